Background: an optimization exercise with open tools, aiming at small area. Do not read the settings as production practice. RTL that was checked went through simulation tests only; none was proved equivalent to the original. Order is by start time. A run may have started before the one above it ended, and the first run may already hold edits. Some runs may be left out. An edit can pass the tests and still lose a function that they never use. Function not checked in runs 2 to 4: the RTL went through the layout flow alone. Power is estimated from default activity; no workload was simulated.

==> design/flow/design.v <==
module music_rom (
    input side,
    input song,
    input [5:0] idx,
    output reg [6:0] w
);
always @(*) begin
    case ({side, song, idx})
        8'b00000000: w = 7'b0001_010;
        8'b00000001: w = 7'b0100_010;
        8'b00000010: w = 7'b0101_010;
        8'b00000011: w = 7'b0110_010;
        8'b00000100: w = 7'b1010_010;
        8'b00000101: w = 7'b1101_100;
        8'b00000110: w = 7'b0110_010;
        8'b00000111: w = 7'b1000_010;
        8'b00001000: w = 7'b1100_100;
        8'b00001001: w = 7'b0110_010;
        8'b00001010: w = 7'b1010_010;
        8'b00001011: w = 7'b1011_100;
        8'b00001100: w = 7'b0110_010;
        8'b00001101: w = 7'b1010_010;
        8'b00001110: w = 7'b1101_010;
        8'b00001111: w = 7'b1010_010;
        8'b00010000: w = 7'b0110_010;
        8'b00010001: w = 7'b1000_010;
        8'b00010010: w = 7'b1100_010;
        8'b00010011: w = 7'b1000_010;
        8'b00010100: w = 7'b0110_010;
        8'b00010101: w = 7'b1001_010;
        8'b00010110: w = 7'b1100_010;
        8'b00010111: w = 7'b1001_010;
        8'b00011000: w = 7'b0011_010;
        8'b00011001: w = 7'b0111_010;
        8'b00011010: w = 7'b1011_010;
        8'b00011011: w = 7'b0111_010;
        8'b00011100: w = 7'b0011_010;
        8'b00011101: w = 7'b0111_010;
        8'b00011110: w = 7'b1011_010;
        8'b00011111: w = 7'b1010_010;
        8'b00100000: w = 7'b0110_010;
        8'b00100001: w = 7'b1010_010;
        8'b00100010: w = 7'b1101_100;
        8'b00100011: w = 7'b0110_010;
        8'b00100100: w = 7'b1000_010;
        8'b00100101: w = 7'b1100_100;
        8'b00100110: w = 7'b0101_010;
        8'b00100111: w = 7'b1010_010;
        8'b00101000: w = 7'b1011_100;
        8'b00101001: w = 7'b0110_010;
        8'b00101010: w = 7'b1010_010;
        8'b00101011: w = 7'b1101_010;
        8'b00101100: w = 7'b1010_010;
        8'b00101101: w = 7'b0010_010;
        8'b00101110: w = 7'b0110_010;
        8'b00101111: w = 7'b1100_010;
        8'b00110000: w = 7'b0110_010;
        8'b00110001: w = 7'b0011_010;
        8'b00110010: w = 7'b0111_010;
        8'b00110011: w = 7'b1011_100;
        8'b00110100: w = 7'b0110_010;
        8'b00110101: w = 7'b1010_010;
        8'b00110110: w = 7'b1101_010;
        8'b00110111: w = 7'b1010_010;
        8'b00111000: w = 7'b0110_010;
        8'b00111001: w = 7'b1010_010;
        8'b00111010: w = 7'b1101_100;
        8'b00111011: w = 7'b0001_000;
        8'b00111100: w = 7'b0001_000;
        8'b00111101: w = 7'b0001_000;
        8'b00111110: w = 7'b0001_000;
        8'b00111111: w = 7'b0001_000;
        8'b01000000: w = 7'b0101_100;
        8'b01000001: w = 7'b0101_100;
        8'b01000010: w = 7'b0011_010;
        8'b01000011: w = 7'b0101_010;
        8'b01000100: w = 7'b0111_010;
        8'b01000101: w = 7'b0101_010;
        8'b01000110: w = 7'b1000_010;
        8'b01000111: w = 7'b0101_010;
        8'b01001000: w = 7'b0111_010;
        8'b01001001: w = 7'b0101_010;
        8'b01001010: w = 7'b0100_010;
        8'b01001011: w = 7'b0110_010;
        8'b01001100: w = 7'b1000_010;
        8'b01001101: w = 7'b0110_010;
        8'b01001110: w = 7'b1001_010;
        8'b01001111: w = 7'b0110_010;
        8'b01010000: w = 7'b1000_010;
        8'b01010001: w = 7'b0110_010;
        8'b01010010: w = 7'b0011_010;
        8'b01010011: w = 7'b0101_010;
        8'b01010100: w = 7'b0111_010;
        8'b01010101: w = 7'b0101_010;
        8'b01010110: w = 7'b1000_010;
        8'b01010111: w = 7'b0101_010;
        8'b01011000: w = 7'b0111_010;
        8'b01011001: w = 7'b0101_010;
        8'b01011010: w = 7'b0010_010;
        8'b01011011: w = 7'b0100_010;
        8'b01011100: w = 7'b0111_010;
        8'b01011101: w = 7'b0100_010;
        8'b01011110: w = 7'b1000_010;
        8'b01011111: w = 7'b0100_010;
        8'b01100000: w = 7'b0111_010;
        8'b01100001: w = 7'b0100_010;
        8'b01100010: w = 7'b0011_010;
        8'b01100011: w = 7'b0101_010;
        8'b01100100: w = 7'b0111_010;
        8'b01100101: w = 7'b0101_010;
        8'b01100110: w = 7'b1000_010;
        8'b01100111: w = 7'b0101_010;
        8'b01101000: w = 7'b0111_010;
        8'b01101001: w = 7'b0101_010;
        8'b01101010: w = 7'b0100_010;
        8'b01101011: w = 7'b0110_010;
        8'b01101100: w = 7'b1000_010;
        8'b01101101: w = 7'b0110_010;
        8'b01101110: w = 7'b1001_010;
        8'b01101111: w = 7'b0110_010;
        8'b01110000: w = 7'b1000_010;
        8'b01110001: w = 7'b0110_010;
        8'b01110010: w = 7'b0011_010;
        8'b01110011: w = 7'b0101_010;
        8'b01110100: w = 7'b0111_010;
        8'b01110101: w = 7'b0101_010;
        8'b01110110: w = 7'b1101_010;
        8'b01110111: w = 7'b1010_010;
        8'b01111000: w = 7'b0110_010;
        8'b01111001: w = 7'b1010_010;
        8'b01111010: w = 7'b1101_100;
        8'b01111011: w = 7'b0001_000;
        8'b01111100: w = 7'b0001_000;
        8'b01111101: w = 7'b0001_000;
        8'b01111110: w = 7'b0001_000;
        8'b01111111: w = 7'b0001_000;
        8'b10000000: w = 7'b0001_010;
        8'b10000001: w = 7'b0101_010;
        8'b10000010: w = 7'b0101_010;
        8'b10000011: w = 7'b0110_010;
        8'b10000100: w = 7'b0111_010;
        8'b10000101: w = 7'b0111_010;
        8'b10000110: w = 7'b1001_010;
        8'b10000111: w = 7'b1001_010;
        8'b10001000: w = 7'b1001_010;
        8'b10001001: w = 7'b1000_010;
        8'b10001010: w = 7'b0001_010;
        8'b10001011: w = 7'b0101_010;
        8'b10001100: w = 7'b0110_010;
        8'b10001101: w = 7'b0110_010;
        8'b10001110: w = 7'b1000_010;
        8'b10001111: w = 7'b1001_001;
        8'b10010000: w = 7'b1000_011;
        8'b10010001: w = 7'b0111_010;
        8'b10010010: w = 7'b0001_100;
        8'b10010011: w = 7'b0101_010;
        8'b10010100: w = 7'b0101_010;
        8'b10010101: w = 7'b0111_010;
        8'b10010110: w = 7'b1000_001;
        8'b10010111: w = 7'b0111_011;
        8'b10011000: w = 7'b0110_010;
        8'b10011001: w = 7'b0011_010;
        8'b10011010: w = 7'b0100_010;
        8'b10011011: w = 7'b0101_100;
        8'b10011100: w = 7'b0111_010;
        8'b10011101: w = 7'b1000_001;
        8'b10011110: w = 7'b0111_011;
        8'b10011111: w = 7'b0110_010;
        8'b10100000: w = 7'b0001_010;
        8'b10100001: w = 7'b0010_010;
        8'b10100010: w = 7'b0111_100;
        8'b10100011: w = 7'b1001_010;
        8'b10100100: w = 7'b1001_010;
        8'b10100101: w = 7'b1001_010;
        8'b10100110: w = 7'b1000_010;
        8'b10100111: w = 7'b0001_010;
        8'b10101000: w = 7'b0101_010;
        8'b10101001: w = 7'b0110_100;
        8'b10101010: w = 7'b1000_010;
        8'b10101011: w = 7'b1001_001;
        8'b10101100: w = 7'b1000_011;
        8'b10101101: w = 7'b0111_010;
        8'b10101110: w = 7'b0001_010;
        8'b10101111: w = 7'b0101_100;
        8'b10110000: w = 7'b1010_010;
        8'b10110001: w = 7'b0001_010;
        8'b10110010: w = 7'b0101_010;
        8'b10110011: w = 7'b0100_010;
        8'b10110100: w = 7'b0111_100;
        8'b10110101: w = 7'b0111_010;
        8'b10110110: w = 7'b0111_010;
        8'b10110111: w = 7'b0101_010;
        8'b10111000: w = 7'b0001_010;
        8'b10111001: w = 7'b0110_001;
        8'b10111010: w = 7'b0101_111;
        8'b10111011: w = 7'b0001_000;
        8'b10111100: w = 7'b0001_000;
        8'b10111101: w = 7'b0001_000;
        8'b10111110: w = 7'b0001_000;
        8'b10111111: w = 7'b0001_000;
        8'b11000000: w = 7'b0110_011;
        8'b11000001: w = 7'b0111_011;
        8'b11000010: w = 7'b1000_100;
        8'b11000011: w = 7'b1000_100;
        8'b11000100: w = 7'b1000_100;
        8'b11000101: w = 7'b1000_100;
        8'b11000110: w = 7'b0111_010;
        8'b11000111: w = 7'b0110_010;
        8'b11001000: w = 7'b0101_010;
        8'b11001001: w = 7'b0110_010;
        8'b11001010: w = 7'b0101_010;
        8'b11001011: w = 7'b0100_110;
        8'b11001100: w = 7'b0010_010;
        8'b11001101: w = 7'b0011_111;
        8'b11001110: w = 7'b0001_111;
        8'b11001111: w = 7'b0001_101;
        8'b11010000: w = 7'b0001_111;
        8'b11010001: w = 7'b0110_011;
        8'b11010010: w = 7'b0111_011;
        8'b11010011: w = 7'b1000_100;
        8'b11010100: w = 7'b1000_100;
        8'b11010101: w = 7'b1000_100;
        8'b11010110: w = 7'b1000_100;
        8'b11010111: w = 7'b0111_010;
        8'b11011000: w = 7'b0110_010;
        8'b11011001: w = 7'b0101_010;
        8'b11011010: w = 7'b0110_010;
        8'b11011011: w = 7'b0101_010;
        8'b11011100: w = 7'b0100_110;
        8'b11011101: w = 7'b0010_010;
        8'b11011110: w = 7'b0011_111;
        8'b11011111: w = 7'b0001_111;
        8'b11100000: w = 7'b0101_010;
        8'b11100001: w = 7'b0110_010;
        8'b11100010: w = 7'b0101_010;
        8'b11100011: w = 7'b0100_110;
        8'b11100100: w = 7'b1001_010;
        8'b11100101: w = 7'b1001_010;
        8'b11100110: w = 7'b1000_010;
        8'b11100111: w = 7'b0001_010;
        8'b11101000: w = 7'b0101_010;
        8'b11101001: w = 7'b0110_100;
        8'b11101010: w = 7'b1000_010;
        8'b11101011: w = 7'b1001_001;
        8'b11101100: w = 7'b1000_011;
        8'b11101101: w = 7'b0111_010;
        8'b11101110: w = 7'b0001_010;
        8'b11101111: w = 7'b0101_100;
        8'b11110000: w = 7'b1010_010;
        8'b11110001: w = 7'b0001_010;
        8'b11110010: w = 7'b0101_010;
        8'b11110011: w = 7'b0100_010;
        8'b11110100: w = 7'b0111_100;
        8'b11110101: w = 7'b0111_010;
        8'b11110110: w = 7'b0111_010;
        8'b11110111: w = 7'b0101_010;
        8'b11111000: w = 7'b0001_010;
        8'b11111001: w = 7'b0110_001;
        8'b11111010: w = 7'b0101_111;
        8'b11111011: w = 7'b0001_000;
        8'b11111100: w = 7'b0001_000;
        8'b11111101: w = 7'b0001_000;
        8'b11111110: w = 7'b0001_000;
        8'b11111111: w = 7'b0001_000;
        default: w = 7'b0001_000;
    endcase
end
endmodule
module top(
    input clk,
    input rst,
    input [1:0] mode_switch,
    output [1:0] rail,
    input [3:0] row1,
    output [2:0] col1,
    output speaker1,
    input [3:0] row2,
    output [2:0] col2,
    output speaker2,
    input wire uart_rx,
    output wire uart_tx,
    output notes_left,
    output notes_right,
    output [6:0] seg,
    output [7:0] an,
    output red, green, blue,
    output red_r, green_r, blue_r,
    output reg [1:0] send_note,
    output counter
);
    localparam [13:0] L14_1     = 14'h0001;
    localparam [13:0] L14_5208  = 14'h3027;
    localparam [13:0] L14_6246  = 14'h2206;
    localparam [13:0] L14_10415 = 14'h1be3;
    localparam [13:0] L14_10416 = 14'h37c6;
    localparam [13:0] L14_M3    = 14'h3800;   
    localparam [13:0] L14_M2    = 14'h3000;   
    localparam [15:0] L16_50000 = 16'h290f;
    localparam [23:0] L24_2001  = 24'h127758;
    localparam [23:0] L24_IDLE  = 24'h42d9e8;  
    localparam [7:0]  L8_249    = 8'hec;
    localparam [7:0]  L8_M1     = 8'h80;       
    function [13:0] l14(input [13:0] x);
        l14 = {x[12:0], ~(x[13] ^ x[4] ^ x[2] ^ x[0])};
    endfunction
    function [15:0] l16(input [15:0] x);
        l16 = {x[14:0], ~(x[15] ^ x[14] ^ x[12] ^ x[3])};
    endfunction
    function [23:0] l24(input [23:0] x);
        l24 = {x[22:0], ~(x[23] ^ x[22] ^ x[21] ^ x[16])};
    endfunction
    function [7:0] l8(input [7:0] x);
        l8 = {x[6:0], ~(x[7] ^ x[5] ^ x[4] ^ x[3])};
    endfunction
    reg [13:0] sr;           
    reg [3:0]  sq;           
    reg [1:0]  col_sel;
    reg [2:0]  col;
    reg [7:0]  blk;          
    wire sr_end    = (sr == L14_10416);
    wire scan_wrap = (sq == 4'd9) && (sr == L14_6246);
    always @(posedge clk) begin
        if (!rst || scan_wrap || sr_end) sr <= 14'd0;
        else sr <= l14(sr);
    end
    always @(posedge clk or negedge rst) begin
        if (!rst) begin
            sq <= 4'd0;
            col_sel <= 2'd0;
            col <= 3'b000;
            blk <= L8_M1;
        end else begin
            if (scan_wrap) begin
                sq <= 4'd0;
                col_sel <= (col_sel == 2'd2) ? 2'd0 : col_sel + 2'd1;
                blk <= (blk == L8_249) ? 8'd0 : l8(blk);
            end else if (sr_end)
                sq <= sq + 4'd1;
            case (col_sel)
                2'd0: col <= 3'b100;
                2'd1: col <= 3'b010;
                default: col <= 3'b001;
            endcase
        end
    end
    assign col1 = col;
    assign col2 = col;
    reg [7:0] cnt_val;
    reg       cnt_tx;
    wire cnt_load = (blk == L8_249) && (sr == L14_1);
    always @(posedge clk or negedge rst) begin
        if (!rst) begin
            cnt_val <= 8'd0;
            cnt_tx <= 1'b1;
        end else if (cnt_load) begin
            case (sq)
                4'd0: cnt_tx <= 1'b0;
                4'd1: cnt_tx <= cnt_val[0];
                4'd2: cnt_tx <= cnt_val[1];
                4'd3: cnt_tx <= cnt_val[2];
                4'd4: cnt_tx <= cnt_val[3];
                4'd5: cnt_tx <= cnt_val[4];
                4'd6: cnt_tx <= cnt_val[5];
                4'd7: cnt_tx <= cnt_val[6];
                4'd8: cnt_tx <= cnt_val[7];
                default: cnt_tx <= 1'b1;
            endcase
            if (sq == 4'd9) cnt_val <= cnt_val + 8'd1;
        end
    end
    assign counter = cnt_tx;
    wire k1 = |row1;
    wire k2 = |row2;
    reg [23:0] kc1, kc2;
    reg pk1, pk2, kp1, kp2;
    reg [3:0] note1, note2;
    wire [23:0] kv1 = (k1 == pk1) ? kc1 : 24'd0;
    wire [23:0] kv2 = (k2 == pk2) ? kc2 : 24'd0;
    wire trig1 = k1 & pk1 & ~kp1 & (kc1 == L24_2001);
    wire trig2 = k2 & pk2 & ~kp2 & (kc2 == L24_2001);
    wire idle1 = ~k1 & ~pk1 & (kc1 == L24_IDLE);
    wire idle2 = ~k2 & ~pk2 & (kc2 == L24_IDLE);
    reg [3:0] dec1, dec2;
    always @(*) begin
        case ({row1, col_sel})
            6'b1000_00: dec1 = 4'd12;
            6'b1000_01: dec1 = 4'd11;
            6'b1000_10: dec1 = 4'd10;
            6'b0100_00: dec1 = 4'd9;
            6'b0100_01: dec1 = 4'd8;
            6'b0100_10: dec1 = 4'd7;
            6'b0010_00: dec1 = 4'd6;
            6'b0010_01: dec1 = 4'd5;
            6'b0010_10: dec1 = 4'd4;
            6'b0001_00: dec1 = 4'd3;
            6'b0001_01: dec1 = 4'd2;
            6'b0001_10: dec1 = 4'd1;
            default: dec1 = 4'd15;
        endcase
        case ({row2, col_sel})
            6'b1000_00: dec2 = 4'd11;
            6'b1000_01: dec2 = 4'd12;
            6'b1000_10: dec2 = 4'd10;
            6'b0100_00: dec2 = 4'd8;
            6'b0100_01: dec2 = 4'd9;
            6'b0100_10: dec2 = 4'd7;
            6'b0010_00: dec2 = 4'd5;
            6'b0010_01: dec2 = 4'd6;
            6'b0010_10: dec2 = 4'd4;
            6'b0001_00: dec2 = 4'd2;
            6'b0001_01: dec2 = 4'd3;
            6'b0001_10: dec2 = 4'd1;
            default: dec2 = 4'd15;
        endcase
    end
    always @(posedge clk) begin
        if (!rst) begin
            kc1 <= 24'd0;
            kc2 <= 24'd0;
        end else begin
            kc1 <= l24(kv1);
            kc2 <= l24(kv2);
        end
    end
    always @(posedge clk or negedge rst) begin
        if (!rst) begin
            pk1 <= 1'b0; pk2 <= 1'b0;
            kp1 <= 1'b0; kp2 <= 1'b0;
            note1 <= 4'd15;
            note2 <= 4'd0;
        end else begin
            pk1 <= k1; pk2 <= k2;
            kp1 <= k1 & (kp1 | trig1);
            kp2 <= k2 & (kp2 | trig2);
            if (trig1) note1 <= dec1;
            else if (idle1) note1 <= 4'd15;
            if (trig2) note2 <= dec2;
            else if (idle2) note2 <= 4'd15;
        end
    end
    reg [18:0] tp1;
    reg [16:0] tp2;
    always @(*) begin
        case ({mode_switch, note1})
            6'h01: tp1 = 142975;
            6'h02: tp1 = 127551;
            6'h03: tp1 = 113636;
            6'h04: tp1 = 101192;
            6'h05: tp1 = 95556;
            6'h06: tp1 = 85122;
            6'h07: tp1 = 71563;
            6'h08: tp1 = 67515;
            6'h09: tp1 = 63776;
            6'h0a: tp1 = 50619;
            6'h0b: tp1 = 47778;
            6'h0c: tp1 = 37927;
            6'h11: tp1 = 142975;
            6'h12: tp1 = 113636;
            6'h13: tp1 = 95556;
            6'h14: tp1 = 75850;
            6'h15: tp1 = 63776;
            6'h16: tp1 = 56818;
            6'h17: tp1 = 47778;
            6'h18: tp1 = 37927;
            6'h21: tp1 = 286255;
            6'h22: tp1 = 255102;
            6'h23: tp1 = 227273;
            6'h24: tp1 = 214617;
            6'h25: tp1 = 191076;
            default: tp1 = 0;
        endcase
        case ({mode_switch, note2})
            6'h01: tp2 = 63766;
            6'h02: tp2 = 56818;
            6'h03: tp2 = 50619;
            6'h04: tp2 = 47778;
            6'h05: tp2 = 42551;
            6'h06: tp2 = 37927;
            6'h07: tp2 = 35794;
            6'h08: tp2 = 31888;
            6'h09: tp2 = 28409;
            6'h11: tp2 = 75850;
            6'h12: tp2 = 63776;
            6'h13: tp2 = 56818;
            6'h14: tp2 = 50619;
            6'h15: tp2 = 47778;
            6'h16: tp2 = 42551;
            6'h17: tp2 = 37927;
            6'h21: tp2 = 95556;
            6'h22: tp2 = 85122;
            6'h23: tp2 = 75850;
            6'h24: tp2 = 71563;
            6'h25: tp2 = 63776;
            6'h26: tp2 = 56818;
            6'h27: tp2 = 53603;
            6'h28: tp2 = 47778;
            6'h29: tp2 = 42551;
            default: tp2 = 0;
        endcase
    end
    reg [18:0] pc1;
    reg [16:0] pc2;
    reg spk1, spk2;
    wire z1 = (tp1 == 19'd0);
    wire z2 = (tp2 == 17'd0);
    wire w1 = (pc1 >= tp1);
    wire w2 = (pc2 >= tp2);
    always @(posedge clk) begin
        if (!rst || z1 || w1) pc1 <= 19'd0;
        else pc1 <= pc1 + 19'd1;
        if (!rst || z2 || w2) pc2 <= 17'd0;
        else pc2 <= pc2 + 17'd1;
    end
    always @(posedge clk or negedge rst) begin
        if (!rst) begin
            spk1 <= 1'b0;
            spk2 <= 1'b0;
        end else begin
            spk1 <= ~z1 & (spk1 ^ w1);
            spk2 <= ~z2 & (spk2 ^ w2);
        end
    end
    assign speaker1 = spk1;
    assign speaker2 = spk2;
    reg [15:0] dc1 [0:3];
    reg [15:0] dc2 [0:3];
    reg [3:0] st1, st2;
    wire [3:0] mis1 = note1 ^ st1;
    wire [3:0] mis2 = note2 ^ st2;
    wire [3:0] hit1, hit2;
    genvar gi;
    generate
        for (gi = 0; gi < 4; gi = gi + 1) begin : g_deb
            assign hit1[gi] = mis1[gi] & (dc1[gi] == L16_50000);
            assign hit2[gi] = mis2[gi] & (dc2[gi] == L16_50000);
            always @(posedge clk) begin
                if (!rst || !mis1[gi] || hit1[gi]) dc1[gi] <= 16'd0;
                else dc1[gi] <= l16(dc1[gi]);
                if (!rst || !mis2[gi] || hit2[gi]) dc2[gi] <= 16'd0;
                else dc2[gi] <= l16(dc2[gi]);
            end
        end
    endgenerate
    wire [3:0] st1_n = st1 ^ hit1;
    wire [3:0] st2_n = st2 ^ hit2;
    wire kx = ((|hit1) & ~(&st1_n)) | ((|hit2) & ~(&st2_n));
    reg kd1, btn;
    always @(posedge clk or negedge rst) begin
        if (!rst) begin
            st1 <= 4'b1111;
            st2 <= 4'b1111;
            kd1 <= 1'b0;
            btn <= 1'b0;
        end else begin
            st1 <= st1_n;
            st2 <= st2_n;
            kd1 <= kx;
            btn <= kd1;
        end
    end
    reg endgame, right_win;
    reg [1:0] ust;
    reg usend;
    reg [5:0] ud;           
    reg [1:0] txs;
    reg [3:0] bidx;
    reg txb;
    reg [13:0] btm;
    wire uready = (txs == 2'd0);
    wire bdone = (btm == L14_10416);
    always @(posedge clk or negedge rst) begin
        if (!rst) begin
            ust <= 2'd0;
            usend <= 1'b0;
        end else begin
            usend <= 1'b0;
            if (endgame) begin
                case (ust)
                    2'd0: if (btn) ust <= 2'd1;
                    2'd1: if (uready) begin usend <= 1'b1; ust <= 2'd2; end
                    default: ust <= 2'd0;
                endcase
            end else begin
                case (ust)
                    2'd0: if (btn) ust <= 2'd1;
                    2'd1: if (uready) begin usend <= 1'b1; ust <= 2'd2; end
                    2'd2: if (!usend && uready) ust <= 2'd3;
                    default: if (uready) begin usend <= 1'b1; ust <= 2'd0; end
                endcase
            end
        end
    end
    always @(posedge clk) begin
        if (uready) begin
            if (endgame) begin
                if (ust == 2'd1) ud <= 6'b01_0010;
            end else begin
                if (ust == 2'd1) ud <= {2'b00, note1};
                else if (ust == 2'd3) ud <= {2'b10, note2};
            end
        end
    end
    reg fbit;
    always @(*) begin
        case (bidx)
            4'd0: fbit = 1'b0;
            4'd1: fbit = ud[0];
            4'd2: fbit = ud[1];
            4'd3: fbit = ud[2];
            4'd4: fbit = ud[3];
            4'd5: fbit = ud[4];
            4'd6: fbit = ud[5];
            4'd7: fbit = 1'b1;
            4'd8: fbit = 1'b0;
            default: fbit = 1'b1;
        endcase
    end
    always @(posedge clk or negedge rst) begin
        if (!rst) begin
            txs <= 2'd0;
            txb <= 1'b1;
        end else begin
            case (txs)
                2'd0: if (usend) txs <= 2'd1;
                2'd1: begin txb <= fbit; txs <= 2'd2; end
                2'd2: if (bdone && bidx == 4'd9) txs <= 2'd0;
                      else if (bdone) txs <= 2'd1;
                default: txs <= 2'd0;
            endcase
        end
    end
    always @(posedge clk) begin
        if (txs == 2'd0) bidx <= 4'd0;
        else if (txs == 2'd2 && bdone) bidx <= bidx + 4'd1;
        if (uready || bdone) btm <= 14'd0;
        else btm <= l14(btm);
    end
    assign uart_tx = txb;
    reg [1:0] rxs;
    reg [13:0] rtm;
    reg [2:0] ridx;
    reg [7:0] sh;
    reg rdy, rdy_d;
    wire r_mid = (rtm == L14_5208);
    wire r_end = (rtm == L14_10416);
    always @(posedge clk or negedge rst) begin
        if (!rst) begin
            rxs <= 2'd0;
            rdy <= 1'b0;
            rdy_d <= 1'b0;
        end else begin
            rdy_d <= rdy;
            rdy <= 1'b0;
            case (rxs)
                2'd0: if (!uart_rx) rxs <= 2'd1;
                2'd1: if (r_mid) rxs <= uart_rx ? 2'd0 : 2'd2;
                2'd2: if (r_end && ridx == 3'd7) rxs <= 2'd3;
                default: if (r_end) begin rdy <= uart_rx; rxs <= 2'd0; end
            endcase
        end
    end
    always @(posedge clk) begin
        if (rxs == 2'd0) begin
            rtm <= 14'd0;
            ridx <= 3'd0;
        end else if ((rxs == 2'd1 && r_mid) || (rxs == 2'd2 && r_end)) begin
            rtm <= 14'd0;
        end else begin
            rtm <= l14(rtm);
        end
        if (rxs == 2'd2 && r_end) begin
            ridx <= ridx + 3'd1;
            sh <= {uart_rx, sh[7:1]};
        end
    end
    wire isC = (sh == 8'h43);
    wire isc = (sh == 8'h63);
    wire isR = (sh == 8'h52);
    wire isr = (sh == 8'h72);
    reg [4:0] q1, q2;
    reg [3:0] o1, o2;
    wire inc1 = rdy_d & isC;
    wire inc2 = rdy_d & isc;
    wire ge1 = q1[4] | q1[3] | (q1[2] & q1[1]);
    wire ge2 = q2[4] | q2[3] | (q2[2] & q2[1]);
    wire [1:0] sn_next = (rdy & isR) ? 2'b01 : (rdy & isr) ? 2'b10 : send_note;
    always @(posedge clk or negedge rst) begin
        if (!rst) begin
            q1 <= 5'd0; o1 <= 4'd0;
            q2 <= 5'd0; o2 <= 4'd0;
            endgame <= 1'b0;
            right_win <= 1'b0;
            send_note <= 2'b00;
        end else begin
            send_note <= sn_next;
            if (inc1) begin
                if (q1 == 5'd25 && o1 == 4'd5) begin q1 <= 5'd0; o1 <= 4'd0; end
                else if (o1 == 4'd9) begin q1 <= q1 + 5'd1; o1 <= 4'd0; end
                else o1 <= o1 + 4'd1;
            end
            if (inc2) begin
                if (q2 == 5'd25 && o2 == 4'd5) begin q2 <= 5'd0; o2 <= 4'd0; end
                else if (o2 == 4'd9) begin q2 <= q2 + 5'd1; o2 <= 4'd0; end
                else o2 <= o2 + 4'd1;
            end
            if (ge1) begin
                endgame <= 1'b1;
                right_win <= 1'b0;
            end else if (ge2) begin
                endgame <= 1'b1;
                right_win <= 1'b1;
            end
        end
    end
    reg [20:0] gt;
    always @(posedge clk or negedge rst) begin
        if (!rst) gt <= 21'd2047;
        else gt <= gt + 21'd1;
    end
    wire [2:0] dsel = gt[13:11];
    reg [3:0] digit;
    always @(*) begin
        case (dsel)
            3'd0: digit = o2;
            3'd1: digit = q2[3:0];
            3'd4: digit = o1;
            3'd5: digit = q1[3:0];
            default: digit = 4'd15;
        endcase
    end
    assign an = ~(8'b00000001 << dsel);
    reg [6:0] segr;
    always @(*) begin
        case (digit)
            4'd0: segr = 7'b1000000;
            4'd1: segr = 7'b1111001;
            4'd2: segr = 7'b0100100;
            4'd3: segr = 7'b0110000;
            4'd4: segr = 7'b0011001;
            4'd5: segr = 7'b0010010;
            4'd6: segr = 7'b0000010;
            4'd7: segr = 7'b1111000;
            4'd8: segr = 7'b0000000;
            4'd9: segr = 7'b0010000;
            default: segr = 7'b1111111;
        endcase
    end
    assign seg = segr;
    reg [6:0] pm;            
    reg [1:0] dir;
    reg [7:0] pa, pb;
    reg lr, lg, lb;
    wire lev = (gt == 21'h1007ff);
    wire pm_zero = (gt[18:0] == 19'd2046) || (pm == 7'd100);
    always @(posedge clk) begin
        if (!rst || pm_zero) pm <= 7'd0;
        else pm <= pm + 7'd1;
    end
    wire lta = (pm < pa);
    wire ltb = (pm < pb);
    always @(posedge clk or negedge rst) begin
        if (!rst) begin
            dir <= 2'd0;
            pa <= 8'd50;
            pb <= 8'd0;
            lr <= 1'b0; lg <= 1'b0; lb <= 1'b0;
        end else begin
            lr <= (dir == 2'd0 & lta) | (dir == 2'd2 & ltb);
            lg <= (dir == 2'd1 & lta) | (dir == 2'd0 & ltb);
            lb <= (dir == 2'd2 & lta) | (dir == 2'd1 & ltb);
            if (lev) begin
                if (endgame) begin
                    pa <= 8'd50;
                    pb <= 8'd0;
                    dir <= right_win ? 2'd0 : 2'd2;
                end else if (pa != 8'd0) begin
                    pa <= pa - 8'd1;
                    pb <= pb + 8'd1;
                end else begin
                    pa <= pb + 8'd1;
                    pb <= 8'd0;
                    dir <= (dir == 2'd2) ? 2'd0 : dir + 2'd1;
                end
            end
        end
    end
    assign red = lr;
    assign green = lg;
    assign blue = lb;
    assign red_r = lr;
    assign green_r = lg;
    assign blue_r = lb;
    reg [3:0] lf;
    always @(posedge clk or negedge rst) begin
        if (!rst) lf <= 4'b1011;
        else lf <= {lf[2:0], lf[3] ^ lf[2]};
    end
    assign rail = {lf[2], lf[1] | (lf[3:1] == 3'b000)};
    wire mclr = (send_note == 2'b00) || (sn_next != send_note);
    wire mside = send_note[1];
    reg [3:0] mslot;
    reg msidx;
    reg [13:0] mbaud;
    reg [5:0] midx;
    reg mcs, msd;
    wire mend = (mbaud == L14_10415);
    wire [6:0] nn = msd ? (mside ? 7'd36 : 7'd54) : 7'd59;
    always @(posedge clk) begin
        if (mclr) begin
            mslot <= 4'd15;
            midx <= 6'd0;
            msd <= 1'b0;
        end else begin
            msd <= mode_switch[0];
            if (mslot == 4'd15) begin
                if ({1'b0, midx} < nn) begin
                    mcs <= mode_switch[0];
                    msidx <= 1'b0;
                    mbaud <= L14_M2;
                    mslot <= 4'd0;
                end
            end else if (mend) begin
                if (mslot == 4'd9) begin
                    if (!msidx) begin
                        msidx <= 1'b1;
                        mslot <= 4'd0;
                        mbaud <= L14_M3;
                    end else begin
                        mslot <= 4'd10;
                    end
                end else if (mslot == 4'd10) begin
                    midx <= midx + 6'd1;
                    mslot <= 4'd15;
                end else begin
                    mslot <= mslot + 4'd1;
                    mbaud <= 14'd0;
                end
            end else begin
                mbaud <= l14(mbaud);
            end
        end
    end
    wire [6:0] mw;
    music_rom rom (.side(mside), .song(mcs), .idx(midx), .w(mw));
    reg [7:0] mbyte;
    always @(*) begin
        if (!msidx)
            mbyte = {2'b01, mside, 1'b0, mw[6:3]};
        else if (!mside)
            mbyte = (mw[2:0] == 3'b010) ? 8'h32 : (mw[2:0] == 3'b100) ? 8'h34 : 8'h58;
        else
            mbyte = (mw[2:0] == 3'b000) ? 8'h58 : {5'b00110, mw[2:0]};
    end
    reg mtx;
    always @(*) begin
        case (mslot)
            4'd1: mtx = 1'b0;
            4'd2: mtx = mbyte[0];
            4'd3: mtx = mbyte[1];
            4'd4: mtx = mbyte[2];
            4'd5: mtx = mbyte[3];
            4'd6: mtx = mbyte[4];
            4'd7: mtx = mbyte[5];
            4'd8: mtx = mbyte[6];
            4'd9: mtx = mbyte[7];
            default: mtx = 1'b1;
        endcase
    end
    assign notes_left = ~send_note[0] | mtx;
    assign notes_right = ~send_note[1] | mtx;
endmodule
==> design/flow/run.sh <==
#!/bin/bash
# synth_recipe.tcl (not shown) runs the flow's synth.tcl, then flattens the netlist and writes it again
# the make line also repeats each setting of config.mk as NAME=value (left out here)
make -C /OpenROAD-flow-scripts/flow DESIGN_CONFIG=/design/flow/config.mk WORK_HOME=/design/flow/orfs CLKGATE_MAP_FILE= SYNTH_SCRIPT=/design/flow/synth_recipe.tcl finish
==> design/flow/config.mk <==
export PLATFORM = sky130hd
export DESIGN_NAME = top
export DESIGN_NICKNAME = top
export VERILOG_FILES = /design/flow/design.v
export SDC_FILE = /design/flow/constraint.sdc
export NUM_CORES = 4
export LEC_CHECK = 0
export CAP_MARGIN = 20
export CORE_MARGIN = 2
export CORE_UTILIZATION = 40
export SLEW_MARGIN = 20
==> design/flow/constraint.sdc <==
create_clock -name core_clock -period 14.0 [get_ports {clk}]
set_input_delay 2.8000 -clock core_clock [delete_from_list [all_inputs] [get_ports {clk}]]
set_output_delay 2.8000 -clock core_clock [all_outputs]
set_load 0.01 [all_outputs]
==> results of run 1 <==
per-stage QoR:
step                      cell area [um2]  cells  power (W)
after floorplan                     23660   2619   0.001413
after global placement              24590   3318   0.001452
after detailed placement            24590   3318   0.001456
after CTS                           26140   3405   0.002694
after global routing                26160   3405   0.002764
final                               26160   3405   0.002653
area by class of cell:
cell class,instances,area share
inverter,104,0.01492
timing repair buffer,63,0.02263
clock inverter,13,0.005883
clock buffer,74,0.05314
multi-input combinational,1941,0.4932
sequential,437,0.3732
tap,773,0.03698
power breakdown:
part	internal, W	switching (W)
sequential	0.00128	0.0000155
clock	0.000706	0.000517
combinational	0.0000552	0.0000750
routing by layer:
metal  track usage  wire, um  vias to the layer above
li1              -         -                     9141
met5             0         0                        -
met2        0.2917     24940                      504
met4       0.05689      1433                        0
met3       0.02572      2970                       94
met1        0.2368     24680                     8827
logic make-up after synthesis:
family / synth area share
buffers and inverters: 0.04331
DFF: 0.4124
AOI/OAI and AO/OA: 0.1403
and+or+nand+nor: 0.2568
adders and majority gates: 0.07773
muxes: 0.01724
xor gates and xnor gates: 0.05219
state kept, by name, summed over array words and instances, names as in the netlist, 5 cells and up:
signal	count
dc2	64
cnt_val	8
pb	8
pm	7
ud	6
pc2	17
q2	5
blk	8
pc1	19
sr	14
rtm	14
pa	8
kc2	24
gt	21
mbaud	14
q1	5
kc1	24
btm	14
midx	6
sh	8
dc1	64
cells in the final DEF, fill, tap and decap left out, types with 33 or more instances in the layout:
master	count
nand2_1	199
a21oi_1	112
dfxtp_1	274
clkbuf_16	49
xor2_1	65
clkdlybuf4s50_1	47
o21ai_0	131
inv_1	101
nand3_1	83
dfrtp_1	95
nand4_1	37
nor2_1	227
xnor2_1	76
edfxtp_1	33
nand2b_1	48
ha_1	147
nor2b_1	50
and3_1	35
nor3_1	51
and2_1	223
how the worst max path moves through the flow:
stage | startpoint | end | slack, ns | cells after the start
after global placement | mode_switch[1] | pc2[13] | 6.97 | 16
after detailed placement | mode_switch[1] | pc2[13] | 6.84 | 16
final | midx[0] | notes_left | 6.24 | 10
after global routing | midx[2] | notes_right | 6.04 | 12
after floorplan | mode_switch[1] | pc2[10] | 7.91 | 17
after CTS | midx[0] | notes_left | 6.30 | 10
==> flow_summary.ini, run 1 <==
[status]
run_status = finished clean

[worst_setup_path]
end_kind = output port
path_class = register to output port
critPathArrivalTime_ns = 4.96
required_ns = 11.20
path_max_fanout = 17
r2r_end = pc2[9]
worstReg2RegStart = note2[0]
rrSetupSlack_ns = 9.42
crit_buf_inv = 2
cp-start-kind = register
crit_slowest_cell = ha_1
path_delay_family = simple AND/OR/NAND/NOR gates
crit_chain = inv_1 -> ha_1 -> nor3_1 -> o211a_1 -> or4_1 -> nand2_1 -> o311ai_0 -> a2111oi_4 -> nand4_1 -> clkdlybuf4s50_1
slowest_delay_ns = 0.83
worstRegToRegCells = 15

[synth]
synth_edf_count = 33
synth.cell_area_um2 = 23660
yosys_warnings = 4
seq_area_frac_synth = 0.4124
yosysUniqueCellTypes = 100
syn_inst = 2619
synth_top_area_share = 0.2335
syn-num-nets = 2779
synth_area_leaders = dfxtp_1 23%, dfrtp_1 10%, ha_1 7.8%, and2_1 5.9%, edfxtp_1 4.2%
yosysTopAreaCell = dfxtp_1
synth_most_common_cell = dfxtp_1
synth_async_sr_flop_share = 0.2929
ys_seq_elements = 437
ys_top_cells_by_count = 276 x dfxtp_1, 227 x nor2_1, 223 x and2_1
avgSynthCellArea_um2 = 9.035
synthFlopType = dfxtp_1

[route]
drt-initial-drc-count = 1689
drtPass1Iterations = 5
drt_wl_total_um = 54020
drc_errors = 0
wl_per_cell_um = 15.87
viasPerCell = 5.453
num_vias = 18570
postRouteAntennaNets = 0

[sta]
rsz0062_at_grt = no
worst_slew_pin_slew_ns = 0.8436
setup_ws_ns = 6.242
slew_viol_final = 0
timing.fmax_ghz = 0.1289
setup_violations = 0
slew_headroom = 0.4376
tns_ns = 0
layout_min_cycle_time_ns = 7.758
finalHoldViolations = 0
holdWs_ns = 0.3564
worst_clock_skew_ns = 0.04402
fin_crit_sh = 0.5542

[placed_design]
io_buffers = 49
gp_congestion = 0.9212
post-place-ws_ns = 6.842
place_hpwl_um = 37030

[clocking]
root_buffer = clkbuf_16
clkTransAtPathRegs_ns = 0.06
ctsResizeCount = 0
h-tree-depth = 2
cts_sinks = 437
postCtsSetupBuffers = 0
cts_buffers = 47
cts_tree = built
ctsHoldBuffers = 0
clk-insertion-delay-late_ns = 0.61
cts_buffer_depth = 3

[finish]
antenna_cells = 0
regArea_um2 = 9763
multiInputGateArea_um2 = 12900
drive_gt1_frac = 0.06269
finish.utilization = 0.4449
nets = 2754
n_fill_cell = 5673
areaGrowthSynthToFinish_pct = 10.54

[global_route]
grt_use_total = 0.1765
grt_pass1_vias = 17910
grt_first_pass_wirelength_um = 90360
antenna_found_initial = 0
grt_overflow = 0
grt_max_degree = 81

[power_and_ir_drop]
leakage_nw = 10.35
powerDensity_nw_per_um2 = 101.4
ir_worst_vdd_mv = 0.09155

[worst_hold_path]
min_to = lf[1]
holdPathStages = 0
hold_start = lf[0]
hp-class = register to register

[floorplanning]
io_pins = 50
dieArea_um2 = 61120
row_count = 89
die_w_um = 247.2
initial_utilization = 0.4025
die_y_um = 247.2
core_um2 = 58800

[run]
drv_cap = 0
==> inputs of run 2 (changes only) <==
--- a/design/flow/design.v
+++ b/design/flow/design.v
@@ -325,3 +325,3 @@
     end
-    always @(posedge clk or negedge rst) begin
+    always @(posedge clk) begin
         if (!rst) begin
@@ -350,3 +350,3 @@
     wire cnt_load = (blk == L8_249) && (sr == L14_1);
-    always @(posedge clk or negedge rst) begin
+    always @(posedge clk) begin
         if (!rst) begin
@@ -424,3 +424,3 @@
     end
-    always @(posedge clk or negedge rst) begin
+    always @(posedge clk) begin
         if (!rst) begin
@@ -513,3 +513,3 @@
     end
-    always @(posedge clk or negedge rst) begin
+    always @(posedge clk) begin
         if (!rst) begin
@@ -547,3 +547,3 @@
     reg kd1, btn;
-    always @(posedge clk or negedge rst) begin
+    always @(posedge clk) begin
         if (!rst) begin
@@ -570,3 +570,3 @@
     wire bdone = (btm == L14_10416);
-    always @(posedge clk or negedge rst) begin
+    always @(posedge clk) begin
         if (!rst) begin
@@ -617,3 +617,3 @@
     end
-    always @(posedge clk or negedge rst) begin
+    always @(posedge clk) begin
         if (!rst) begin
@@ -645,3 +645,3 @@
     wire r_end = (rtm == L14_10416);
-    always @(posedge clk or negedge rst) begin
+    always @(posedge clk) begin
         if (!rst) begin
@@ -686,3 +686,3 @@
     wire [1:0] sn_next = (rdy & isR) ? 2'b01 : (rdy & isr) ? 2'b10 : send_note;
-    always @(posedge clk or negedge rst) begin
+    always @(posedge clk) begin
         if (!rst) begin
@@ -715,3 +715,3 @@
     reg [20:0] gt;
-    always @(posedge clk or negedge rst) begin
+    always @(posedge clk) begin
         if (!rst) gt <= 21'd2047;
@@ -760,3 +760,3 @@
     wire ltb = (pm < pb);
-    always @(posedge clk or negedge rst) begin
+    always @(posedge clk) begin
         if (!rst) begin
@@ -793,3 +793,3 @@
     reg [3:0] lf;
-    always @(posedge clk or negedge rst) begin
+    always @(posedge clk) begin
         if (!rst) lf <= 4'b1011;
--- a/design/flow/config.mk
+++ b/design/flow/config.mk
@@ -7,2 +7,3 @@
 export LEC_CHECK = 0
+export ABC_AREA = 1
 export CAP_MARGIN = 20
==> run 2 against run 1 <==
Against the previous run:
- critical path type unchanged
- largest power group is now the clock network
- final area is 0.22% lower
- clock power is 9.8% higher
- critical endpoint is now notes_right
- via count is 8.8% higher
==> flow_summary.ini, run 2 <==
[floorplanning]
row_count = 88
die_y_um = 245.6
dieArea_um2 = 60300
core_um2 = 57700
io_pins = 50
die_w_um = 245.6
initial_utilization = 0.4046

[finish]
final_common_cell = inv_1
nets = 3425
antenna_cells = 0
n_fill_cell = 5953
drive_gt1_frac = 0.05325
areaGrowthSynthToFinish_pct = 11.83
layout_common_cells = 542 x inv_1, 526 x nor2_1, 502 x nand2_1, 404 x dfxtp_1, 190 x nand3_1
regArea_um2 = 9079
top_regs = dc1 x64, dc2 x64
multiInputGateArea_um2 = 11690
design_area_um2 = 26100

[route]
postRouteAntennaNets = 0
wl_per_cell_um = 13.51
drt_wl_total_um = 54980
viasPerCell = 4.961
drtPass1Iterations = 8
num_vias = 20190
drt-initial-drc-count = 1385
drc_errors = 0

[status]
run_status = finished clean

[clocking]
cts_buffers = 50
h-tree-depth = 2
ctsResizeCount = 0
ctsHoldBuffers = 0
cts_buffer_depth = 3
cts_sinks = 437
cts_tree = built
clk-insertion-delay-late_ns = 0.62
clkTransAtPathRegs_ns = 0.06
root_buffer = clkbuf_16
postCtsSetupBuffers = 0

[run]
drv_cap = 0

[power_and_ir_drop]
seqPwrFrac = 0.456
ir_worst_vdd_mv = 0.1008
switching_share = 0.2493
p_switching_w = 0.0007246
leakage_nw = 10.83
p_clk_frac = 0.461
power.total_w = 0.002906
power.share.combinational = 0.083
powerDensity_nw_per_um2 = 111.3
internal_power_w = 0.002182

[synth]
yosys_warnings = 4
ys_seq_elements = 437
synth_xor_xnor_area_share = 0.03114
synth_async_sr_flop_share = 0
synth_edf_count = 33
synth_compound_area_frac = 0.1083
synthAdderAreaFrac = 0.07826
synthFlopType = dfxtp_1
ys_top_cells_by_count = 543 x inv_1, 526 x nor2_1, 502 x nand2_1
synth_top_family_by_area = simple AND/OR/NAND/NOR gates
syn_inst = 3248
synth_area_leaders = dfxtp_1 35%, inv_1 8.7%, nor2_1 8.5%, nand2_1 8.1%, ha_1 7.8%
synth_most_common_cell = inv_1
synthSimpleGateAreaFrac = 0.2825
synth.cell_area_um2 = 23340
yosysTopAreaCell = dfxtp_1
syn-num-nets = 3407
synth_mux_area_frac = 0
seq_area_frac_synth = 0.3890
avgSynthCellArea_um2 = 7.186
synth_top_area_share = 0.3465
yosysUniqueCellTypes = 70

[sta]
worst_clock_skew_ns = 0.05136
rsz0062_at_grt = no
holdWs_ns = 0.3986
timing.fmax_ghz = 0.1433
fin_crit_sh = 0.4986
slew_viol_final = 0
layout_min_cycle_time_ns = 6.980
slew_headroom = 0.3625
setup_violations = 0
worst_slew_pin_slew_ns = 0.9543
setup_ws_ns = 7.020
tns_ns = 0
finalHoldViolations = 0

[placed_design]
post-place-ws_ns = 7.703
io_buffers = 49
gp_congestion = 0.9381
dpl-instance-area_um2 = 24370
place_hpwl_um = 39170

[worst_setup_path]
crit_chain = clkinv_1 -> nand2_1 -> o21ai_0 -> nand2_1 -> nand2_1 -> nor2_1 -> nor2_1 -> nor2_1 -> nand2_1 -> nand2_1 -> nand2_1 -> nand3_1 -> nand3_1 -> nand4_1 -> clkdlybuf4s50_1
crit_buf_inv = 2
critPathArrivalTime_ns = 4.18
cp-start-kind = register
crit_slowest_cell = edfxtp_1
path_delay_family = buffers and inverters
path_class = register to output port
end_kind = output port
crit_top_cell = nand2_1
path_max_fanout = 21
required_ns = 11.20
slowest_delay_ns = 0.92

[global_route]
grt_first_pass_wirelength_um = 92260
antenna_found_initial = 2
grt_max_degree = 54
grt_overflow = 0
grt_use_total = 0.1818
grt_pass1_vias = 19160

[worst_hold_path]
hp-class = register to register
-- run 2: per-stage QoR --
step / std cells / util
final: 4070 / 0.4524
after detailed placement: 3979 / 0.4223
after CTS: 4070 / 0.4523
after global placement: 3979 / 0.4223
after floorplan: 3248 / -
after global routing: 4070 / 0.4524
-- run 2: logic make-up after synthesis --
logic type	Yosys count
flip-flops	437
XOR/XNOR	83
AO/OA/AOI/OAI	434
buffers and inverters	649
AND/OR/NAND/NOR	1499
adder cells (fa/ha/maj)	146
-- run 2: worst min-delay path: stages (launching register included) --
cell and delay (ns):
dfxtp_1 0.29, inv_1 0.06, nor2_1 0.05
-- run 2: final cells by class --
type | count | share of cell area
well taps | 765 | 0.03667
flip-flops and latches | 437 | 0.3478
multi-input cells | 2162 | 0.4478
repair buffers | 60 | 0.02176
inverters | 555 | 0.07981
clock buffers | 69 | 0.05498
clock inverters | 22 | 0.01117
-- run 2: path summary, 6_finish.rpt --
kind | end | from | slack [ns] | depth (start not counted)
setup reg to reg | pc1[16] | note1[2] | 10.13 | 13
setup / recovery | notes_right | mcs | 7.02 | 15
hold reg to reg | dc1[1][12] | dc1[1][11] | 0.40 | 2
hold / removal | dc1[1][12] | dc1[1][11] | 0.40 | 2
-- run 2: layer usage --
metal | up-vias | share of wire | GRT usage
li1 | 10520 | - | -
met1 | 8934 | 0.47 | 0.2431
met2 | 598 | 0.44 | 0.2919
met3 | 133 | 0.060 | 0.03165
met4 | 4 | 0.030 | 0.06863
met5 | - | 0.00047 | 0
-- run 2: power groups by stage --
stage                     clock [W]  sequential (W)  combinational [W]
after global placement            0         0.00135           0.000240
after CTS                   0.00138         0.00133           0.000245
after floorplan                   0         0.00134           0.000186
final                       0.00134         0.00133           0.000242
after detailed placement          0         0.00135           0.000241
after global routing        0.00143         0.00133           0.000277
==> inputs of run 3 (changes only) <==
--- a/design/flow/design.v
+++ b/design/flow/design.v
@@ -1 +1,105 @@
+module tone_table1 (
+    input [1:0] mode,
+    input [3:0] note,
+    output [18:0] tp,
+    output zero
+);
+    wire [24:0] oh;
+    assign oh[0] = ({mode, note} == 6'h01);   
+    assign oh[1] = ({mode, note} == 6'h02);   
+    assign oh[2] = ({mode, note} == 6'h03);   
+    assign oh[3] = ({mode, note} == 6'h04);   
+    assign oh[4] = ({mode, note} == 6'h05);   
+    assign oh[5] = ({mode, note} == 6'h06);   
+    assign oh[6] = ({mode, note} == 6'h07);   
+    assign oh[7] = ({mode, note} == 6'h08);   
+    assign oh[8] = ({mode, note} == 6'h09);   
+    assign oh[9] = ({mode, note} == 6'h0a);   
+    assign oh[10] = ({mode, note} == 6'h0b);   
+    assign oh[11] = ({mode, note} == 6'h0c);   
+    assign oh[12] = ({mode, note} == 6'h11);   
+    assign oh[13] = ({mode, note} == 6'h12);   
+    assign oh[14] = ({mode, note} == 6'h13);   
+    assign oh[15] = ({mode, note} == 6'h14);   
+    assign oh[16] = ({mode, note} == 6'h15);   
+    assign oh[17] = ({mode, note} == 6'h16);   
+    assign oh[18] = ({mode, note} == 6'h17);   
+    assign oh[19] = ({mode, note} == 6'h18);   
+    assign oh[20] = ({mode, note} == 6'h21);   
+    assign oh[21] = ({mode, note} == 6'h22);   
+    assign oh[22] = ({mode, note} == 6'h23);   
+    assign oh[23] = ({mode, note} == 6'h24);   
+    assign oh[24] = ({mode, note} == 6'h25);   
+    assign tp[0] = oh[0] | oh[1] | oh[6] | oh[7] | oh[9] | oh[11] | oh[12] | oh[19] | oh[20] | oh[22] | oh[23];
+    assign tp[1] = oh[0] | oh[1] | oh[5] | oh[6] | oh[7] | oh[9] | oh[10] | oh[11] | oh[12] | oh[15] | oh[17] | oh[18] | oh[19] | oh[20] | oh[21];
+    assign tp[2] = oh[0] | oh[1] | oh[2] | oh[4] | oh[11] | oh[12] | oh[13] | oh[14] | oh[19] | oh[20] | oh[21] | oh[24];
+    assign tp[3] = oh[0] | oh[1] | oh[3] | oh[6] | oh[7] | oh[9] | oh[12] | oh[15] | oh[20] | oh[21] | oh[22] | oh[23];
+    assign tp[4] = oh[0] | oh[1] | oh[7] | oh[9] | oh[12] | oh[17] | oh[21] | oh[23];
+    assign tp[5] = oh[0] | oh[1] | oh[2] | oh[7] | oh[8] | oh[9] | oh[10] | oh[11] | oh[12] | oh[13] | oh[16] | oh[17] | oh[18] | oh[19] | oh[20] | oh[21] | oh[24];
+    assign tp[6] = oh[0] | oh[2] | oh[3] | oh[4] | oh[12] | oh[13] | oh[14] | oh[15] | oh[17] | oh[21] | oh[22] | oh[23] | oh[24];
+    assign tp[7] = oh[2] | oh[5] | oh[6] | oh[7] | oh[9] | oh[10] | oh[13] | oh[17] | oh[18] | oh[22];
+    assign tp[8] = oh[2] | oh[3] | oh[4] | oh[6] | oh[7] | oh[8] | oh[9] | oh[13] | oh[14] | oh[16] | oh[17] | oh[22];
+    assign tp[9] = oh[0] | oh[1] | oh[2] | oh[3] | oh[6] | oh[7] | oh[10] | oh[12] | oh[13] | oh[18] | oh[20] | oh[22] | oh[23] | oh[24];
+    assign tp[10] = oh[0] | oh[4] | oh[5] | oh[6] | oh[7] | oh[9] | oh[11] | oh[12] | oh[14] | oh[17] | oh[19] | oh[20] | oh[21] | oh[22] | oh[23];
+    assign tp[11] = oh[0] | oh[2] | oh[3] | oh[5] | oh[8] | oh[10] | oh[12] | oh[13] | oh[15] | oh[16] | oh[17] | oh[18] | oh[20] | oh[24];
+    assign tp[12] = oh[1] | oh[2] | oh[4] | oh[6] | oh[8] | oh[10] | oh[11] | oh[13] | oh[14] | oh[16] | oh[17] | oh[18] | oh[19] | oh[20] | oh[22];
+    assign tp[13] = oh[0] | oh[1] | oh[2] | oh[4] | oh[8] | oh[10] | oh[12] | oh[13] | oh[14] | oh[15] | oh[16] | oh[18] | oh[21] | oh[22] | oh[24];
+    assign tp[14] = oh[1] | oh[4] | oh[5] | oh[8] | oh[9] | oh[14] | oh[16] | oh[17] | oh[20] | oh[21] | oh[22] | oh[23] | oh[24];
+    assign tp[15] = oh[1] | oh[2] | oh[3] | oh[8] | oh[9] | oh[10] | oh[11] | oh[13] | oh[16] | oh[17] | oh[18] | oh[19] | oh[21] | oh[24];
+    assign tp[16] = oh[1] | oh[2] | oh[3] | oh[4] | oh[5] | oh[6] | oh[7] | oh[13] | oh[14] | oh[15] | oh[21] | oh[22] | oh[23];
+    assign tp[17] = oh[0] | oh[12] | oh[21] | oh[22] | oh[23] | oh[24];
+    assign tp[18] = oh[20];
+    assign zero = ~|oh;
+endmodule
+module tone_table2 (
+    input [1:0] mode,
+    input [3:0] note,
+    output [16:0] tp,
+    output zero
+);
+    wire [24:0] oh;
+    assign oh[0] = ({mode, note} == 6'h01);   
+    assign oh[1] = ({mode, note} == 6'h02);   
+    assign oh[2] = ({mode, note} == 6'h03);   
+    assign oh[3] = ({mode, note} == 6'h04);   
+    assign oh[4] = ({mode, note} == 6'h05);   
+    assign oh[5] = ({mode, note} == 6'h06);   
+    assign oh[6] = ({mode, note} == 6'h07);   
+    assign oh[7] = ({mode, note} == 6'h08);   
+    assign oh[8] = ({mode, note} == 6'h09);   
+    assign oh[9] = ({mode, note} == 6'h11);   
+    assign oh[10] = ({mode, note} == 6'h12);   
+    assign oh[11] = ({mode, note} == 6'h13);   
+    assign oh[12] = ({mode, note} == 6'h14);   
+    assign oh[13] = ({mode, note} == 6'h15);   
+    assign oh[14] = ({mode, note} == 6'h16);   
+    assign oh[15] = ({mode, note} == 6'h17);   
+    assign oh[16] = ({mode, note} == 6'h21);   
+    assign oh[17] = ({mode, note} == 6'h22);   
+    assign oh[18] = ({mode, note} == 6'h23);   
+    assign oh[19] = ({mode, note} == 6'h24);   
+    assign oh[20] = ({mode, note} == 6'h25);   
+    assign oh[21] = ({mode, note} == 6'h26);   
+    assign oh[22] = ({mode, note} == 6'h27);   
+    assign oh[23] = ({mode, note} == 6'h28);   
+    assign oh[24] = ({mode, note} == 6'h29);   
+    assign tp[0] = oh[2] | oh[4] | oh[5] | oh[8] | oh[12] | oh[14] | oh[15] | oh[19] | oh[22] | oh[24];
+    assign tp[1] = oh[0] | oh[1] | oh[2] | oh[3] | oh[4] | oh[5] | oh[6] | oh[9] | oh[11] | oh[12] | oh[13] | oh[14] | oh[15] | oh[17] | oh[18] | oh[19] | oh[21] | oh[22] | oh[23] | oh[24];
+    assign tp[2] = oh[0] | oh[4] | oh[5] | oh[14] | oh[15] | oh[16] | oh[24];
+    assign tp[3] = oh[2] | oh[8] | oh[9] | oh[12] | oh[18] | oh[19];
+    assign tp[4] = oh[0] | oh[1] | oh[2] | oh[4] | oh[6] | oh[7] | oh[8] | oh[11] | oh[12] | oh[14] | oh[21] | oh[24];
+    assign tp[5] = oh[1] | oh[2] | oh[3] | oh[4] | oh[5] | oh[8] | oh[10] | oh[11] | oh[12] | oh[13] | oh[14] | oh[15] | oh[20] | oh[21] | oh[22] | oh[23] | oh[24];
+    assign tp[6] = oh[1] | oh[6] | oh[8] | oh[9] | oh[11] | oh[16] | oh[18] | oh[21] | oh[22];
+    assign tp[7] = oh[1] | oh[2] | oh[3] | oh[6] | oh[7] | oh[8] | oh[11] | oh[12] | oh[13] | oh[17] | oh[19] | oh[21] | oh[23];
+    assign tp[8] = oh[0] | oh[1] | oh[2] | oh[6] | oh[10] | oh[11] | oh[12] | oh[16] | oh[19] | oh[20] | oh[21] | oh[22];
+    assign tp[9] = oh[3] | oh[4] | oh[6] | oh[8] | oh[13] | oh[14] | oh[19] | oh[23] | oh[24];
+    assign tp[10] = oh[1] | oh[2] | oh[4] | oh[5] | oh[7] | oh[8] | oh[11] | oh[12] | oh[14] | oh[15] | oh[16] | oh[17] | oh[19] | oh[21] | oh[24];
+    assign tp[11] = oh[0] | oh[1] | oh[3] | oh[6] | oh[7] | oh[8] | oh[9] | oh[10] | oh[11] | oh[13] | oh[17] | oh[18] | oh[20] | oh[21] | oh[23];
+    assign tp[12] = oh[0] | oh[1] | oh[3] | oh[5] | oh[7] | oh[10] | oh[11] | oh[13] | oh[15] | oh[16] | oh[19] | oh[20] | oh[21] | oh[22] | oh[23];
+    assign tp[13] = oh[0] | oh[3] | oh[4] | oh[7] | oh[8] | oh[9] | oh[10] | oh[13] | oh[14] | oh[16] | oh[18] | oh[20] | oh[23] | oh[24];
+    assign tp[14] = oh[0] | oh[1] | oh[2] | oh[7] | oh[8] | oh[10] | oh[11] | oh[12] | oh[16] | oh[17] | oh[20] | oh[21] | oh[22];
+    assign tp[15] = oh[0] | oh[1] | oh[2] | oh[3] | oh[4] | oh[5] | oh[6] | oh[10] | oh[11] | oh[12] | oh[13] | oh[14] | oh[15] | oh[20] | oh[21] | oh[22] | oh[23] | oh[24];
+    assign tp[16] = oh[9] | oh[16] | oh[17] | oh[18] | oh[19];
+    assign zero = ~|oh;
+endmodule
 module music_rom (
@@ -67,7 +171,7 @@
         8'b00111010: w = 7'b1101_100;
-        8'b00111011: w = 7'b0001_000;
-        8'b00111100: w = 7'b0001_000;
-        8'b00111101: w = 7'b0001_000;
-        8'b00111110: w = 7'b0001_000;
-        8'b00111111: w = 7'b0001_000;
+        8'b00111011: w = 7'b1101_100;
+        8'b00111100: w = 7'b1101_100;
+        8'b00111101: w = 7'b1101_100;
+        8'b00111110: w = 7'b1101_100;
+        8'b00111111: w = 7'b1101_100;
         8'b01000000: w = 7'b0101_100;
@@ -131,7 +235,7 @@
         8'b01111010: w = 7'b1101_100;
-        8'b01111011: w = 7'b0001_000;
-        8'b01111100: w = 7'b0001_000;
-        8'b01111101: w = 7'b0001_000;
-        8'b01111110: w = 7'b0001_000;
-        8'b01111111: w = 7'b0001_000;
+        8'b01111011: w = 7'b1101_100;
+        8'b01111100: w = 7'b1101_100;
+        8'b01111101: w = 7'b1101_100;
+        8'b01111110: w = 7'b1101_100;
+        8'b01111111: w = 7'b1101_100;
         8'b10000000: w = 7'b0001_010;
@@ -195,7 +299,7 @@
         8'b10111010: w = 7'b0101_111;
-        8'b10111011: w = 7'b0001_000;
-        8'b10111100: w = 7'b0001_000;
-        8'b10111101: w = 7'b0001_000;
-        8'b10111110: w = 7'b0001_000;
-        8'b10111111: w = 7'b0001_000;
+        8'b10111011: w = 7'b0101_111;
+        8'b10111100: w = 7'b0101_111;
+        8'b10111101: w = 7'b0101_111;
+        8'b10111110: w = 7'b0101_111;
+        8'b10111111: w = 7'b0101_111;
         8'b11000000: w = 7'b0110_011;
@@ -259,7 +363,7 @@
         8'b11111010: w = 7'b0101_111;
-        8'b11111011: w = 7'b0001_000;
-        8'b11111100: w = 7'b0001_000;
-        8'b11111101: w = 7'b0001_000;
-        8'b11111110: w = 7'b0001_000;
-        8'b11111111: w = 7'b0001_000;
+        8'b11111011: w = 7'b0101_111;
+        8'b11111100: w = 7'b0101_111;
+        8'b11111101: w = 7'b0101_111;
+        8'b11111110: w = 7'b0101_111;
+        8'b11111111: w = 7'b0101_111;
         default: w = 7'b0001_000;
@@ -295,4 +399,4 @@
     localparam [13:0] L14_10416 = 14'h37c6;
-    localparam [13:0] L14_M3    = 14'h3800;   
-    localparam [13:0] L14_M2    = 14'h3000;   
+    localparam [13:0] L14_10417 = 14'h2f8d;
+    localparam [13:0] L14_10418 = 14'h1f1a;
     localparam [15:0] L16_50000 = 16'h290f;
@@ -301,2 +405,4 @@
     localparam [7:0]  L8_249    = 8'hec;
+    localparam [3:0]  L4_0      = 4'h0;
+    localparam [3:0]  L4_9      = 4'h9;
     localparam [7:0]  L8_M1     = 8'h80;       
@@ -320,3 +426,3 @@
     wire sr_end    = (sr == L14_10416);
-    wire scan_wrap = (sq == 4'd9) && (sr == L14_6246);
+    wire scan_wrap = (sq == L4_9) && (sr == L14_6246);
     always @(posedge clk) begin
@@ -327,3 +433,3 @@
         if (!rst) begin
-            sq <= 4'd0;
+            sq <= L4_0;
             col_sel <= 2'd0;
@@ -333,3 +439,3 @@
             if (scan_wrap) begin
-                sq <= 4'd0;
+                sq <= L4_0;
                 col_sel <= (col_sel == 2'd2) ? 2'd0 : col_sel + 2'd1;
@@ -337,3 +443,3 @@
             end else if (sr_end)
-                sq <= sq + 4'd1;
+                sq <= {sq[2:0], ~(sq[3] ^ sq[2])};
             case (col_sel)
@@ -349,2 +455,3 @@
     reg       cnt_tx;
+    reg       cnt_cy;
     wire cnt_load = (blk == L8_249) && (sr == L14_1);
@@ -355,15 +462,12 @@
         end else if (cnt_load) begin
-            case (sq)
-                4'd0: cnt_tx <= 1'b0;
-                4'd1: cnt_tx <= cnt_val[0];
-                4'd2: cnt_tx <= cnt_val[1];
-                4'd3: cnt_tx <= cnt_val[2];
-                4'd4: cnt_tx <= cnt_val[3];
-                4'd5: cnt_tx <= cnt_val[4];
-                4'd6: cnt_tx <= cnt_val[5];
-                4'd7: cnt_tx <= cnt_val[6];
-                4'd8: cnt_tx <= cnt_val[7];
-                default: cnt_tx <= 1'b1;
-            endcase
-            if (sq == 4'd9) cnt_val <= cnt_val + 8'd1;
+            if (sq == L4_0) begin
+                cnt_tx <= 1'b0;
+                cnt_cy <= 1'b1;
+            end else if (sq == L4_9) begin
+                cnt_tx <= 1'b1;
+            end else begin
+                cnt_tx <= cnt_val[0];
+                cnt_val <= {cnt_val[0] ^ cnt_cy, cnt_val[7:1]};
+                cnt_cy <= cnt_val[0] & cnt_cy;
+            end
         end
@@ -440,62 +544,7 @@
     end
-    reg [18:0] tp1;
-    reg [16:0] tp2;
-    always @(*) begin
-        case ({mode_switch, note1})
-            6'h01: tp1 = 142975;
-            6'h02: tp1 = 127551;
-            6'h03: tp1 = 113636;
-            6'h04: tp1 = 101192;
-            6'h05: tp1 = 95556;
-            6'h06: tp1 = 85122;
-            6'h07: tp1 = 71563;
-            6'h08: tp1 = 67515;
-            6'h09: tp1 = 63776;
-            6'h0a: tp1 = 50619;
-            6'h0b: tp1 = 47778;
-            6'h0c: tp1 = 37927;
-            6'h11: tp1 = 142975;
-            6'h12: tp1 = 113636;
-            6'h13: tp1 = 95556;
-            6'h14: tp1 = 75850;
-            6'h15: tp1 = 63776;
-            6'h16: tp1 = 56818;
-            6'h17: tp1 = 47778;
-            6'h18: tp1 = 37927;
-            6'h21: tp1 = 286255;
-            6'h22: tp1 = 255102;
-            6'h23: tp1 = 227273;
-            6'h24: tp1 = 214617;
-            6'h25: tp1 = 191076;
-            default: tp1 = 0;
-        endcase
-        case ({mode_switch, note2})
-            6'h01: tp2 = 63766;
-            6'h02: tp2 = 56818;
-            6'h03: tp2 = 50619;
-            6'h04: tp2 = 47778;
-            6'h05: tp2 = 42551;
-            6'h06: tp2 = 37927;
-            6'h07: tp2 = 35794;
-            6'h08: tp2 = 31888;
-            6'h09: tp2 = 28409;
-            6'h11: tp2 = 75850;
-            6'h12: tp2 = 63776;
-            6'h13: tp2 = 56818;
-            6'h14: tp2 = 50619;
-            6'h15: tp2 = 47778;
-            6'h16: tp2 = 42551;
-            6'h17: tp2 = 37927;
-            6'h21: tp2 = 95556;
-            6'h22: tp2 = 85122;
-            6'h23: tp2 = 75850;
-            6'h24: tp2 = 71563;
-            6'h25: tp2 = 63776;
-            6'h26: tp2 = 56818;
-            6'h27: tp2 = 53603;
-            6'h28: tp2 = 47778;
-            6'h29: tp2 = 42551;
-            default: tp2 = 0;
-        endcase
-    end
+    wire [18:0] tp1;
+    wire [16:0] tp2;
+    wire z1, z2;
+    tone_table1 tt1 (.mode(mode_switch), .note(note1), .tp(tp1), .zero(z1));
+    tone_table2 tt2 (.mode(mode_switch), .note(note2), .tp(tp2), .zero(z2));
     reg [18:0] pc1;
@@ -503,4 +552,2 @@
     reg spk1, spk2;
-    wire z1 = (tp1 == 19'd0);
-    wire z2 = (tp2 == 17'd0);
     wire w1 = (pc1 >= tp1);
@@ -714,8 +761,15 @@
     end
-    reg [20:0] gt;
+    reg [10:0] glo;
+    reg [9:0]  gup;
+    wire glo_last = (glo == 11'd0);
     always @(posedge clk) begin
-        if (!rst) gt <= 21'd2047;
-        else gt <= gt + 21'd1;
+        if (!rst) begin
+            glo <= 11'd0;
+            gup <= 10'd0;
+        end else begin
+            glo <= {glo[9:0], glo[10] ^ glo[8] ^ (glo[9:0] == 10'd0)};
+            gup <= gup + {9'd0, glo_last};
+        end
     end
-    wire [2:0] dsel = gt[13:11];
+    wire [2:0] dsel = gup[2:0];
     reg [3:0] digit;
@@ -752,4 +806,4 @@
     reg lr, lg, lb;
-    wire lev = (gt == 21'h1007ff);
-    wire pm_zero = (gt[18:0] == 19'd2046) || (pm == 7'd100);
+    wire lev = glo_last && (gup == 10'd512);
+    wire pm_zero = ((glo == 11'h400) && (gup[7:0] == 8'd0)) || (pm == 7'd100);
     always @(posedge clk) begin
@@ -805,5 +859,9 @@
     reg mcs, msd;
-    wire mend = (mbaud == L14_10415);
+    wire mend = (mslot == 4'd0)  ? (mbaud == (msidx ? L14_10418 : L14_10417)) :
+                (mslot == 4'd10) ? (mbaud == 14'd0) : (mbaud == L14_10415);
     wire [6:0] nn = msd ? (mside ? 7'd36 : 7'd54) : 7'd59;
+    wire mgo = (mslot == 4'd15) && ({1'b0, midx} < nn);
     always @(posedge clk) begin
+        if (mclr || mgo || mend) mbaud <= 14'd0;
+        else mbaud <= l14(mbaud);
         if (mclr) begin
@@ -814,18 +872,10 @@
             msd <= mode_switch[0];
-            if (mslot == 4'd15) begin
-                if ({1'b0, midx} < nn) begin
-                    mcs <= mode_switch[0];
-                    msidx <= 1'b0;
-                    mbaud <= L14_M2;
-                    mslot <= 4'd0;
-                end
-            end else if (mend) begin
+            if (mgo) begin
+                mcs <= mode_switch[0];
+                msidx <= 1'b0;
+                mslot <= 4'd0;
+            end else if (mend && mslot != 4'd15) begin
                 if (mslot == 4'd9) begin
-                    if (!msidx) begin
-                        msidx <= 1'b1;
-                        mslot <= 4'd0;
-                        mbaud <= L14_M3;
-                    end else begin
-                        mslot <= 4'd10;
-                    end
+                    msidx <= 1'b1;
+                    mslot <= msidx ? 4'd10 : 4'd0;
                 end else if (mslot == 4'd10) begin
@@ -835,6 +885,3 @@
                     mslot <= mslot + 4'd1;
-                    mbaud <= 14'd0;
                 end
-            end else begin
-                mbaud <= l14(mbaud);
             end
@@ -844,11 +891,3 @@
     music_rom rom (.side(mside), .song(mcs), .idx(midx), .w(mw));
-    reg [7:0] mbyte;
-    always @(*) begin
-        if (!msidx)
-            mbyte = {2'b01, mside, 1'b0, mw[6:3]};
-        else if (!mside)
-            mbyte = (mw[2:0] == 3'b010) ? 8'h32 : (mw[2:0] == 3'b100) ? 8'h34 : 8'h58;
-        else
-            mbyte = (mw[2:0] == 3'b000) ? 8'h58 : {5'b00110, mw[2:0]};
-    end
+    wire [7:0] mbyte = msidx ? {5'b00110, mw[2:0]} : {2'b01, mside, 1'b0, mw[6:3]};
     reg mtx;
--- a/design/flow/config.mk
+++ b/design/flow/config.mk
@@ -7,6 +7,8 @@
 export LEC_CHECK = 0
-export ABC_AREA = 1
-export CAP_MARGIN = 20
+export ABC_AREA = 0
+export CAP_MARGIN = 0
 export CORE_MARGIN = 2
-export CORE_UTILIZATION = 40
-export SLEW_MARGIN = 20
+export CORE_UTILIZATION = 70
+export CTS_CLUSTER_DIAMETER = 60
+export CTS_CLUSTER_SIZE = 30
+export SLEW_MARGIN = 0
==> run 3 against run 2 <==
Against the previous run:
- critical endpoint is now notes_left
- still clean on timing, DRC and antenna
- global-route usage grew 12 points
- via count decreased by 8.0%
- worst hold slack improved by 0.036 ns
- highest routed layer is now met4
- clock skew down 0.035 ns
- sequential share of layout area increased by 2.4 points
- area after synthesis is 3.4% lower
- largest cell class unchanged
- non-clock buffer count grew 6
- core utilization up 31 points
- clock-buffer cell count down 37
- sequential power barely moved
==> flow_summary.ini, run 3 <==
[synth]
yosysUniqueCellTypes = 84
syn-num-nets = 2745
ys_top_cells_by_count = 418 x dfxtp_1, 276 x nor2_1, 255 x and2_1
seq_area_frac_synth = 0.3977
synthFlopType = dfxtp_1
synth.cell_area_um2 = 22550
synth_edf_count = 20
synth_top_area_share = 0.3711
synth_area_leaders = dfxtp_1 37%, and2_1 7.1%, ha_1 6.7%, nor2_1 4.6%, a21oi_1 3.0%
avgSynthCellArea_um2 = 8.636
yosys_warnings = 4
yosysTopAreaCell = dfxtp_1
ys_seq_elements = 438
synth_most_common_cell = dfxtp_1
synth_async_sr_flop_share = 0
syn_inst = 2611

[worst_setup_path]
r2r_end = pc2[0]
end_kind = output port
cp-start-kind = register
crit_start = midx[2]
rrSetupSlack_ns = 9.69
path_class = register to output port
endpoint = notes_left
path_max_fanout = 71
worstRegToRegCells = 12
critPathArrivalTime_ns = 4.66
required_ns = 11.20
worstReg2RegStart = note2[1]

[sta]
worst_clock_skew_ns = 0.01682
setup_violations = 0
timing.fmax_ghz = 0.1341
tns_ns = 0
finalHoldViolations = 0
rsz0062_at_grt = no
fin_crit_sh = 0.5327
holdWs_ns = 0.4346
slew_headroom = 0.1647
worst_slew_pin_slew_ns = 1.250
layout_min_cycle_time_ns = 7.457
slew_viol_final = 0

[power_and_ir_drop]
power.total_w = 0.002444
internal_power_w = 0.001810
power.share.combinational = 0.085
switching_share = 0.2596
seqPwrFrac = 0.536
p_switching_w = 0.0006346
leakage_nw = 9.349
ir_worst_vdd_mv = 0.1430
p_clk_frac = 0.379
powerDensity_nw_per_um2 = 101.4

[placed_design]
io_buffers = 49
place_hpwl_um = 34630
gp_congestion = 0.9894

[route]
postRouteAntennaNets = 0
num_vias = 18570
drc_errors = 0
drt_wl_total_um = 51610
wl_per_cell_um = 17.35
viasPerCell = 6.244
drtPass1Iterations = 7
drt-initial-drc-count = 1502

[clocking]
clk-insertion-delay-late_ns = 0.57
h-tree-depth = 1
cts_buffers = 28
ctsHoldBuffers = 0
ctsResizeCount = 0
cts_buffer_depth = 3
cts_tree = built
clkTransAtPathRegs_ns = 0.10
root_buffer = clkbuf_16
postCtsSetupBuffers = 0
cts_sinks = 438

[finish]
nets = 2685
final_common_cell = dfxtp_1
layout_common_cells = 416 x dfxtp_1, 276 x nor2_1, 255 x and2_1, 151 x nand2_1, 134 x a21oi_1
drive_gt1_frac = 0.04432
areaGrowthSynthToFinish_pct = 6.864
top_regs = dc1 x64, dc2 x64
antenna_cells = 0

[global_route]
grt_use_total = 0.3030
antenna_found_initial = 0
grt_overflow = 0
grt_max_degree = 80
grt_first_pass_wirelength_um = 85920
grt_pass1_vias = 17980

[worst_hold_path]
hp-class = register to register

[floorplanning]
io_pins = 50
die_w_um = 183.5
row_count = 65
initial_utilization = 0.7128
dieArea_um2 = 33660
die_y_um = 183.5
core_um2 = 31640

[run]
drv_cap = 0

[status]
run_status = finished clean
run 3: cell type report:
| type | instances | area [um2] |
|---|---|---|
| clock buffers | 32 | 757.0 |
| inverters | 96 | 360.3 |
| repair buffers | 66 | 608.1 |
| well taps | 402 | 503.0 |
| clock inverters | 19 | 302.8 |
| multi-input cells | 1921 | 12590 |
| fillers | 2236 | 7540 |
| flip-flops and latches | 438 | 8971 |
run 3: logic make-up after synthesis:
group                      after synthesis  share of synthesized area
AOI/OAI and AO/OA                      485                     0.1388
buffers and inverters                  252                    0.04372
and+or+nand+nor                       1131                     0.2728
muxes                                   51                    0.02813
xor gates and xnor gates               133                    0.05166
adders and majority gates              121                    0.06714
DFF                                    438                     0.3977
run 3: routing by layer:
| layer | wire length, um | track usage | up-vias |
|---|---|---|---|
| met5 | 0 | 0 | - |
| met3 | 2760 | 0.03467 | 140 |
| met4 | 1803 | 0.1114 | 0 |
| met2 | 24990 | 0.5313 | 661 |
| met1 | 22050 | 0.3851 | 8774 |
| li1 | - | - | 8994 |
run 3: worst min-delay path by stage:
| stage | startpoint | to | depth (start not counted) |
|---|---|---|---|
| floorplan | lf[0] | lf[1] | 1 |
| global placement | lf[0] | lf[1] | 1 |
| detailed placement | lf[0] | lf[1] | 1 |
| CTS | lf[0] | lf[1] | 1 |
| global route | lf[0] | lf[1] | 1 |
| finish | lf[0] | lf[1] | 1 |
run 3: per-stage QoR:
stage | utilization | setup slack, ns | instance area (um2) | cells
floorplan | - | 8.233 | 22550 | 2611
global placement | 0.7282 | 7.062 | 23040 | 2923
detailed placement | 0.7282 | 6.894 | 23040 | 2923
CTS | 0.7617 | 6.588 | 24100 | 2974
global route | 0.7617 | 6.249 | 24100 | 2974
finish | 0.7617 | 6.543 | 24100 | 2974
run 3: power groups by stage:
stage	combinational (W)	clock [W]	sequential (W)
4_1_cts	0.000207	0.000941	0.00131
6_report	0.000208	0.000926	0.00131
3_5_place_dp	0.000205	0	0.00134
2_1_floorplan	0.000150	0	0.00133
3_3_place_gp	0.000195	0	0.00134
5_1_grt	0.000232	0.000988	0.00132
run 3: critical path, stage by stage, from the launching register on:
cell and delay [ns]:
dfxtp_2 0.33, buf_4 0.56, clkinv_1 0.71, ha_1 0.57
nor2b_1 0.16, o311ai_0 0.32, a31oi_1 0.07, nor3_1 0.24
nor4_1 0.09, or3_1 0.40, nand4_1 0.10, clkdlybuf4s50_1 0.54
==> inputs of run 4 (changes only) <==
--- a/design/flow/config.mk
+++ b/design/flow/config.mk
@@ -7,3 +7,3 @@
 export LEC_CHECK = 0
-export ABC_AREA = 0
+export ABC_AREA = 1
 export CAP_MARGIN = 0
@@ -11,4 +11,4 @@
 export CORE_UTILIZATION = 70
-export CTS_CLUSTER_DIAMETER = 60
-export CTS_CLUSTER_SIZE = 30
+export CTS_CLUSTER_DIAMETER = 100
+export CTS_CLUSTER_SIZE = 25
 export SLEW_MARGIN = 0
==> run 4 against run 3 <==
Against the previous run:
- worst setup slack improved by 0.81 ns
- area after synthesis rose by 0.29%
- synthesized cell count rose by 22%
- global-route usage rose by 1.9 points
- still clean on timing, DRC and antenna
- power fell by 9.2%
- combinational power barely moved
- largest power group unchanged
- highest routed layer unchanged
==> flow_summary.ini, run 4 <==
[worst_setup_path]
path_class = register to output port
cp-start-kind = register
required_ns = 11.20
path_max_fanout = 12
crit_slowest_cell = dfxtp_1
worstReg2RegStart = note1[1]
rrSetupSlack_ns = 10.15
r2r_end = pc1[8]
crit_top_cell = nand2_1
end_kind = output port
crit_chain = inv_1 -> ha_1 -> nor2_1 -> a21oi_1 -> nand3_1 -> nand2_1 -> nand2_1 -> nand2_1 -> nand2_1 -> nand2_1 -> nand2_1 -> nor2_1 -> nor2_1 -> nand3_1 -> clkdlybuf4s50_1
critPathArrivalTime_ns = 3.84
slowest_delay_ns = 0.64
worstRegToRegCells = 18

[sta]
slew_headroom = 0.3217
worst_slew_pin_slew_ns = 1.013
worst_clock_skew_ns = 0.03954
timing.fmax_ghz = 0.1505
tns_ns = 0
layout_min_cycle_time_ns = 6.643
slew_viol_final = 0
finalHoldViolations = 0
fin_crit_sh = 0.4745
holdWs_ns = 0.4078
rsz0062_at_grt = no
setup_violations = 0

[route]
drc_errors = 0
wl_per_cell_um = 15.17
drt_wl_total_um = 54590
viasPerCell = 5.739
drtPass1Iterations = 7
num_vias = 20650
postRouteAntennaNets = 0
drt-initial-drc-count = 1842

[power_and_ir_drop]
internal_power_w = 0.001664
leakage_nw = 10.17
seqPwrFrac = 0.589
powerDensity_nw_per_um2 = 92.88
p_switching_w = 0.0005561
power.share.combinational = 0.095
p_clk_frac = 0.316
switching_share = 0.2505
ir_worst_vdd_mv = 0.1169

[synth]
avgSynthCellArea_um2 = 7.098
ys_seq_elements = 438
yosysUniqueCellTypes = 66
yosysTopAreaCell = dfxtp_1
seq_area_frac_synth = 0.3966
syn-num-nets = 3320
synth.cell_area_um2 = 22620
synthFlopType = dfxtp_1
synth_most_common_cell = nand2_1
yosys_warnings = 4
synth_top_area_share = 0.3700
synth_edf_count = 20
ys_top_cells_by_count = 560 x nand2_1, 553 x nor2_1, 519 x inv_1
synth_async_sr_flop_share = 0
synth_area_leaders = dfxtp_1 37%, nand2_1 9.3%, nor2_1 9.2%, inv_1 8.6%, ha_1 6.7%
syn_inst = 3186

[floorplanning]
initial_utilization = 0.7130
core_um2 = 31720
die_w_um = 183.7
row_count = 65
die_y_um = 183.7
dieArea_um2 = 33760
io_pins = 50

[clocking]
clk-insertion-delay-late_ns = 0.57
cts_tree = built
clkTransAtPathRegs_ns = 0.11
postCtsSetupBuffers = 0
cts_buffers = 22
h-tree-depth = 1
cts_sinks = 438
ctsHoldBuffers = 0
root_buffer = clkbuf_16
cts_buffer_depth = 3
ctsResizeCount = 0

[finish]
nets = 3321
top_regs = dc1 x64, dc2 x64
layout_common_cells = 560 x nand2_1, 553 x nor2_1, 518 x inv_1, 418 x dfxtp_1, 196 x nand3_1
areaGrowthSynthToFinish_pct = 5.688
n_fill_cell = 2282
antenna_cells = 0
final_common_cell = nand2_1
drive_gt1_frac = 0.03473

[placed_design]
io_buffers = 49
place_hpwl_um = 40100
gp_congestion = 0.9643

[global_route]
grt_max_degree = 66
grt_first_pass_wirelength_um = 91690
antenna_found_initial = 0
grt_pass1_vias = 19890
grt_overflow = 0
grt_use_total = 0.3217

[run]
drv_cap = 0

[worst_hold_path]
min_to = dc1[0][14]
hp-class = register to register
holdPathStages = 2
hold_start = dc1[0][13]

[status]
run_status = finished clean
==> run 4: cell count changes in the layout (fill, tap and decap cells not counted), moves of 48 or more <==
cell | previous run | this run
nand4_1 | 34 | 113
inv_1 | 92 | 518
and2_1 | 255 | 0
nand3_1 | 84 | 196
nand2_1 | 151 | 560
nand2b_1 | 49 | 1
nor2b_1 | 49 | 0
nor2_1 | 276 | 553
==> run 4: power groups by stage <==
stage / logic [W] / registers [W] / clock network (W)
global route: 0.000235 / 0.00131 / 0.000758
CTS: 0.000209 / 0.00131 / 0.000714
global placement: 0.000194 / 0.00133 / 0
finish: 0.000211 / 0.00131 / 0.000702
detailed placement: 0.000206 / 0.00134 / 0
floorplan: 0.000144 / 0.00133 / 0
==> run 4: how the worst max path moves through the flow <==
stage                       end  cells after the start            from
floorplan               pc1[10]                     22  mode_switch[0]
global placement         pc1[7]                     17  mode_switch[0]
detailed placement       pc1[8]                     17  mode_switch[1]
CTS                 notes_right                     15         midx[1]
global route             pc1[8]                     17  mode_switch[0]
finish              notes_right                     15         midx[1]
==> run 4: logic make-up (layout without fill, tap and decap cells) <==
group,count (synthesis),after routing,synth area share
AOI/OAI and AO/OA,312,312,0.07856
adders and majority gates,121,121,0.06694
buffers and inverters,617,627,0.1081
and+or+nand+nor,1617,1617,0.3185
DFF,438,438,0.3966
xor gates and xnor gates,81,81,0.03137
==> run 4: metal layers <==
metal	global-route usage	up-vias	part of all wire
li1	-	10190	-
met1	0.4039	9451	0.42
met2	0.5686	820	0.48
met3	0.03467	184	0.062
met4	0.1238	0	0.037
met5	0	-	0
==> run 4: cell type report <==
| class | instances | area [um2] | share of cell area |
|---|---|---|---|
| Timing Repair Buffer | 58 | 553.0 | 0.02314 |
| Clock inverter | 5 | 80.08 | 0.003350 |
| Inverter | 536 | 2022 | 0.08459 |
| Multi-Input combinational cell | 2131 | 11200 | 0.4687 |
| Tap cell | 402 | 503.0 | 0.02104 |
| Sequential cell | 438 | 8969 | 0.3752 |
| Clock buffer | 28 | 573.1 | 0.02398 |
==> run 4: stage by stage <==
stage / cells / power (W) / utilization / instance area [um2] / worst slack [ns]
5_1_grt: 3598 / 0.002304 / 0.7536 / 23900 / 7.121
6_report: 3598 / 0.002220 / 0.7536 / 23900 / 7.357
2_1_floorplan: 3186 / 0.001474 / - / 22620 / 8.746
4_1_cts: 3598 / 0.002230 / 0.7536 / 23900 / 7.420
3_5_place_dp: 3565 / 0.001542 / 0.7330 / 23250 / 7.066
3_3_place_gp: 3565 / 0.001528 / 0.7330 / 23250 / 7.167
==> run 4: critical path: cells and delay by family, from the launching register on <==
family	cells	cell delay [ns]
adders and majority gates	1	0.54
and+or+nand+nor	11	0.97
buffers and inverters	2	0.84
AOI/OAI and AO/OA	1	0.30
DFF	1	0.64
==> inputs of run 5 (changes only) <==
--- a/design/flow/design.v
+++ b/design/flow/design.v
@@ -108,265 +108,19 @@
     input [5:0] idx,
-    output reg [6:0] w
+    output [6:0] w
 );
-always @(*) begin
-    case ({side, song, idx})
-        8'b00000000: w = 7'b0001_010;
-        8'b00000001: w = 7'b0100_010;
-        8'b00000010: w = 7'b0101_010;
-        8'b00000011: w = 7'b0110_010;
-        8'b00000100: w = 7'b1010_010;
-        8'b00000101: w = 7'b1101_100;
-        8'b00000110: w = 7'b0110_010;
-        8'b00000111: w = 7'b1000_010;
-        8'b00001000: w = 7'b1100_100;
-        8'b00001001: w = 7'b0110_010;
-        8'b00001010: w = 7'b1010_010;
-        8'b00001011: w = 7'b1011_100;
-        8'b00001100: w = 7'b0110_010;
-        8'b00001101: w = 7'b1010_010;
-        8'b00001110: w = 7'b1101_010;
-        8'b00001111: w = 7'b1010_010;
-        8'b00010000: w = 7'b0110_010;
-        8'b00010001: w = 7'b1000_010;
-        8'b00010010: w = 7'b1100_010;
-        8'b00010011: w = 7'b1000_010;
-        8'b00010100: w = 7'b0110_010;
-        8'b00010101: w = 7'b1001_010;
-        8'b00010110: w = 7'b1100_010;
-        8'b00010111: w = 7'b1001_010;
-        8'b00011000: w = 7'b0011_010;
-        8'b00011001: w = 7'b0111_010;
-        8'b00011010: w = 7'b1011_010;
-        8'b00011011: w = 7'b0111_010;
-        8'b00011100: w = 7'b0011_010;
-        8'b00011101: w = 7'b0111_010;
-        8'b00011110: w = 7'b1011_010;
-        8'b00011111: w = 7'b1010_010;
-        8'b00100000: w = 7'b0110_010;
-        8'b00100001: w = 7'b1010_010;
-        8'b00100010: w = 7'b1101_100;
-        8'b00100011: w = 7'b0110_010;
-        8'b00100100: w = 7'b1000_010;
-        8'b00100101: w = 7'b1100_100;
-        8'b00100110: w = 7'b0101_010;
-        8'b00100111: w = 7'b1010_010;
-        8'b00101000: w = 7'b1011_100;
-        8'b00101001: w = 7'b0110_010;
-        8'b00101010: w = 7'b1010_010;
-        8'b00101011: w = 7'b1101_010;
-        8'b00101100: w = 7'b1010_010;
-        8'b00101101: w = 7'b0010_010;
-        8'b00101110: w = 7'b0110_010;
-        8'b00101111: w = 7'b1100_010;
-        8'b00110000: w = 7'b0110_010;
-        8'b00110001: w = 7'b0011_010;
-        8'b00110010: w = 7'b0111_010;
-        8'b00110011: w = 7'b1011_100;
-        8'b00110100: w = 7'b0110_010;
-        8'b00110101: w = 7'b1010_010;
-        8'b00110110: w = 7'b1101_010;
-        8'b00110111: w = 7'b1010_010;
-        8'b00111000: w = 7'b0110_010;
-        8'b00111001: w = 7'b1010_010;
-        8'b00111010: w = 7'b1101_100;
-        8'b00111011: w = 7'b1101_100;
-        8'b00111100: w = 7'b1101_100;
-        8'b00111101: w = 7'b1101_100;
-        8'b00111110: w = 7'b1101_100;
-        8'b00111111: w = 7'b1101_100;
-        8'b01000000: w = 7'b0101_100;
-        8'b01000001: w = 7'b0101_100;
-        8'b01000010: w = 7'b0011_010;
-        8'b01000011: w = 7'b0101_010;
-        8'b01000100: w = 7'b0111_010;
-        8'b01000101: w = 7'b0101_010;
-        8'b01000110: w = 7'b1000_010;
-        8'b01000111: w = 7'b0101_010;
-        8'b01001000: w = 7'b0111_010;
-        8'b01001001: w = 7'b0101_010;
-        8'b01001010: w = 7'b0100_010;
-        8'b01001011: w = 7'b0110_010;
-        8'b01001100: w = 7'b1000_010;
-        8'b01001101: w = 7'b0110_010;
-        8'b01001110: w = 7'b1001_010;
-        8'b01001111: w = 7'b0110_010;
-        8'b01010000: w = 7'b1000_010;
-        8'b01010001: w = 7'b0110_010;
-        8'b01010010: w = 7'b0011_010;
-        8'b01010011: w = 7'b0101_010;
-        8'b01010100: w = 7'b0111_010;
-        8'b01010101: w = 7'b0101_010;
-        8'b01010110: w = 7'b1000_010;
-        8'b01010111: w = 7'b0101_010;
-        8'b01011000: w = 7'b0111_010;
-        8'b01011001: w = 7'b0101_010;
-        8'b01011010: w = 7'b0010_010;
-        8'b01011011: w = 7'b0100_010;
-        8'b01011100: w = 7'b0111_010;
-        8'b01011101: w = 7'b0100_010;
-        8'b01011110: w = 7'b1000_010;
-        8'b01011111: w = 7'b0100_010;
-        8'b01100000: w = 7'b0111_010;
-        8'b01100001: w = 7'b0100_010;
-        8'b01100010: w = 7'b0011_010;
-        8'b01100011: w = 7'b0101_010;
-        8'b01100100: w = 7'b0111_010;
-        8'b01100101: w = 7'b0101_010;
-        8'b01100110: w = 7'b1000_010;
-        8'b01100111: w = 7'b0101_010;
-        8'b01101000: w = 7'b0111_010;
-        8'b01101001: w = 7'b0101_010;
-        8'b01101010: w = 7'b0100_010;
-        8'b01101011: w = 7'b0110_010;
-        8'b01101100: w = 7'b1000_010;
-        8'b01101101: w = 7'b0110_010;
-        8'b01101110: w = 7'b1001_010;
-        8'b01101111: w = 7'b0110_010;
-        8'b01110000: w = 7'b1000_010;
-        8'b01110001: w = 7'b0110_010;
-        8'b01110010: w = 7'b0011_010;
-        8'b01110011: w = 7'b0101_010;
-        8'b01110100: w = 7'b0111_010;
-        8'b01110101: w = 7'b0101_010;
-        8'b01110110: w = 7'b1101_010;
-        8'b01110111: w = 7'b1010_010;
-        8'b01111000: w = 7'b0110_010;
-        8'b01111001: w = 7'b1010_010;
-        8'b01111010: w = 7'b1101_100;
-        8'b01111011: w = 7'b1101_100;
-        8'b01111100: w = 7'b1101_100;
-        8'b01111101: w = 7'b1101_100;
-        8'b01111110: w = 7'b1101_100;
-        8'b01111111: w = 7'b1101_100;
-        8'b10000000: w = 7'b0001_010;
-        8'b10000001: w = 7'b0101_010;
-        8'b10000010: w = 7'b0101_010;
-        8'b10000011: w = 7'b0110_010;
-        8'b10000100: w = 7'b0111_010;
-        8'b10000101: w = 7'b0111_010;
-        8'b10000110: w = 7'b1001_010;
-        8'b10000111: w = 7'b1001_010;
-        8'b10001000: w = 7'b1001_010;
-        8'b10001001: w = 7'b1000_010;
-        8'b10001010: w = 7'b0001_010;
-        8'b10001011: w = 7'b0101_010;
-        8'b10001100: w = 7'b0110_010;
-        8'b10001101: w = 7'b0110_010;
-        8'b10001110: w = 7'b1000_010;
-        8'b10001111: w = 7'b1001_001;
-        8'b10010000: w = 7'b1000_011;
-        8'b10010001: w = 7'b0111_010;
-        8'b10010010: w = 7'b0001_100;
-        8'b10010011: w = 7'b0101_010;
-        8'b10010100: w = 7'b0101_010;
-        8'b10010101: w = 7'b0111_010;
-        8'b10010110: w = 7'b1000_001;
-        8'b10010111: w = 7'b0111_011;
-        8'b10011000: w = 7'b0110_010;
-        8'b10011001: w = 7'b0011_010;
-        8'b10011010: w = 7'b0100_010;
-        8'b10011011: w = 7'b0101_100;
-        8'b10011100: w = 7'b0111_010;
-        8'b10011101: w = 7'b1000_001;
-        8'b10011110: w = 7'b0111_011;
-        8'b10011111: w = 7'b0110_010;
-        8'b10100000: w = 7'b0001_010;
-        8'b10100001: w = 7'b0010_010;
-        8'b10100010: w = 7'b0111_100;
-        8'b10100011: w = 7'b1001_010;
-        8'b10100100: w = 7'b1001_010;
-        8'b10100101: w = 7'b1001_010;
-        8'b10100110: w = 7'b1000_010;
-        8'b10100111: w = 7'b0001_010;
-        8'b10101000: w = 7'b0101_010;
-        8'b10101001: w = 7'b0110_100;
-        8'b10101010: w = 7'b1000_010;
-        8'b10101011: w = 7'b1001_001;
-        8'b10101100: w = 7'b1000_011;
-        8'b10101101: w = 7'b0111_010;
-        8'b10101110: w = 7'b0001_010;
-        8'b10101111: w = 7'b0101_100;
-        8'b10110000: w = 7'b1010_010;
-        8'b10110001: w = 7'b0001_010;
-        8'b10110010: w = 7'b0101_010;
-        8'b10110011: w = 7'b0100_010;
-        8'b10110100: w = 7'b0111_100;
-        8'b10110101: w = 7'b0111_010;
-        8'b10110110: w = 7'b0111_010;
-        8'b10110111: w = 7'b0101_010;
-        8'b10111000: w = 7'b0001_010;
-        8'b10111001: w = 7'b0110_001;
-        8'b10111010: w = 7'b0101_111;
-        8'b10111011: w = 7'b0101_111;
-        8'b10111100: w = 7'b0101_111;
-        8'b10111101: w = 7'b0101_111;
-        8'b10111110: w = 7'b0101_111;
-        8'b10111111: w = 7'b0101_111;
-        8'b11000000: w = 7'b0110_011;
-        8'b11000001: w = 7'b0111_011;
-        8'b11000010: w = 7'b1000_100;
-        8'b11000011: w = 7'b1000_100;
-        8'b11000100: w = 7'b1000_100;
-        8'b11000101: w = 7'b1000_100;
-        8'b11000110: w = 7'b0111_010;
-        8'b11000111: w = 7'b0110_010;
-        8'b11001000: w = 7'b0101_010;
-        8'b11001001: w = 7'b0110_010;
-        8'b11001010: w = 7'b0101_010;
-        8'b11001011: w = 7'b0100_110;
-        8'b11001100: w = 7'b0010_010;
-        8'b11001101: w = 7'b0011_111;
-        8'b11001110: w = 7'b0001_111;
-        8'b11001111: w = 7'b0001_101;
-        8'b11010000: w = 7'b0001_111;
-        8'b11010001: w = 7'b0110_011;
-        8'b11010010: w = 7'b0111_011;
-        8'b11010011: w = 7'b1000_100;
-        8'b11010100: w = 7'b1000_100;
-        8'b11010101: w = 7'b1000_100;
-        8'b11010110: w = 7'b1000_100;
-        8'b11010111: w = 7'b0111_010;
-        8'b11011000: w = 7'b0110_010;
-        8'b11011001: w = 7'b0101_010;
-        8'b11011010: w = 7'b0110_010;
-        8'b11011011: w = 7'b0101_010;
-        8'b11011100: w = 7'b0100_110;
-        8'b11011101: w = 7'b0010_010;
-        8'b11011110: w = 7'b0011_111;
-        8'b11011111: w = 7'b0001_111;
-        8'b11100000: w = 7'b0101_010;
-        8'b11100001: w = 7'b0110_010;
-        8'b11100010: w = 7'b0101_010;
-        8'b11100011: w = 7'b0100_110;
-        8'b11100100: w = 7'b1001_010;
-        8'b11100101: w = 7'b1001_010;
-        8'b11100110: w = 7'b1000_010;
-        8'b11100111: w = 7'b0001_010;
-        8'b11101000: w = 7'b0101_010;
-        8'b11101001: w = 7'b0110_100;
-        8'b11101010: w = 7'b1000_010;
-        8'b11101011: w = 7'b1001_001;
-        8'b11101100: w = 7'b1000_011;
-        8'b11101101: w = 7'b0111_010;
-        8'b11101110: w = 7'b0001_010;
-        8'b11101111: w = 7'b0101_100;
-        8'b11110000: w = 7'b1010_010;
-        8'b11110001: w = 7'b0001_010;
-        8'b11110010: w = 7'b0101_010;
-        8'b11110011: w = 7'b0100_010;
-        8'b11110100: w = 7'b0111_100;
-        8'b11110101: w = 7'b0111_010;
-        8'b11110110: w = 7'b0111_010;
-        8'b11110111: w = 7'b0101_010;
-        8'b11111000: w = 7'b0001_010;
-        8'b11111001: w = 7'b0110_001;
-        8'b11111010: w = 7'b0101_111;
-        8'b11111011: w = 7'b0101_111;
-        8'b11111100: w = 7'b0101_111;
-        8'b11111101: w = 7'b0101_111;
-        8'b11111110: w = 7'b0101_111;
-        8'b11111111: w = 7'b0101_111;
-        default: w = 7'b0001_000;
-    endcase
-end
+    wire [7:0] a = {side, song, idx};
+    localparam [255:0] K0 = 256'hfe001800c007e003fe00180060c1800000000000000000000000000000000000;
+    assign w[0] = K0[a];
+    localparam [255:0] K1 = 256'hfdef75ffff877fc3fdef75fbd7bb7fff03fffffffffffffc03f7fedbfffff6df;
+    assign w[1] = K1[a];
+    localparam [255:0] K2 = 256'hfc108208d079e83cfc10820408040000fc00000000000003fc08012400000920;
+    assign w[2] = K2[a];
+    localparam [255:0] K3 = 256'hfdf6e9b5ca85e542fdf6e9bd5abe8df7fc7c43bd13bc43bffc4e09447fa04825;
+    assign w[3] = K3[a];
+    localparam [255:0] K4 = 256'h02712202658632c302712206d3a230380396a9151516a91403bf778bff11be58;
+    assign w[4] = K4[a];
+    localparam [255:0] K5 = 256'hfefca30f1f860fc3fefca304ddba383efd7aafbbbbbaafbbfd55ca6d2a55536e;
+    assign w[5] = K5[a];
+    localparam [255:0] K6 = 256'h00011c700078003c00011c782041c3c0fec1504040415040fee89db6c4eeedb0;
+    assign w[6] = K6[a];
 endmodule
--- a/design/flow/config.mk
+++ b/design/flow/config.mk
@@ -7,3 +7,3 @@
 export LEC_CHECK = 0
-export ABC_AREA = 1
+export ABC_AREA = 0
 export CAP_MARGIN = 0
==> run 5 against run 4 <==
Against the previous run:
- still clean
- maximum frequency shrank 11%
- combinational power is essentially flat
- worst setup slack lost 0.81 ns
- sequential share of layout area grew 0.21 points
- clock power shrank 1%
- die area is essentially flat
- area after synthesis is essentially flat
- core utilization shrank 0.41 points
- non-clock buffer count grew 15
- critical path type unchanged
- largest power group unchanged
==> flow_summary.ini, run 5 <==
[status]
run_status = finished clean

[synth]
ys_top_cells_by_count = 418 x dfxtp_1, 293 x nor2_1, 241 x and2_1
synth_async_sr_flop_share = 0
synth_top_area_share = 0.3699
synth_area_leaders = dfxtp_1 37%, and2_1 6.7%, ha_1 6.4%, nor2_1 4.9%, a21oi_1 3.3%
seq_area_frac_synth = 0.3964
avgSynthCellArea_um2 = 8.499
synthFlopType = dfxtp_1
syn-num-nets = 2790
yosysUniqueCellTypes = 87
yosys_warnings = 3
yosysTopAreaCell = dfxtp_1
synth.cell_area_um2 = 22620
ys_seq_elements = 438
synth_edf_count = 20
synth_most_common_cell = dfxtp_1
syn_inst = 2662

[floorplanning]
initial_utilization = 0.7133
die_w_um = 183.8
dieArea_um2 = 33780
io_pins = 50
die_y_um = 183.8
row_count = 65
core_um2 = 31720

[sta]
rsz0062_at_grt = no
timing.fmax_ghz = 0.1342
setup_violations = 0
worst_clock_skew_ns = 0.05485
setup_ws_ns = 6.550
layout_min_cycle_time_ns = 7.450
finalHoldViolations = 0
slew_headroom = 0.1852
slew_viol_final = 0
tns_ns = 0
fin_crit_sh = 0.5322
worst_slew_pin_slew_ns = 1.220

[worst_setup_path]
cp-start-kind = register
path_max_fanout = 22
crit_slowest_cell = ha_1
slowest_delay_ns = 0.72
worstRegToRegCells = 15
crit_chain = ha_1 -> or3b_1 -> buf_4 -> mux2i_1 -> a211oi_1 -> o41ai_1 -> a31oi_1 -> a2111oi_0 -> a211oi_1 -> o211ai_1 -> clkdlybuf4s50_1
crit_top_cell = a211oi_1
critPathArrivalTime_ns = 4.65
end_kind = output port
required_ns = 11.20
path_class = register to output port

[finish]
layout_common_cells = 417 x dfxtp_1, 293 x nor2_1, 241 x and2_1, 170 x nand2_1, 149 x a21oi_1
drive_gt1_frac = 0.03186
areaGrowthSynthToFinish_pct = 5.077
final_common_cell = dfxtp_1
nets = 2727
top_regs = dc1 x64, dc2 x64
antenna_cells = 0

[run]
drv_cap = 0

[power_and_ir_drop]
leakage_nw = 9.239
ir_worst_vdd_mv = 0.1308
p_clk_frac = 0.313
power.share.combinational = 0.095
p_switching_w = 0.0005359
seqPwrFrac = 0.592
internal_power_w = 0.001674
switching_share = 0.2425
powerDensity_nw_per_um2 = 92.95

[route]
drt_wl_total_um = 50820
viasPerCell = 6.247
wl_per_cell_um = 16.90
num_vias = 18790
drt-initial-drc-count = 1868
drtPass1Iterations = 6
postRouteAntennaNets = 0
drc_errors = 0

[worst_hold_path]
hp-class = register to register
holdPathStages = 1

[placed_design]
gp_congestion = 0.9580
place_hpwl_um = 34760
post-place-ws_ns = 7.249
io_buffers = 49

[global_route]
grt_use_total = 0.2947
grt_pass1_vias = 17500
grt_max_degree = 63
grt_first_pass_wirelength_um = 84060
grt_overflow = 0
antenna_found_initial = 0

[clocking]
postCtsSetupBuffers = 0
clkTransAtPathRegs_ns = 0.09
h-tree-depth = 1
root_buffer = clkbuf_16
cts_buffers = 22
cts_sinks = 438
cts_buffer_depth = 3
ctsHoldBuffers = 0
ctsResizeCount = 0
clk-insertion-delay-late_ns = 0.56
cts_tree = built
-- run 5: per-layer routing --
layer  global-route usage  routed length (um)
met1               0.4008               22560
met2               0.5001               24050
met3              0.02694                2886
met4              0.08768                1322
met5                    0                   0
-- run 5: critical path, delay by kind of cell (launching register included) --
kind,cells,cell delay [ns]
AO/OA/AOI/OAI,6,1.34
buffers and inverters,2,0.84
adder cells (fa/ha/maj),1,0.72
AND/OR/NAND/NOR,1,0.61
flip-flops,1,0.43
multiplexers,1,0.17
-- run 5: cell type report --
cell class,count,area [um2]
clock inverters,3,56.30
clock buffers,27,569.3
multi-input cells,1969,12660
well taps,402,503.0
fillers,2360,7945
repair buffers,73,655.6
flip-flops and latches,438,8970
inverters,95,356.6
-- run 5: power by group through the flow --
stage	combinational, W	sequential [W]	clock [W]
after CTS	0.000209	0.00131	0.000706
after detailed placement	0.000206	0.00134	0
final	0.000209	0.00131	0.000692
after floorplan	0.000149	0.00133	0
after global placement	0.000196	0.00134	0
after global routing	0.000234	0.00131	0.000746
-- run 5: final timing paths --
path	slack, ns	startpoint	to
worst max-delay path	6.55	mslot[0]	notes_left
worst min-delay path	0.43	lf[0]	lf[1]
worst max register to register	10.17	note1[1]	pc1[3]
worst min register to register	0.43	lf[0]	lf[1]
-- run 5: through the flow --
| stage | utilization | hold WS (ns) | power (W) | std cells | area, um2 |
|---|---|---|---|---|---|
| finish | 0.7495 | 0.4335 | 0.002210 | 3007 | 23770 |
| global route | 0.7495 | 0.4383 | 0.002294 | 3007 | 23770 |
| CTS | 0.7493 | 0.4412 | 0.002223 | 3007 | 23770 |
| detailed placement | 0.7296 | 0.4199 | 0.001544 | 2977 | 23140 |
| global placement | 0.7296 | 0.3983 | 0.001531 | 2977 | 23140 |
| floorplan | - | 0.3863 | 0.001476 | 2662 | 22620 |
-- run 5: logic make-up after synthesis --
logic type,after synthesis,share of synthesized area
compound gates,530,0.1498
xor+xnor,132,0.05110
fa+ha+maj,115,0.06360
buf+inv,255,0.04413
flops,438,0.3964
mux,39,0.01985
simple gates,1153,0.2751
==> inputs of run 6 (changes only) <==
--- a/design/flow/config.mk
+++ b/design/flow/config.mk
@@ -11,3 +11,3 @@
 export CORE_UTILIZATION = 70
-export CTS_CLUSTER_DIAMETER = 100
+export CTS_CLUSTER_DIAMETER = 150
 export CTS_CLUSTER_SIZE = 25
==> run 6 against run 5 <==
Against the previous run:
- wire length is essentially flat
- via count is essentially flat
- maximum frequency grew 0.45%
- die area is the same
- non-clock buffer count is the same
- synthesized cell count is the same
- area after synthesis is the same
- largest power group unchanged
- highest routed layer unchanged
==> flow_summary.ini, run 6 <==
[finish]
layout_common_cells = 417 x dfxtp_1, 293 x nor2_1, 241 x and2_1, 170 x nand2_1, 149 x a21oi_1
areaGrowthSynthToFinish_pct = 4.789
final_common_cell = dfxtp_1
drive_gt1_frac = 0.03075
antenna_cells = 0
n_fill_cell = 2359
finish.utilization = 0.7475
top_regs = dc1 x64, dc2 x64
layout.cells.non_filler = 3004
nets = 2726

[clocking]
cts_sinks = 438
ctsHoldBuffers = 0
cts_buffer_depth = 3
cts_buffers = 21
postCtsSetupBuffers = 0
cts_tree = built
root_buffer = clkbuf_16
ctsResizeCount = 0
clk-insertion-delay-late_ns = 0.55
clkTransAtPathRegs_ns = 0.10
h-tree-depth = 1

[power_and_ir_drop]
leakage_nw = 9.208
powerDensity_nw_per_um2 = 91.77
ir_worst_vdd_mv = 0.1033

[global_route]
grt_use_total = 0.2943
antenna_found_initial = 0
busiest_layer = met2
grt_first_pass_wirelength_um = 84170
grt_use_met3 = 0.02991
grt_pass1_vias = 17610
use_met1 = 0.3993
grt_use_met2 = 0.5004
grt_max_degree = 63
grt_overflow = 0

[worst_setup_path]
cp-start-kind = register
crit_top_cell = a211oi_1
slowest_delay_ns = 0.72
end_kind = output port
path_max_fanout = 22
crit_chain = ha_1 -> or3b_1 -> buf_4 -> nand2_1 -> o21ai_0 -> a21oi_1 -> a211oi_1 -> a211oi_1 -> o32ai_1 -> o211ai_1 -> clkdlybuf4s50_1
crit_slowest_cell = ha_1
path_class = register to output port
critPathArrivalTime_ns = 4.62
required_ns = 11.20

[synth]
synth_async_sr_flop_share = 0
yosysUniqueCellTypes = 87
seq_area_frac_synth = 0.3964
synth_most_common_cell = dfxtp_1
syn_inst = 2662
synth.cell_area_um2 = 22620
syn-num-nets = 2790
yosys_warnings = 3
ys_seq_elements = 438
avgSynthCellArea_um2 = 8.499
synth_top_area_share = 0.3699
synth_edf_count = 20
synth_area_leaders = dfxtp_1 37%, and2_1 6.7%, ha_1 6.4%, nor2_1 4.9%, a21oi_1 3.3%
ys_top_cells_by_count = 418 x dfxtp_1, 293 x nor2_1, 241 x and2_1
yosysTopAreaCell = dfxtp_1
synthFlopType = dfxtp_1

[status]
run_status = finished clean

[placed_design]
place_hpwl_um = 34760
io_buffers = 49
gp_congestion = 0.9580
dpl.cell_count = 2977

[sta]
rsz0062_at_grt = no
timing.fmax_ghz = 0.1348
finalHoldViolations = 0
slew_headroom = 0.1539
slew_viol_final = 0
setup_violations = 0
worst_slew_pin_slew_ns = 1.266
tns_ns = 0
fin_crit_sh = 0.5298
layout_min_cycle_time_ns = 7.417
worst_clock_skew_ns = 0.02288

[route]
drt_wl_total_um = 50780
viasPerCell = 6.258
postRouteAntennaNets = 0
drtPass1Iterations = 6
num_vias = 18800
drt-initial-drc-count = 1810
wl_per_cell_um = 16.90
drc_errors = 0

[floorplanning]
io_pins = 50
die_w_um = 183.8
row_count = 65
initial_utilization = 0.7133
core_um2 = 31720
dieArea_um2 = 33780
die_y_um = 183.8

[run]
drv_cap = 0

[worst_hold_path]
hp-class = register to register
[run 6: worst max-delay path, delay by kind of cell, from the launching register on]
kind,cells,cell delay (ns)
buffers and inverters,2,0.83
and+or+nand+nor,2,0.91
DFF,1,0.43
adders and majority gates,1,0.72
AOI/OAI and AO/OA,6,1.18
[run 6: kinds of logic (layout without fill, tap and decap cells)]
| logic type | Yosys count | count (layout) | share of synthesized area |
|---|---|---|---|
| mux | 39 | 39 | 0.01985 |
| simple gates | 1153 | 1153 | 0.2751 |
| flops | 438 | 438 | 0.3964 |
| compound gates | 530 | 530 | 0.1498 |
| xor+xnor | 132 | 132 | 0.05110 |
| buf+inv | 255 | 195 | 0.04413 |
| fa+ha+maj | 115 | 115 | 0.06360 |
[run 6: final timing paths]
path	start	to	slack (ns)	depth (start not counted)
worst max-delay path	mslot[0]	notes_left	6.58	11
worst min-delay path	lf[0]	lf[1]	0.43	1
worst max register to register	note1[1]	pc1[16]	10.17	15
worst min register to register	lf[0]	lf[1]	0.43	1
[run 6: routing by layer]
layer  vias up  wire [um]
met1      8890      22510
met4         0       1307
met3       118       2975
li1       9180          -
met5         -          0
met2       611      23990
[run 6: area by class of cell]
class,count,area [um2],share of cell area
clock buffers,25,540.5,0.02280
clock inverters,2,25.02,0.001056
inverters,95,356.6,0.01504
multi-input cells,1969,12660,0.5339
flip-flops and latches,438,8970,0.3784
well taps,402,503.0,0.02122
repair buffers,73,655.6,0.02765
[run 6: report_power, final]
part / switching (W) / internal (W) / total (W)
clock network: 0.000381 / 0.000278 / 0.000659
registers: 0.0000244 / 0.00128 / 0.00131
logic: 0.000116 / 0.0000917 / 0.000208
[run 6: per-stage QoR]
step                power, W  setup slack, ns  cell area, um2  hold slack [ns]
global placement    0.001531            7.321           23140           0.3983
finish              0.002176            6.583           23710           0.4338
CTS                 0.002190            6.667           23710           0.4456
detailed placement  0.001544            7.249           23140           0.4199
global route        0.002258            6.337           23710           0.4458
floorplan           0.001476            7.967           22620           0.3863

afterwards: timing with drivers on the ports:
How much do the figures lean on ideal ports? The routed layouts below were timed once more, with nothing changed but the port constraints. Step 1: set_driving_cell puts a clkbuf_16 on clk and a buf_2 on each other input, an assumption about the parent block. Step 2 adds t to the input delays and takes it off the output delays; t is the mean of the earliest and latest rising clock arrival at the registers after step 1. Input paths then give back, and output paths get back, about the clock's delay inside the block. a / b / c = ideal ports / drivers / drivers and shift; a / b = the first two.
run	t, ns	setup slack, ns	worst setup path after step 2	clock arrival spread, ns
run 1	0.641	6.242 / 6.184 / 6.815	input to register	0.049 / 0.049
run 2	0.649	7.020 / 6.962 / 7.612	register to output	0.055 / 0.055
run 3	0.614	6.543 / 6.488 / 6.730	input to register	0.019 / 0.020
run 4	0.604	7.357 / 7.305 / 6.953	input to register	0.053 / 0.052
run 5	0.589	6.550 / 6.497 / 7.086	register to output	0.055 / 0.056
run 6	0.592	6.583 / 6.527 / 7.119	register to output	0.031 / 0.032
After both steps every run listed still meets setup and hold. The setup slack of run 4, which loses most, moves by -0.052 ns with the drivers and by -0.404 ns with both steps.
